This design comes from an exercise in tuning for small area and a short achievable clock period on the open sky130 flow, not from production work.
Function was checked by simulation only, so behaviour that the tests miss may differ from the original.
Runs are listed by start time; runs that overlapped did not see each other's results, and the first one shown may already differ from the original design.
Some runs may be left out. An edit can pass the tests and still lose a function that they never use.
Power is estimated from default activity; no workload was simulated.

## flow/run.sh

```bash
#!/bin/bash
# synth_recipe.tcl (not shown) runs the flow's synth.tcl, then flattens the netlist and writes it again
# the make line also repeats each setting of config.mk as NAME=value (left out here)
make -C /OpenROAD-flow-scripts/flow DESIGN_CONFIG=/design/flow/config.mk WORK_HOME=/design/flow/orfs CLKGATE_MAP_FILE= SYNTH_SCRIPT=/design/flow/synth_recipe.tcl finish
```

## flow/config.mk

```make
export PLATFORM = sky130hd
export DESIGN_NAME = top_processor
export DESIGN_NICKNAME = top_processor
export VERILOG_FILES = /design/flow/design.v
export SDC_FILE = /design/flow/constraint.sdc
export NUM_CORES = 4
export LEC_CHECK = 0
export CAP_MARGIN = 20
export CORE_MARGIN = 2
export CORE_UTILIZATION = 40
export SLEW_MARGIN = 20
```

## flow/constraint.sdc

```tcl
create_clock -name core_clock -period 8.0 [get_ports {clk}]
set_input_delay 1.6000 -clock core_clock [delete_from_list [all_inputs] [get_ports {clk}]]
set_output_delay 1.6000 -clock core_clock [all_outputs]
set_load 0.01 [all_outputs]
```

## flow/design.v

```verilog
module add_op(input [31:0] A, input [31:0] B, output [31:0] result);
    assign result = A + B;
endmodule
module sub_op(input [31:0] A, input [31:0] B, output [31:0] result);
    assign result = A - B;
endmodule
module and_op(input [31:0] A, input [31:0] B, output [31:0] result);
    assign result = A & B;
endmodule
module or_op(input [31:0] A, input [31:0] B, output [31:0] result);
    assign result = A | B;
endmodule
module xor_op(input [31:0] A, input [31:0] B, output [31:0] result);
    assign result = A ^ B;
endmodule
module nor_op(input [31:0] A, input [31:0] B, output [31:0] result);
    assign result = ~(A | B);
endmodule
module not_op(input [31:0] A, output [31:0] result);
    assign result = ~A;
endmodule
module sll_op(input [31:0] A, input [31:0] B, output [31:0] result);
    assign result = A << B;
endmodule
module srl_op(input [31:0] A, input [31:0] B, output [31:0] result);
    assign result = A >> B;
endmodule
module sra_op(input [31:0] A, input [31:0] B, output [31:0] result);
    assign result = A >> B;
endmodule
module inc_op(input [31:0] A, output [31:0] result);
    assign result = A + 4;
endmodule
module dec_op(input [31:0] A, output [31:0] result);
    assign result = A - 4;
endmodule
module slt_op(input [31:0] A, input [31:0] B, output [31:0] result);
    assign result = (A < B) ? 32'b1 : 32'b0;
endmodule
module sgt_op(input [31:0] A, input [31:0] B, output [31:0] result);
    assign result = (A > B) ? 32'b1 : 32'b0;
endmodule
module lui_op(input [31:0] B, output [31:0] result);
    assign result = {B[15:0], 16'b0};
endmodule
module alu(
    input [31:0] A,
    input [31:0] B,
    input [3:0] opcode,
    output [31:0] result
);
    wire [31:0] add_result;
    wire [31:0] sub_result;
    wire [31:0] and_result;
    wire [31:0] or_result;
    wire [31:0] xor_result;
    wire [31:0] nor_result;
    wire [31:0] not_result;
    wire [31:0] sll_result;
    wire [31:0] srl_result;
    wire [31:0] sra_result;
    wire [31:0] inc_result;
    wire [31:0] dec_result;
    wire [31:0] slt_result;
    wire [31:0] sgt_result;
    wire [31:0] lui_result;
    add_op add(A, B, add_result);
    sub_op sub(A, B, sub_result);
    and_op and_gate(A, B, and_result);
    or_op or_gate(A, B, or_result);
    xor_op xor_gate(A, B, xor_result);
    nor_op nor_gate(A, B, nor_result);
    not_op not_gate(A, not_result);
    sll_op sll(A, B,sll_result);
    srl_op srl(A, B,srl_result);
    sra_op sra(A, B,sra_result);
    inc_op inc(A,  inc_result);
    dec_op dec(A, dec_result);
    slt_op slt(A, B, slt_result);
    sgt_op sgt(A, B, sgt_result);
    lui_op lui(B, lui_result);
    assign result = (opcode == 4'b0000) ? add_result : 
                    (opcode == 4'b0001) ? sub_result :
                    (opcode == 4'b0010) ? and_result :
                    (opcode == 4'b0011) ? or_result :
                    (opcode == 4'b0100) ? xor_result :
                    (opcode == 4'b0101) ? nor_result :
                    (opcode == 4'b0110) ? not_result :
                    (opcode == 4'b0111) ? sll_result :
                    (opcode == 4'b1000) ? srl_result :
                    (opcode == 4'b1001) ? sra_result :
                    (opcode == 4'b1010) ? inc_result :
                    (opcode == 4'b1011) ? dec_result :
                    (opcode == 4'b1100) ? slt_result :
                    (opcode == 4'b1101) ? sgt_result :
                    (opcode == 4'b1110) ? lui_result : 32'b0;
endmodule
module register_bank(
    input clk,
    input rst,
    input [3:0] read_reg1,
    input [3:0] read_reg2,
    input [3:0] write_reg,
    input [31:0] write_data,
    input write_enable,
    output reg [31:0] data_out1,
    output reg [31:0] data_out2,
    output [15:0] output_display
);
    reg [31:0] registers [15:0];  
    reg [15:0] out_display_reg;
    integer i;
    always @(posedge clk or posedge rst) begin
        if (rst) begin
            for (i = 0; i < 16; i = i + 1)
                registers[i] <= (i == 0 || i == 15) ? 32'd0 : i * 10;
        end else if (write_enable) begin
            registers[write_reg] <= write_data;  
        end
    end
    always @(*) begin
        data_out1 = registers[read_reg1];
        data_out2 = registers[read_reg2];
    end
    always @(posedge clk) begin
        out_display_reg <= registers[write_reg][15:0];  
    end
    assign output_display = out_display_reg;
endmodule
module top_processor(
    input clk,
    input rst,
    input [3:0] rx,      
    input [3:0] ry,      
    input [3:0] rz,      
    input [3:0] op,      
    input write_en,      
    output [31:0] result_out   
);
    wire [31:0] operand1;
    wire [31:0] operand2;
    wire [31:0] alu_result;
    reg [31:0] result_reg;
    always @(posedge clk or posedge rst) begin
        if (rst)
            result_reg <= 32'b0;
        else
            result_reg <= alu_result;
    end
    register_bank reg_bank(
        .clk(clk),
        .rst(rst),
        .read_reg1(ry),
        .read_reg2(rz),
        .write_reg(rx),
        .write_data(alu_result),
        .write_enable(write_en),
        .data_out1(operand1),
        .data_out2(operand2),
        .output_display()
    );
    alu alu_unit(
        .A(operand1),
        .B(operand2),
        .opcode(op),
        .result(alu_result)
    );
    assign result_out = result_reg;
endmodule
```

==> parameters.txt, run 1 <==
Parameter                              Value

Worst setup path
  Crit path required time    8.53 ns
  Category of the worst setup path capture point    register
  Number of cell instances on the worst register-to-register path    18
  Maximum fanout count along the critical path    30
  Arrival time worst endpoint    8.30 ns
  Critical Setup Path Class    in -> reg
  Category of the worst setup path launch point    primary input
  FF-to-FF Start    reg_bank.registers[10][11]
  Worst reg2reg setup slack    1.56 ns
  Delay of the slowest cell on the worst path    1.01 ns
  Cell family with the largest share of critical-path delay    compound AO/OA/AOI/OAI gates
  List of cells traversed by the critical path    buf_4 > nor2b_1 > buf_4 > a22oi_1 > o2111ai_1 > o22a_1 > ha_1 > or4_1 > or3_1 > nor4_1 > o21ai_1 > a31oi_1 > nor2_2 > o21ai_1 > buf_4 > mux2_2 > a311oi_4 > buf_12 > o21ai_0
  Endpoint of the worst-slack reg-to-reg timing path    reg_bank.registers[1][0]
  Crit path depth    19
  Crit-path slowest cell    sky130_fd_sc_hd__nor2b_1
  Sum of buffers and inverters on the critical path    4
  Cell seen most often among critical-path stages    sky130_fd_sc_hd__buf_4

Detailed routing
  Routed wire length    240 mm
  Antenna Nets Post-Route    0
  Number of vias per cell after detailed routing    7.01
  Iter 0 DRT Violations    6645
  Post-DR wirelength/cell    37.9 microns
  Detailed Routing Iterations Pass 1    10
  Total vias in the final route    44400
  DRC errors left    0

Synth
  Fraction of synthesis flops using an asynchronous set or reset pin    100%
  Most instantiated flip-flop cell in the synthesis netlist    sky130_fd_sc_hd__dfrtp_1
  Number of storage elements in the synthesis netlist    544
  Avg Inst Size Synth    8.63 sq um
  Number of instances in the synthesized netlist    4842
  Number of flops mapped to enable cells by yosys    0
  Cell variety after synth    119
  Yosys warnings    3
  Mapped Area    41800 sq um
  Net Count, Synth    4951
  Sequential cell area fraction in the yosys report    32.7%

Floorplan
  Die Ht    327 microns
  Io pins    51
  Core Footprint    103000 sq um
  Starting utilization of the core area    40.4%
  Rows    118
  Horizontal die dimension    327 microns
  Die area    107000 sq um

Power and ir drop
  Max VDD drop    0.272 mV
  Static Leak    19.4 nW
  Power density cells    355 nW/um^2

Timing
  Slew Limit Headroom    15.8%
  Hold slack final    0.484 ns
  Final-report hold violation count    0
  Maximum clock frequency    129 MHz
  Worst slew pin tran    1.26 ns
  Post-layout minimum cycle time    7.77 ns
  Unrepaired setup endpoints after global routing    no
  Final Max Slew Viols    0
  PnR worst setup slack    0.227 ns
  Number of setup violations in the final report    0
  Final critical-path share of the clock period    97.2%
  Setup Skew    0.0614 ns
  Fin Setup TNS    0 ns

Clocking
  TritonCTS clock tree    yes
  Num CTS Buffers    57
  Cts hold-fix bufs    0
  Clock latency at the later pin of the worst-skew pair    0.70 ns
  Postcts setup bufs    0
  Number of H-tree levels    2
  Clk sink count    544
  Clk pin slew, worst setup/hold paths    0.06 ns
  Gates resized, CTS repair    0
  Maximum buffer depth of the clock tree    3
  Master cell of the clock root buffer    sky130_fd_sc_hd__clkbuf_16

Finish
  Cell Count, Final, Fillers Out    6329
  Register cell area after layout    13700 sq um
  Area growth, synth to finish    12.7%
  Number of filler cells placed in the layout    10300
  Ratio of cells with drive above 1 in the final layout    20.4%
  Largest register FFs    512
  Final-stage net count    5006
  Area occupied by multi-input gates    25300 sq um
  Core Util, Final    45.5%

Place
  Routability cong.    1.10
  Total of buffers placed on input and output ports    50
  Worst-case setup slack after placement    0.384 ns
  Dpl hpwl    176 mm
  Placed cells    6217

Global route
  Largest net degree at the start of global routing    143
  Number of antenna violations at the first check in global routing    11
  Global route total overflow    0
  GRT Total Usage    43.7%
  Via count of the first global-routing pass    41800
  Wire length of the first global-routing pass    332 mm

Hold path
  Worst hold path endpoint    reg_bank.registers[1][23]
  Hold Crit Class    reg -> reg
  Hold path cells    2
  Worst Min Path Start    reg_bank.registers[1][23]

Run
  Number of maximum-capacitance constraint violations    0

Outcome
  Outcome  timing/DRC/antenna clean
[cells by family (layout without fill, tap and decap cells)]
family / after synthesis / after routing / synth area share [%]
buffers and inverters: 597 / 699 / 7.23
xor gates and xnor gates: 53 / 53 / 1.11
and+or+nand+nor: 1530 / 1530 / 18.2
muxes: 486 / 486 / 13.0
DFF: 544 / 544 / 32.7
other: 0 / 5 / 0
AOI/OAI and AO/OA: 1542 / 1542 / 25.1
adders and majority gates: 90 / 90 / 2.69
[metal layers]
layer	up-vias	global-route usage [%]	wire (microns)
met5	-	0	38
met4	6	33.4	23000
met3	1045	11.7	25800
met2	3369	65.6	102000
met1	21800	53.5	89000
li1	18100	-	-
[final cells by class]
cell class	count	share of cell area [%]
multi-input cells	3701	53.8
flip-flops and latches	544	29.0
repair buffers	454	8.10
well taps	1380	3.67
clock buffers	74	3.32
inverters	139	1.12
clock inverters	32	0.925
diodes	5	0.0266
[through the flow]
stage,power [W],area (sq um)
final,0.0167,47100
after global routing,0.0173,47100
after CTS,0.0163,47100
after detailed placement,0.0133,45100
after global placement,0.0133,45100
after floorplan,0.00948,41800
[worst max-delay path by stage]
stage          startpoint  slack [ns]                       end
4_1_cts             ry[3]        1.05  reg_bank.registers[1][0]
3_3_place_gp        ry[3]        0.31  reg_bank.registers[1][0]
3_5_place_dp        rz[0]        0.38  reg_bank.registers[1][0]
6_report            ry[2]        0.23  reg_bank.registers[1][0]
5_1_grt             ry[2]        0.31  reg_bank.registers[2][0]
2_1_floorplan         rst       -0.96  reg_bank.registers[0][0]
[cells in the mapped netlist (19+ instances only)]
| library cell | n | area (sq um) |
|---|---|---|
| sky130_fd_sc_hd__dfrtp_1 | 501 | 12500 |
| sky130_fd_sc_hd__nand2_1 | 448 | 1680 |
| sky130_fd_sc_hd__nor2_1 | 391 | 1470 |
| sky130_fd_sc_hd__o21ai_0 | 338 | 1690 |
| sky130_fd_sc_hd__a21oi_1 | 314 | 1570 |
| sky130_fd_sc_hd__mux2_2 | 293 | 3300 |
| sky130_fd_sc_hd__clkbuf_1 | 211 | 792 |
| sky130_fd_sc_hd__mux2i_1 | 169 | 1690 |
| sky130_fd_sc_hd__inv_1 | 126 | 473 |
| sky130_fd_sc_hd__nand3_1 | 126 | 631 |
| sky130_fd_sc_hd__a22oi_1 | 115 | 863 |
| sky130_fd_sc_hd__nor3_1 | 104 | 521 |
| sky130_fd_sc_hd__buf_2 | 102 | 510 |
| sky130_fd_sc_hd__ha_1 | 90 | 1130 |
| sky130_fd_sc_hd__a31oi_1 | 89 | 557 |
| sky130_fd_sc_hd__nand3b_1 | 77 | 578 |
| sky130_fd_sc_hd__o22ai_1 | 69 | 432 |
| sky130_fd_sc_hd__buf_4 | 66 | 495 |
| sky130_fd_sc_hd__o211ai_1 | 60 | 450 |
| sky130_fd_sc_hd__a22o_1 | 55 | 482 |
| sky130_fd_sc_hd__xnor2_1 | 50 | 438 |
| sky130_fd_sc_hd__a221oi_1 | 43 | 377 |
| sky130_fd_sc_hd__and3_1 | 43 | 269 |
| sky130_fd_sc_hd__dfstp_2 | 43 | 1130 |
| sky130_fd_sc_hd__a211oi_1 | 42 | 315 |
| sky130_fd_sc_hd__nor2b_1 | 42 | 263 |
| sky130_fd_sc_hd__nand2b_1 | 41 | 257 |
| sky130_fd_sc_hd__a32oi_1 | 38 | 333 |
| sky130_fd_sc_hd__buf_6 | 34 | 383 |
| sky130_fd_sc_hd__or2_2 | 31 | 194 |
| sky130_fd_sc_hd__nor4_1 | 30 | 188 |
| sky130_fd_sc_hd__o21ai_1 | 29 | 145 |
| sky130_fd_sc_hd__and2_1 | 28 | 175 |
| sky130_fd_sc_hd__o221ai_1 | 28 | 245 |
| sky130_fd_sc_hd__or3_1 | 28 | 175 |
| sky130_fd_sc_hd__nand4_1 | 27 | 169 |
| sky130_fd_sc_hd__dlygate4sd1_1 | 22 | 193 |
| sky130_fd_sc_hd__nor3b_1 | 20 | 150 |
| sky130_fd_sc_hd__o22a_1 | 20 | 175 |
| sky130_fd_sc_hd__o32a_1 | 20 | 200 |
| sky130_fd_sc_hd__o2111ai_1 | 19 | 166 |
[placed cells by master, fill, tap and decap left out, types with 27 or more instances in the layout]
cell | netlist | routed
sky130_fd_sc_hd__o22ai_1 | 69 | 69
sky130_fd_sc_hd__clkdlybuf4s50_1 | 0 | 39
sky130_fd_sc_hd__a211oi_1 | 42 | 42
sky130_fd_sc_hd__nor2_1 | 391 | 376
sky130_fd_sc_hd__a221oi_1 | 43 | 43
sky130_fd_sc_hd__ha_1 | 90 | 90
sky130_fd_sc_hd__nor4_1 | 30 | 30
sky130_fd_sc_hd__buf_4 | 66 | 386
sky130_fd_sc_hd__a32oi_1 | 38 | 38
sky130_fd_sc_hd__xnor2_1 | 50 | 50
sky130_fd_sc_hd__dfrtp_1 | 501 | 501
sky130_fd_sc_hd__or2_2 | 31 | 31
sky130_fd_sc_hd__a31oi_1 | 89 | 85
sky130_fd_sc_hd__o21ai_1 | 29 | 27
sky130_fd_sc_hd__nand2b_1 | 41 | 41
sky130_fd_sc_hd__nand3_1 | 126 | 126
sky130_fd_sc_hd__o221ai_1 | 28 | 28
sky130_fd_sc_hd__clkbuf_16 | 0 | 58
sky130_fd_sc_hd__inv_1 | 126 | 125
sky130_fd_sc_hd__o21ai_0 | 338 | 338
sky130_fd_sc_hd__and3_1 | 43 | 43
sky130_fd_sc_hd__nand2_1 | 448 | 446
sky130_fd_sc_hd__nor2b_1 | 42 | 37
sky130_fd_sc_hd__a22oi_1 | 115 | 115
sky130_fd_sc_hd__mux2i_1 | 169 | 169
sky130_fd_sc_hd__and2_1 | 28 | 28
sky130_fd_sc_hd__a21oi_1 | 314 | 311
sky130_fd_sc_hd__o211ai_1 | 60 | 60
sky130_fd_sc_hd__or3_1 | 28 | 28
sky130_fd_sc_hd__mux2_2 | 293 | 293
sky130_fd_sc_hd__nand4_1 | 27 | 27
sky130_fd_sc_hd__dfstp_2 | 43 | 43
sky130_fd_sc_hd__a22o_1 | 55 | 55
sky130_fd_sc_hd__nand3b_1 | 77 | 77
sky130_fd_sc_hd__nor3_1 | 104 | 99
[report_power, final]
part           switching (W)  leakage, nW  internal [W]
sequential           0.00130         6.73       0.00392
clock                0.00125        0.974       0.00168
combinational        0.00545         11.7       0.00312
[worst min-delay path, cell delays in order, from the launching register on]
cell                      delay (ns)
sky130_fd_sc_hd__dfrtp_1        0.34
sky130_fd_sc_hd__nand2_1        0.05
sky130_fd_sc_hd__o21ai_1        0.06
==> run 2: changes to the inputs <==
==> flow/design.v (replaced) <==
module alu(
    input [31:0] A,
    input [31:0] B,
    input [3:0] opcode,
    output [31:0] result
);
    wire op_add = (opcode == 4'd0);
    wire op_sub = (opcode == 4'd1);
    wire op_and = (opcode == 4'd2);
    wire op_or  = (opcode == 4'd3);
    wire op_xor = (opcode == 4'd4);
    wire op_nor = (opcode == 4'd5);
    wire op_not = (opcode == 4'd6);
    wire op_sll = (opcode == 4'd7);
    wire op_srl = (opcode == 4'd8) | (opcode == 4'd9);
    wire op_inc = (opcode == 4'd10);
    wire op_dec = (opcode == 4'd11);
    wire op_slt = (opcode == 4'd12);
    wire op_sgt = (opcode == 4'd13);
    wire op_lui = (opcode == 4'd14);
    wire use_b  = op_add | op_sub | op_and | op_or | op_xor | op_nor | op_slt | op_sgt;
    wire inv_b  = op_sub | op_slt | op_sgt | op_not | op_dec;
    wire cin    = op_sub | op_dec | op_slt;
    wire arith  = op_add | op_sub | op_inc | op_dec;
    wire sel_p  = arith | op_or | op_xor | op_nor | op_not;
    wire sel_g  = op_and | op_or | op_nor;
    wire [31:0] bx;
    genvar i;
    generate
        for (i = 0; i < 32; i = i + 1) begin : BX
            if (i == 2)
                assign bx[i] = (B[i] & use_b) ^ (inv_b ? 1'b1 : 1'b0) ^ (op_inc | op_dec);
            else
                assign bx[i] = (B[i] & use_b) ^ inv_b;
        end
    endgenerate
    wire [31:0] p = A ^ bx;
    wire [31:0] g = A & bx;
    wire [32:0] c;
    prefix_carry pc(.p(p), .g(g), .cin(cin), .c(c));
    wire [31:0] core = ((p & {32{sel_p}}) | (g & {32{sel_g}})) ^
                       ((c[31:0] & {32{arith}}) | {32{op_nor}});
    wire [31:0] x;
    generate
        for (i = 0; i < 32; i = i + 1) begin : XS
            assign x[i] = (A[i] & op_srl) | (A[31-i] & op_sll);
        end
    endgenerate
    wire [31:0] s = x >> B[4:0];
    wire big = |B[31:5];
    wire en_r = op_srl & ~big;
    wire en_l = op_sll & ~big;
    wire [31:0] sh;
    generate
        for (i = 0; i < 32; i = i + 1) begin : SO
            assign sh[i] = (s[i] & en_r) | (s[31-i] & en_l);
        end
    endgenerate
    wire cmp = (c[32] ^ op_slt) & (op_slt | op_sgt);
    wire [31:0] lui = {B[15:0] & {16{op_lui}}, 16'd0};
    assign result = core | sh | lui | {31'd0, cmp};
endmodule
module prefix_carry(
    input [31:0] p,
    input [31:0] g,
    input cin,
    output [32:0] c
);
    wire [31:0] g0 = {g[31:1], g[0] | (p[0] & cin)};
    reg [31:0] G, P;
    integer k, j;
    always @(*) begin
        G = g0; P = p;
        for (k = 1; k < 32; k = k * 2)
            for (j = 2*k - 1; j < 32; j = j + 2*k) begin
                G[j] = G[j] | (P[j] & G[j-k]);
                P[j] = P[j] & P[j-k];
            end
        for (k = 8; k >= 1; k = k / 2)
            for (j = 3*k - 1; j < 32; j = j + 2*k) begin
                G[j] = G[j] | (P[j] & G[j-k]);
                P[j] = P[j] & P[j-k];
            end
    end
    assign c = {G, cin};
endmodule
module register_bank(
    input clk,
    input rst,
    input [3:0] read_reg1,
    input [3:0] read_reg2,
    input [3:0] write_reg,
    input [31:0] write_data,
    input write_enable,
    output reg [31:0] data_out1,
    output reg [31:0] data_out2
);
    wire [511:0] regs_flat;
    wire [15:0] sel1 = 16'd1 << read_reg1;
    wire [15:0] sel2 = 16'd1 << read_reg2;
    wire [15:0] wsel = {15'd0, write_enable} << write_reg;
    genvar g;
    generate
        for (g = 0; g < 16; g = g + 1) begin : R
            localparam [31:0] INIT = (g == 0 || g == 15) ? 32'd0 : g * 10;
            reg [31:0] q;
            always @(posedge clk or posedge rst) begin
                if (rst)
                    q <= INIT;
                else if (wsel[g])
                    q <= write_data;
            end
            assign regs_flat[g*32 +: 32] = q;
        end
    endgenerate
    integer i;
    always @(*) begin
        data_out1 = 32'd0;
        data_out2 = 32'd0;
        for (i = 0; i < 16; i = i + 1) begin
            data_out1 = data_out1 | ({32{sel1[i]}} & regs_flat[i*32 +: 32]);
            data_out2 = data_out2 | ({32{sel2[i]}} & regs_flat[i*32 +: 32]);
        end
    end
endmodule
module top_processor(
    input clk,
    input rst,
    input [3:0] rx,      
    input [3:0] ry,      
    input [3:0] rz,      
    input [3:0] op,      
    input write_en,      
    output [31:0] result_out   
);
    wire [31:0] operand1;
    wire [31:0] operand2;
    wire [31:0] alu_result;
    reg [31:0] result_reg;
    always @(posedge clk or posedge rst) begin
        if (rst)
            result_reg <= 32'b0;
        else
            result_reg <= alu_result;
    end
    register_bank reg_bank(
        .clk(clk),
        .rst(rst),
        .read_reg1(ry),
        .read_reg2(rz),
        .write_reg(rx),
        .write_data(alu_result),
        .write_enable(write_en),
        .data_out1(operand1),
        .data_out2(operand2)
    );
    alu alu_unit(
        .A(operand1),
        .B(operand2),
        .opcode(op),
        .result(alu_result)
    );
    assign result_out = result_reg;
endmodule
==> run 2 against run 1 <==
  * Global-route usage is 2.2 points higher
  * Combinational power is about 30% lower
  * Count of clock-buffer cells in the layout is 9 higher
  * Critical endpoint is now reg_bank.R[6].q[13]
  * Largest cell class unchanged
  * Largest power group unchanged
==> parameters.txt, run 2 <==
Parameter                              Value

Detailed routing
  DRC errors left    0 (unchanged)
  Post-DR wirelength/cell    39.5 microns (+4.3%)
  Detailed Routing Iterations Pass 1    11 (+1)
  Routed wire length    213 mm (-11%)
  Iter 0 DRT Violations    7398 (+11%)
  Total vias in the final route    39100 (-12%)
  Antenna Nets Post-Route    0 (unchanged)
  Number of vias per cell after detailed routing    7.27 (+3.6%)

Worst setup path
  Critical Setup Path Class    in -> reg
  Launch point of the worst path    ry[1]
  Worst reg2reg setup slack    2.40 ns (+0.84 ns)
  Category of the worst setup path capture point    register
  Category of the worst setup path launch point    primary input
  Crit path required time    8.49 ns (-0.04 ns)
  Arrival time worst endpoint    7.57 ns (-0.73 ns)
  FF-to-FF Start    reg_bank.R[15].q[2]
  Maximum fanout count along the critical path    52 (+73%)

Synth
  Mapped Area    35300 sq um (-15%)
  Most common library cells after synthesis    sky130_fd_sc_hd__nor2_1 (626), sky130_fd_sc_hd__dfrtp_1 (501), sky130_fd_sc_hd__nand2_1 (322)
  Yosys top cell by area    sky130_fd_sc_hd__dfrtp_1
  Number of storage elements in the synthesis netlist    544 (unchanged)
  Top-area cell type share of the netlist area    35.5% (+5.5 points)
  Most instantiated flip-flop cell in the synthesis netlist    sky130_fd_sc_hd__dfrtp_1
  Cell with the most instances after synthesis    sky130_fd_sc_hd__nor2_1
  Sequential cell area fraction in the yosys report    38.7% (+6.0 points)
  Net Count, Synth    4164 (-16%)
  Cell types occupying the most area after synthesis    sky130_fd_sc_hd__dfrtp_1 (35%), sky130_fd_sc_hd__nor2_1 (6.7%), sky130_fd_sc_hd__a31oi_1 (5.4%)
  Number of flops mapped to enable cells by yosys    0 (unchanged)
  Cell variety after synth    99 (-17%)
  Avg Inst Size Synth    8.59 sq um (-0.49%)
  Fraction of synthesis flops using an asynchronous set or reset pin    100% (unchanged)
  Yosys warnings    3 (unchanged)
  Number of instances in the synthesized netlist    4113 (-15%)

Floorplan
  Starting utilization of the core area    40.5% (+0.15 points)
  Die Ht    301 microns (-8.0%)
  Rows    108 (-8.5%)
  Die area    90700 sq um (-15%)
  Core Footprint    87200 sq um (-16%)
  Io pins    51 (unchanged)
  Horizontal die dimension    301 microns (-8.0%)

Clocking
  TritonCTS clock tree    yes
  Cts hold-fix bufs    0 (unchanged)
  Maximum buffer depth of the clock tree    3 (unchanged)
  Clk sink count    544 (unchanged)
  Postcts setup bufs    0 (unchanged)
  Master cell of the clock root buffer    sky130_fd_sc_hd__clkbuf_16
  Num CTS Buffers    61 (+7.0%)
  Clk pin slew, worst setup/hold paths    0.07 ns (about the same)
  Gates resized, CTS repair    0 (unchanged)
  Number of H-tree levels    2 (unchanged)
  Clock latency at the later pin of the worst-skew pair    0.68 ns (-0.02 ns)

Finish
  Area of all placed cells without fillers    40500 sq um (-14%)
  Largest register FFs    512 (unchanged)
  Most common cell after layout, fill and taps aside    sky130_fd_sc_hd__nor2_1
  Commonest non-fill, non-tap cells in the layout    sky130_fd_sc_hd__nor2_1 (610), sky130_fd_sc_hd__dfrtp_1 (501), sky130_fd_sc_hd__nand2_1 (321), sky130_fd_sc_hd__a31oi_1 (304), sky130_fd_sc_hd__buf_4 (303)
  Final-stage net count    4212 (-16%)
  Number of filler cells placed in the layout    8561 (-17%)
  Area growth, synth to finish    14.8%
  Ratio of cells with drive above 1 in the final layout    15.6% (-4.9 points)

Power and ir drop
  Max VDD drop    0.214 mV (-21%)
  Static Leak    16.4 nW (-16%)
  Power density cells    348 nW/um^2 (-2.0%)

Timing
  Unrepaired setup endpoints after global routing    no
  Setup Skew    0.0228 ns (-0.0387 ns)
  Maximum clock frequency    141 MHz (+9.8%)
  Worst slew pin tran    1.25 ns (-0.0172 ns)
  PnR worst setup slack    0.921 ns (+0.694 ns)
  Number of setup violations in the final report    0 (unchanged)
  Slew Limit Headroom    16.8% (+0.93 points)
  Final-report hold violation count    0 (unchanged)
  Final Max Slew Viols    0 (unchanged)
  Fin Setup TNS    0 ns (unchanged)
  Post-layout minimum cycle time    7.08 ns (-0.694 ns)
  Final critical-path share of the clock period    88.5% (-8.7 points)

Global route
  Number of antenna violations at the first check in global routing    13 (+2)
  Global route total overflow    0 (unchanged)
  Via count of the first global-routing pass    35500 (-15%)
  Wire length of the first global-routing pass    292 mm (-12%)
  GRT Total Usage    45.9% (+2.2 points)
  Largest net degree at the start of global routing    138 (-3.5%)

Place
  Dpl hpwl    152 mm (-13%)
  Placed inst area    38500 sq um (-15%)
  Total of buffers placed on input and output ports    50 (unchanged)
  Routability cong.    1.08 (-1.1%)
  Worst-case setup slack after placement    0.693 ns (+0.309 ns)

Hold path
  Worst Min Path Start    reg_bank.R[12].q[6]
  Hold Crit Class    reg -> reg

Run
  Number of maximum-capacitance constraint violations    0 (unchanged)

Outcome
  Outcome  timing/DRC/antenna clean
run 2: cell types whose count changed after synthesis, moves of 53 or more:
| cell | before | now |
|---|---|---|
| sky130_fd_sc_hd__mux2_2 | 293 | 39 |
| sky130_fd_sc_hd__nor2_1 | 391 | 626 |
| sky130_fd_sc_hd__a31oi_1 | 89 | 304 |
| sky130_fd_sc_hd__o21ai_0 | 338 | 150 |
| sky130_fd_sc_hd__nand2_1 | 448 | 322 |
| sky130_fd_sc_hd__inv_1 | 126 | 28 |
| sky130_fd_sc_hd__a21oi_1 | 314 | 226 |
| sky130_fd_sc_hd__a22oi_1 | 115 | 176 |
| sky130_fd_sc_hd__ha_1 | 90 | 32 |
| sky130_fd_sc_hd__buf_4 | 66 | 13 |
run 2: path summary, 6_finish.rpt:
kind / endpoint / cells past startpoint
worst max-delay path: reg_bank.R[6].q[13] / 19
worst min-delay path: reg_bank.R[12].q[6] / 2
worst max register to register: reg_bank.R[6].q[13] / 21
worst min register to register: reg_bank.R[12].q[6] / 2
max in group asynchronous: reg_bank.R[7].q[27] / 4
min in group asynchronous: reg_bank.R[14].q[1] / 2
run 2: per-stage QoR:
stage	std cells	util, %	total power [W]	hold slack [ns]
after floorplan	4113	-	0.00792	0.452
after global placement	5253	44.2	0.0108	0.471
after detailed placement	5253	44.2	0.0108	0.476
after CTS	5367	46.5	0.0137	0.486
after global routing	5368	46.5	0.0145	0.513
final	5382	46.5	0.0141	0.483
run 2: routing by layer:
metal / part of all wire, % / GRT usage [%]
met1: 37 / 59.0
met2: 39 / 62.4
met3: 15 / 18.6
met4: 8.6 / 31.4
met5: 0.011 / 0.635
run 2: worst max-delay path, cell delays in order:
cell	delay [ns]
sky130_fd_sc_hd__buf_4	0.59
sky130_fd_sc_hd__nand3b_1	0.75
sky130_fd_sc_hd__o22ai_1	0.16
sky130_fd_sc_hd__a311oi_1	0.60
sky130_fd_sc_hd__nand3_1	0.57
sky130_fd_sc_hd__ha_1	0.53
sky130_fd_sc_hd__a21o_1	0.19
sky130_fd_sc_hd__a21oi_1	0.17
sky130_fd_sc_hd__o22ai_1	0.16
sky130_fd_sc_hd__or2_2	0.37
sky130_fd_sc_hd__nor2b_1	0.15
sky130_fd_sc_hd__o311ai_0	0.30
sky130_fd_sc_hd__buf_4	0.21
sky130_fd_sc_hd__nand2_1	0.08
sky130_fd_sc_hd__xnor2_1	0.18
sky130_fd_sc_hd__buf_4	0.15
sky130_fd_sc_hd__a21oi_1	0.41
sky130_fd_sc_hd__buf_12	0.23
sky130_fd_sc_hd__a31oi_1	0.11
run 2: power breakdown:
part,internal [W],switching [W]
combinational,0.00218,0.00385
clock,0.00164,0.00127
sequential,0.00387,0.00129
run 2: logic make-up (layout without fill, tap and decap cells):
group	after synthesis	count (layout)	synth area share [%]
DFF	544	544	38.7
muxes	233	233	7.35
buffers and inverters	414	513	5.16
AOI/OAI and AO/OA	1387	1387	27.0
xor gates and xnor gates	61	61	1.51
and+or+nand+nor	1442	1442	19.1
other	0	15	0
adders and majority gates	32	32	1.13
run 2: layout make-up:
class / instances / area, sq um / area share, %
inverters: 32 / 124 / 0.305
flip-flops and latches: 544 / 13700 / 33.7
well taps: 1155 / 1450 / 3.56
diodes: 15 / 37.5 / 0.0926
repair buffers: 367 / 3130 / 7.71
clock inverters: 31 / 284 / 0.700
clock buffers: 83 / 1730 / 4.27
multi-input cells: 3155 / 20100 / 49.7
==> run 3: changes to the inputs <==
--- a/flow/design.v
+++ b/flow/design.v
@@ -28,5 +28,5 @@
     genvar i;
     generate
-        for (i = 0; i < 32; i = i + 1) begin : BX
+        for (i = 0; i < 32; i = i + 1) begin : BXG
             if (i == 2)
                 assign bx[i] = (B[i] & use_b) ^ (inv_b ? 1'b1 : 1'b0) ^ (op_inc | op_dec);
@@ -67,21 +67,22 @@
     output [32:0] c
 );
-    wire [31:0] g0 = {g[31:1], g[0] | (p[0] & cin)};
-    reg [31:0] G, P;
-    integer k, j;
-    always @(*) begin
-        G = g0; P = p;
-        for (k = 1; k < 32; k = k * 2)
-            for (j = 2*k - 1; j < 32; j = j + 2*k) begin
-                G[j] = G[j] | (P[j] & G[j-k]);
-                P[j] = P[j] & P[j-k];
-            end
-        for (k = 8; k >= 1; k = k / 2)
-            for (j = 3*k - 1; j < 32; j = j + 2*k) begin
-                G[j] = G[j] | (P[j] & G[j-k]);
-                P[j] = P[j] & P[j-k];
-            end
-    end
-    assign c = {G, cin};
+    function [32:0] carries(input [31:0] pv, input [31:0] gv, input ci);
+        reg [31:0] G, P;
+        integer l, j, m;
+        begin
+            G = gv;
+            G[0] = gv[0] | (pv[0] & ci);
+            P = pv;
+            for (l = 0; l < 5; l = l + 1)
+                for (j = 0; j < 32; j = j + 1)
+                    if (((j >> l) & 1) == 1) begin
+                        m = ((j >> l) << l) - 1;
+                        G[j] = G[j] | (P[j] & G[m]);
+                        P[j] = P[j] & P[m];
+                    end
+            carries = {G, ci};
+        end
+    endfunction
+    assign c = carries(p, g, cin);
 endmodule
 module register_bank(
==> flow/flow/run.sh (new file) <==
#!/bin/bash
# Own flow: the standard ORFS flow, except that ABC maps the logic with an
# area-recovering script (flow/abc_area.scr) instead of ORFS's delay-first one.
# Registers are mapped by the unchanged dfflibmap step, so their names and cells
# are those of the standard synthesis.
set -euo pipefail
W=$(pwd)
F=$W/flow
{
  cat <<'T'
proc abc {args} {
  set i [lsearch $args -script]
  if {$i >= 0} { lset args [expr {$i + 1}] $::env(OWN_ABC_SCRIPT) }
  yosys abc {*}$args
}
T
  cat "$W/synth_recipe.tcl"
} > "$W/own_synth.tcl"
sed "s#$W/synth_recipe.tcl#$W/own_synth.tcl#g" "$W/standard.sh" > "$W/own_standard.sh"
grep -q own_synth.tcl "$W/own_standard.sh"
export OWN_ABC_SCRIPT=$F/abc_area.scr
bash "$W/own_standard.sh" > "$W/flow.log" 2>&1
==> flow/flow/abc_area.scr (new file) <==
&get -n
&st
&dch
&nf -R 1000
&put
topo
stime -c
==> flow/standard.sh (new file) <==
#!/bin/bash
# synth_recipe.tcl (not shown) runs the flow's synth.tcl, then flattens the netlist and writes it again
# the make line also repeats each setting of config.mk as NAME=value (left out here)
make -C /OpenROAD-flow-scripts/flow DESIGN_CONFIG=/design/flow/config.mk WORK_HOME=/design/flow/orfs CLKGATE_MAP_FILE= SYNTH_SCRIPT=/design/flow/synth_recipe.tcl "${@:-finish}"
removed: flow/run.sh
==> run 3 against run 2 <==
  * Clock skew up 0.012 ns
  * Sequential share of layout area up 6.7 points
  * Non-clock buffer count is 104 lower
  * Maximum frequency down 6.6%
  * Die area is 22% lower
  * Synthesized area is 22% lower
  * Cell area shrank 17%
  * Clock power is 3% higher
  * Critical endpoint is now reg_bank.R[15].q[25]
  * Largest power group is now registers
==> parameters.txt, run 3 <==
Parameter                              Value

Place
  Routability cong.    1.03 (-5.3%)
  Total of buffers placed on input and output ports    50 (unchanged)
  Worst-case setup slack after placement    -0.460 ns (-1.15 ns)
  Placed inst area    31700 sq um (-18%)
  Placed cells    4112 (-22%)
  Dpl hpwl    77.9 mm (-49%)

Floorplan
  Core Footprint    68500 sq um (-21%)
  Io pins    51 (unchanged)
  Starting utilization of the core area    40.3% (-0.23 points)
  Die area    71100 sq um (-22%)
  Horizontal die dimension    267 microns (-11%)
  Die Ht    267 microns (-11%)
  Rows    96 (-11%)

Synth
  Yosys warnings    3 (unchanged)
  Cell with the most instances after synthesis    sky130_fd_sc_hd__dfrtp_1
  Number of instances in the synthesized netlist    2969 (-28%)
  Cell types occupying the most area after synthesis    sky130_fd_sc_hd__dfrtp_1 (45%), sky130_fd_sc_hd__nand2_1 (6.5%), sky130_fd_sc_hd__a21oi_1 (6.2%)
  Yosys top cell by area    sky130_fd_sc_hd__dfrtp_1
  Net Count, Synth    3020 (-27%)
  Cell variety after synth    53 (-46%)
  Fraction of synthesis flops using an asynchronous set or reset pin    100% (unchanged)
  Most instantiated flip-flop cell in the synthesis netlist    sky130_fd_sc_hd__dfrtp_1
  Sequential cell area fraction in the yosys report    49.5% (+11 points)
  Most common library cells after synthesis    sky130_fd_sc_hd__dfrtp_1 (501), sky130_fd_sc_hd__nand2_1 (478), sky130_fd_sc_hd__nor2_1 (380)
  Number of storage elements in the synthesis netlist    544 (unchanged)
  Avg Inst Size Synth    9.29 sq um (+8.2%)
  Number of flops mapped to enable cells by yosys    0 (unchanged)
  Mapped Area    27600 sq um (-22%)
  Top-area cell type share of the netlist area    45.4% (+9.9 points)

Power and ir drop
  Static Leak    14.0 nW (-14%)
  Max VDD drop    0.179 mV (-16%)
  Power density cells    330 nW/um^2 (-5.1%)

Timing
  Slew Limit Headroom    29.9% (+13 points)
  Number of setup violations in the final report    0 (unchanged)
  Worst slew pin tran    1.05 ns (-0.193 ns)
  PnR worst setup slack    0.419 ns (-0.501 ns)
  Setup Skew    0.0346 ns (+0.0118 ns)
  Unrepaired setup endpoints after global routing    no
  Final Max Slew Viols    0 (unchanged)
  Maximum clock frequency    132 MHz (-6.6%)
  Hold slack final    0.493 ns (+0.0103 ns)
  Post-layout minimum cycle time    7.58 ns (+0.501 ns)
  Final critical-path share of the clock period    94.8% (+6.3 points)
  Final-report hold violation count    0 (unchanged)
  Fin Setup TNS    0 ns (unchanged)

Clocking
  Num CTS Buffers    58 (-4.9%)
  Maximum buffer depth of the clock tree    3 (unchanged)
  Master cell of the clock root buffer    sky130_fd_sc_hd__clkbuf_16
  TritonCTS clock tree    yes
  Clk pin slew, worst setup/hold paths    0.06 ns (about the same)
  Number of H-tree levels    2 (unchanged)
  Clk sink count    544 (unchanged)
  Clock latency at the later pin of the worst-skew pair    0.66 ns (-0.02 ns)

Detailed routing
  Total vias in the final route    28000 (-28%)
  Detailed Routing Iterations Pass 1    12 (+1)
  Iter 0 DRT Violations    4825 (-35%)
  Post-DR wirelength/cell    29.1 microns (-26%)
  Routed wire length    123 mm (-42%)
  Number of vias per cell after detailed routing    6.63 (-8.8%)
  DRC errors left    0 (unchanged)
  Antenna Nets Post-Route    0 (unchanged)

Hold path
  Hold path cells    2 (unchanged)
  Worst Min Path Start    reg_bank.R[8].q[6]
  Hold Crit Class    reg -> reg
  Worst hold path endpoint    reg_bank.R[8].q[6]

Finish
  Ratio of cells with drive above 1 in the final layout    12.9% (-2.6 points)
  Largest register FFs    512 (unchanged)
  Cell Count, Final, Fillers Out    4224 (-22%)
  Number of filler cells placed in the layout    6294 (-26%)
  Area growth, synth to finish    22.7%
  Most common cell after layout, fill and taps aside    sky130_fd_sc_hd__dfrtp_1
  Commonest non-fill, non-tap cells in the layout    sky130_fd_sc_hd__dfrtp_1 (501), sky130_fd_sc_hd__nand2_1 (475), sky130_fd_sc_hd__nor2_1 (373), sky130_fd_sc_hd__a21oi_1 (336), sky130_fd_sc_hd__o21ai_0 (300)
  Area of all placed cells without fillers    33900 sq um (-17%)
  Final-stage net count    3343 (-21%)

Global route
  Number of antenna violations at the first check in global routing    2 (-11)
  GRT Total Usage    34.1% (-12 points)
  Global route total overflow    0 (unchanged)
  Wire length of the first global-routing pass    180 mm (-39%)
  Via count of the first global-routing pass    26900 (-24%)
  Largest net degree at the start of global routing    190 (+38%)

Worst setup path
  Critical Setup Path Class    in -> reg
  Arrival time worst endpoint    8.08 ns (+0.51 ns)
  Cell seen most often among critical-path stages    sky130_fd_sc_hd__nor2_1
  Crit path required time    8.50 ns (about the same)
  Delay of the slowest cell on the worst path    0.57 ns (-0.18 ns)
  Maximum fanout count along the critical path    17 (-67%)
  Endpoint of the worst-slack reg-to-reg timing path    reg_bank.R[15].q[25]
  Category of the worst setup path launch point    primary input
  Worst reg2reg setup slack    1.71 ns (-0.69 ns)
  Category of the worst setup path capture point    register
  Number of cell instances on the worst register-to-register path    29 (+38%)
  FF-to-FF Start    reg_bank.R[2].q[3]
  Crit-path slowest cell    sky130_fd_sc_hd__a222oi_1

Outcome
  Outcome  timing/DRC/antenna clean

Run
  Number of maximum-capacitance constraint violations    0 (unchanged)
==> run 3: stage by stage <==
| step | power, W | utilization [%] |
|---|---|---|
| detailed placement | 0.00808 | 46.2 |
| global route | 0.0117 | 49.4 |
| floorplan | 0.00638 | - |
| global placement | 0.00794 | 46.2 |
| finish | 0.0112 | 49.4 |
| CTS | 0.0111 | 49.4 |
==> run 3: layout make-up <==
type	count	area, sq um	share of cell area [%]
Inverter	54	219	0.647
Sequential cell	544	13700	40.4
Clock buffer	80	1670	4.95
Tap cell	882	1100	3.26
Multi-Input combinational cell	2371	14200	42.0
Antenna cell	2	5.00	0.0148
Clock inverter	28	455	1.35
Timing Repair Buffer	263	2520	7.46
==> run 3: layer usage <==
layer  global-route usage, %  vias up  part of all wire [%]
met3                    8.28      385                    12
met1                    45.8    13600                    39
met4                    16.4        0                   5.3
met5                       0        -                     0
met2                    51.9     1849                    44
li1                        -    12100                     -
==> run 3: repair_timing <==
action	in CTS	in global routing
endpoints found under the hold margin	0	0
hold buffers	0	0
gates resized for setup	0	4
setup buffers	0	1
setup endpoints to repair	0	272
==> run 3: kinds of logic after synthesis <==
| family | after synthesis | synth area share, % |
|---|---|---|
| AOI/OAI and AO/OA | 1175 | 28.6 |
| adders and majority gates | 32 | 1.45 |
| and+or+nand+nor | 1064 | 16.3 |
| buffers and inverters | 54 | 0.735 |
| DFF | 544 | 49.5 |
| muxes | 36 | 1.33 |
| xor gates and xnor gates | 64 | 2.03 |
==> run 3: worst max-delay path: cells and delay by family <==
family	cells	cell delay [ns]
adder cells (fa/ha/maj)	1	0.26
buffers and inverters	4	1.02
AND/OR/NAND/NOR	11	1.26
AO/OA/AOI/OAI	14	3.67
XOR/XNOR	2	0.24
==> run 3: worst max-delay path by stage <==
stage / startpoint / endpoint / slack (ns) / cells past startpoint
after floorplan: rz[0] / reg_bank.R[0].q[25] / 0.01 / 29
after global routing: rz[3] / reg_bank.R[12].q[25] / 0.05 / 34
after global placement: rz[0] / reg_bank.R[11].q[25] / -0.26 / 31
final: rz[3] / reg_bank.R[15].q[25] / 0.42 / 32
after CTS: rz[0] / reg_bank.R[12].q[25] / 0.19 / 33
after detailed placement: rz[0] / reg_bank.R[13].q[25] / -0.46 / 33
==> run 3: power by group <==
| group | total (W) | switching, W | leakage [nW] | internal (W) |
|---|---|---|---|---|
| Clock | 0.00301 | 0.00121 | 1.03 | 0.00179 |
| Sequential | 0.00453 | 0.000795 | 6.69 | 0.00374 |
| Combinational | 0.00364 | 0.00226 | 6.30 | 0.00138 |
==> run 4: changes to the inputs <==
--- a/flow/design.v
+++ b/flow/design.v
@@ -28,5 +28,5 @@
     genvar i;
     generate
-        for (i = 0; i < 32; i = i + 1) begin : BXG
+        for (i = 0; i < 32; i = i + 1) begin : BX
             if (i == 2)
                 assign bx[i] = (B[i] & use_b) ^ (inv_b ? 1'b1 : 1'b0) ^ (op_inc | op_dec);
@@ -67,22 +67,21 @@
     output [32:0] c
 );
-    function [32:0] carries(input [31:0] pv, input [31:0] gv, input ci);
-        reg [31:0] G, P;
-        integer l, j, m;
-        begin
-            G = gv;
-            G[0] = gv[0] | (pv[0] & ci);
-            P = pv;
-            for (l = 0; l < 5; l = l + 1)
-                for (j = 0; j < 32; j = j + 1)
-                    if (((j >> l) & 1) == 1) begin
-                        m = ((j >> l) << l) - 1;
-                        G[j] = G[j] | (P[j] & G[m]);
-                        P[j] = P[j] & P[m];
-                    end
-            carries = {G, ci};
-        end
-    endfunction
-    assign c = carries(p, g, cin);
+    wire [31:0] g0 = {g[31:1], g[0] | (p[0] & cin)};
+    reg [31:0] G, P;
+    integer k, j;
+    always @(*) begin
+        G = g0; P = p;
+        for (k = 1; k < 32; k = k * 2)
+            for (j = 2*k - 1; j < 32; j = j + 2*k) begin
+                G[j] = G[j] | (P[j] & G[j-k]);
+                P[j] = P[j] & P[j-k];
+            end
+        for (k = 8; k >= 1; k = k / 2)
+            for (j = 3*k - 1; j < 32; j = j + 2*k) begin
+                G[j] = G[j] | (P[j] & G[j-k]);
+                P[j] = P[j] & P[j-k];
+            end
+    end
+    assign c = {G, cin};
 endmodule
 module register_bank(
==> run 4 against run 3 <==
  * Largest power group unchanged
  * Die area rose by 0.11%
  * Highest routed layer is now met5
  * Critical endpoint is now reg_bank.R[13].q[23]
  * Non-clock buffer count fell by 1
  * Critical path depth fell by 2
  * Combinational power fell by 6.6%
  * Setup slack improved by 0.14 ns
  * Via count rose by 1.1%
  * Cell area fell by 0.52%
  * First-iteration DRC count rose by 2.0%
  * Sequential share of layout area rose by 0.21 points
  * Synthesized area rose by 0.11%
  * Synthesized cell count rose by 0.54%
  * Register-to-register slack improved by 0.14 ns
==> parameters.txt, run 4 <==
Parameter                              Value

Synth
  Most common library cells after synthesis    sky130_fd_sc_hd__dfrtp_1 (501), sky130_fd_sc_hd__nand2_1 (500), sky130_fd_sc_hd__nor2_1 (373)
  Sequential cell area fraction in the yosys report    49.5% (-0.056 points)
  Yosys warnings    3 (unchanged)
  Fraction of synthesis flops using an asynchronous set or reset pin    100% (unchanged)
  Avg Inst Size Synth    9.25 sq um (-0.42%)
  Net Count, Synth    3036 (+0.53%)
  Cell variety after synth    49 (-7.5%)
  Cell types occupying the most area after synthesis    sky130_fd_sc_hd__dfrtp_1 (45%), sky130_fd_sc_hd__nand2_1 (6.8%), sky130_fd_sc_hd__a222oi_1 (6.3%)
  Yosys top cell by area    sky130_fd_sc_hd__dfrtp_1
  Number of storage elements in the synthesis netlist    544 (unchanged)
  Top-area cell type share of the netlist area    45.4% (-0.051 points)
  Most instantiated flip-flop cell in the synthesis netlist    sky130_fd_sc_hd__dfrtp_1
  Number of instances in the synthesized netlist    2985 (+0.54%)
  Cell with the most instances after synthesis    sky130_fd_sc_hd__dfrtp_1
  Mapped Area    27600 sq um (+0.11%)
  Number of flops mapped to enable cells by yosys    0 (unchanged)

Place
  Dpl hpwl    81.1 mm (+4.2%)
  Routability cong.    1.06 (+3.5%)
  Worst-case setup slack after placement    -0.191 ns (+0.269 ns)
  Total of buffers placed on input and output ports    50 (unchanged)
  Placed inst area    31600 sq um (-0.30%)

Worst setup path
  Sum of buffers and inverters on the critical path    4 (unchanged)
  Maximum fanout count along the critical path    17 (unchanged)
  Category of the worst setup path launch point    primary input
  Crit path required time    8.50 ns (about the same)
  Cell family with the largest share of critical-path delay    compound AO/OA/AOI/OAI gates
  Critical Setup Path Class    in -> reg
  Crit-path slowest cell    sky130_fd_sc_hd__clkdlybuf4s50_1
  Category of the worst setup path capture point    register
  Arrival time worst endpoint    7.94 ns (-0.14 ns)
  Delay of the slowest cell on the worst path    0.44 ns (-0.13 ns)
  Launch point of the worst path    rz[0]
  FF-to-FF Start    reg_bank.R[1].q[4]

Clocking
  Maximum buffer depth of the clock tree    3 (unchanged)
  Master cell of the clock root buffer    sky130_fd_sc_hd__clkbuf_16
  Clk sink count    544 (unchanged)
  Clock latency at the later pin of the worst-skew pair    0.66 ns (about the same)
  Num CTS Buffers    59 (+1.7%)
  Cts hold-fix bufs    0 (unchanged)
  Number of H-tree levels    2 (unchanged)
  Clk pin slew, worst setup/hold paths    0.06 ns (about the same)
  TritonCTS clock tree    yes

Timing
  Final-report hold violation count    0 (unchanged)
  Unrepaired setup endpoints after global routing    no
  Final Max Slew Viols    0 (unchanged)
  Worst slew pin tran    1.00 ns (-0.0503 ns)
  PnR worst setup slack    0.558 ns (+0.139 ns)
  Setup Skew    0.0487 ns (+0.0141 ns)
  Fin Setup TNS    0 ns (unchanged)
  Hold slack final    0.490 ns (-0.00279 ns)
  Final critical-path share of the clock period    93.0% (-1.7 points)
  Slew Limit Headroom    33.2% (+3.4 points)
  Number of setup violations in the final report    0 (unchanged)
  Maximum clock frequency    134 MHz (+1.9%)
  Post-layout minimum cycle time    7.44 ns (-0.139 ns)

Finish
  Most common cell after layout, fill and taps aside    sky130_fd_sc_hd__dfrtp_1
  Area of all placed cells without fillers    33700 sq um (-0.52%)
  Final-stage net count    3359 (+0.48%)
  Area growth, synth to finish    21.9%
  Ratio of cells with drive above 1 in the final layout    12.6% (-0.31 points)
  Largest register FFs    512 (unchanged)
  Commonest non-fill, non-tap cells in the layout    sky130_fd_sc_hd__dfrtp_1 (501), sky130_fd_sc_hd__nand2_1 (496), sky130_fd_sc_hd__nor2_1 (366), sky130_fd_sc_hd__a21oi_1 (329), sky130_fd_sc_hd__o21ai_0 (319)

Detailed routing
  Total vias in the final route    28300 (+1.1%)
  Post-DR wirelength/cell    29.1 microns (+0.17%)
  DRC errors left    0 (unchanged)
  Detailed Routing Iterations Pass 1    9 (-3)
  Antenna Nets Post-Route    0 (unchanged)
  Number of vias per cell after detailed routing    6.68 (+0.71%)
  Iter 0 DRT Violations    4923 (+2.0%)
  Routed wire length    123 mm (+0.57%)

Global route
  GRT Total Usage    34.4% (+0.29 points)
  Largest net degree at the start of global routing    184 (-3.2%)
  Global route total overflow    0 (unchanged)
  Wire length of the first global-routing pass    181 mm (+0.53%)
  Via count of the first global-routing pass    27700 (+2.8%)
  Number of antenna violations at the first check in global routing    3 (+1)

Floorplan
  Core Footprint    68500 sq um (unchanged)
  Io pins    51 (unchanged)
  Die area    71200 sq um (+0.11%)
  Horizontal die dimension    267 microns (about the same)
  Starting utilization of the core area    40.3% (+0.046 points)
  Rows    96 (unchanged)
  Die Ht    267 microns (about the same)

Outcome
  Outcome  timing/DRC/antenna clean

Power and ir drop
  Max VDD drop    0.242 mV (+35%)
  Static Leak    14.0 nW (-0.13%)
  Power density cells    321 nW/um^2 (-2.9%)

Hold path
  Worst Min Path Start    reg_bank.R[11].q[6]
  Hold Crit Class    reg -> reg

Run
  Number of maximum-capacitance constraint violations    0 (unchanged)
[run 4: cell count changes after synthesis, moves of 5 or more]
cell                       before  now
sky130_fd_sc_hd__nand2_1      478  500
sky130_fd_sc_hd__a221o_1       71   51
sky130_fd_sc_hd__o21ai_0      304  323
sky130_fd_sc_hd__a21oi_1      344  331
sky130_fd_sc_hd__a222oi_1     163  174
sky130_fd_sc_hd__nand3_1       51   42
sky130_fd_sc_hd__nor2_1       380  373
sky130_fd_sc_hd__o22ai_1       10   15
[run 4: layout make-up]
class                      count  area (sq um)
antenna                        1          2.50
tap                          882          1100
sequential                   544         13700
timing repair buffer         262          2400
clock buffer                  84          1720
fill                        6438         34800
inverter                      54           219
clock inverter                27           343
multi-input combinational   2387         14200
[run 4: logic make-up (layout without fill, tap and decap cells)]
| group | count (synthesis) | after routing | synth area share (%) |
|---|---|---|---|
| and+or+nand+nor | 1089 | 1089 | 16.7 |
| buffers and inverters | 54 | 427 | 0.734 |
| xor gates and xnor gates | 60 | 60 | 1.90 |
| adders and majority gates | 32 | 32 | 1.45 |
| DFF | 544 | 544 | 49.5 |
| AOI/OAI and AO/OA | 1163 | 1163 | 28.1 |
| muxes | 43 | 43 | 1.60 |
| other | 0 | 1 | 0 |
[run 4: routing by layer]
layer  track usage [%]  wire [microns]  part of all wire (%)
met2              52.6           54000                    44
met1              43.9           46900                    38
met5                 0              27                 0.022
met3              7.88           13400                    11
met4              22.6            9100                   7.4
[run 4: power by group]
part | internal (W) | total [W] | switching [W] | leakage, nW
combinational | 0.00127 | 0.00340 | 0.00212 | 6.29
sequential | 0.00373 | 0.00450 | 0.000774 | 6.69
clock | 0.00170 | 0.00290 | 0.00120 | 1.02
total | 0.00670 | 0.0108 | 0.00410 | 14.0
[run 4: timing repair]
action,in CTS,in global routing
endpoints found under the setup margin,0,43
buffers inserted,0,0
gates resized for setup,0,3
[run 4: final timing paths]
path	slack, ns	cells after the start	endpoint
max	0.56	30	reg_bank.R[13].q[23]
min	0.49	2	reg_bank.R[11].q[6]
max reg2reg	1.85	27	reg_bank.R[13].q[23]
min reg2reg	0.49	2	reg_bank.R[11].q[6]
max in group asynchronous	5.10	3	reg_bank.R[6].q[1]
min in group asynchronous	1.47	2	result_reg[28]
[run 4: per-stage QoR]
step | instances | power (W) | utilization [%]
after floorplan | 2985 | 0.00630 | -
after detailed placement | 4128 | 0.00782 | 46.1
after global placement | 4128 | 0.00769 | 46.1
after global routing | 4240 | 0.0113 | 49.2
final | 4241 | 0.0108 | 49.2
after CTS | 4239 | 0.0107 | 49.1
[run 4: tightest hold or removal path, stage by stage (launching register included)]
cell                      delay [ns]
sky130_fd_sc_hd__dfstp_2        0.37
sky130_fd_sc_hd__nand2_1        0.04
sky130_fd_sc_hd__o21ai_0        0.06
==> run 5: changes to the inputs <==
--- a/flow/design.v
+++ b/flow/design.v
@@ -28,5 +28,5 @@
     genvar i;
     generate
-        for (i = 0; i < 32; i = i + 1) begin : BX
+        for (i = 0; i < 32; i = i + 1) begin : BXG
             if (i == 2)
                 assign bx[i] = (B[i] & use_b) ^ (inv_b ? 1'b1 : 1'b0) ^ (op_inc | op_dec);
@@ -67,21 +67,22 @@
     output [32:0] c
 );
-    wire [31:0] g0 = {g[31:1], g[0] | (p[0] & cin)};
-    reg [31:0] G, P;
-    integer k, j;
-    always @(*) begin
-        G = g0; P = p;
-        for (k = 1; k < 32; k = k * 2)
-            for (j = 2*k - 1; j < 32; j = j + 2*k) begin
-                G[j] = G[j] | (P[j] & G[j-k]);
-                P[j] = P[j] & P[j-k];
-            end
-        for (k = 8; k >= 1; k = k / 2)
-            for (j = 3*k - 1; j < 32; j = j + 2*k) begin
-                G[j] = G[j] | (P[j] & G[j-k]);
-                P[j] = P[j] & P[j-k];
-            end
-    end
-    assign c = {G, cin};
+    function [32:0] carries(input [31:0] pv, input [31:0] gv, input ci);
+        reg [31:0] G, P;
+        integer l, j, m;
+        begin
+            G = gv;
+            G[0] = gv[0] | (pv[0] & ci);
+            P = pv;
+            for (l = 0; l < 5; l = l + 1)
+                for (j = 0; j < 32; j = j + 1)
+                    if (((j >> l) & 1) == 1) begin
+                        m = ((j >> l) << l) - 1;
+                        G[j] = G[j] | (P[j] & G[m]);
+                        P[j] = P[j] & P[m];
+                    end
+            carries = {G, ci};
+        end
+    endfunction
+    assign c = carries(p, g, cin);
 endmodule
 module register_bank(
@@ -93,6 +94,6 @@
     input [31:0] write_data,
     input write_enable,
-    output reg [31:0] data_out1,
-    output reg [31:0] data_out2
+    output [31:0] data_out1,
+    output [31:0] data_out2
 );
     wire [511:0] regs_flat;
@@ -114,13 +115,15 @@
         end
     endgenerate
-    integer i;
-    always @(*) begin
-        data_out1 = 32'd0;
-        data_out2 = 32'd0;
-        for (i = 0; i < 16; i = i + 1) begin
-            data_out1 = data_out1 | ({32{sel1[i]}} & regs_flat[i*32 +: 32]);
-            data_out2 = data_out2 | ({32{sel2[i]}} & regs_flat[i*32 +: 32]);
+    genvar b, r;
+    generate
+        for (b = 0; b < 32; b = b + 1) begin : RD
+            wire [15:0] col;
+            for (r = 0; r < 16; r = r + 1) begin : C
+                assign col[r] = regs_flat[r*32 + b];
+            end
+            assign data_out1[b] = |(sel1 & col);
+            assign data_out2[b] = |(sel2 & col);
         end
-    end
+    endgenerate
 endmodule
 module top_processor(
--- a/flow/config.mk
+++ b/flow/config.mk
@@ -8,4 +8,6 @@
 export CAP_MARGIN = 20
 export CORE_MARGIN = 2
-export CORE_UTILIZATION = 40
+export CORE_UTILIZATION = 55
+export CTS_BUF_LIST = sky130_fd_sc_hd__clkbuf_8
+export SETUP_SLACK_MARGIN = 2.5
 export SLEW_MARGIN = 20
==> run 5 against run 4 <==
  * Die area down 26%
  * Non-clock buffer count up 78
  * Hold slack improved by 0.0013 ns
  * Clock skew down 0.0031 ns
  * Sequential power hardly changed
==> parameters.txt, run 5 <==
Parameter                              Value

Outcome
  Outcome  timing/DRC/antenna clean

Synth
  Adder-Cell Fraction of Synth Area    1.44% (-0.0086 points)
  Top-area cell type share of the netlist area    45.1% (-0.27 points)
  Yosys warnings    3 (unchanged)
  Portion of netlist area occupied by mux cells    2.68% (+1.1 points)
  Fraction of synthesis flops using an asynchronous set or reset pin    100% (unchanged)
  Net Count, Synth    3063 (+0.89%)
  Most common library cells after synthesis    sky130_fd_sc_hd__dfrtp_1 (501), sky130_fd_sc_hd__nand2_1 (453), sky130_fd_sc_hd__nor2_1 (396)
  Cell with the most instances after synthesis    sky130_fd_sc_hd__dfrtp_1
  Yosys top cell by area    sky130_fd_sc_hd__dfrtp_1
  Avg Inst Size Synth    9.22 sq um (-0.30%)
  Synth Area in Compound Gates    26.7% (-1.3 points)
  Synthesized-area fraction occupied by and/or/nand/nor cells    16.9% (+0.20 points)
  Cell variety after synth    52 (+6.1%)
  Number of storage elements in the synthesis netlist    544 (unchanged)
  Cell types occupying the most area after synthesis    sky130_fd_sc_hd__dfrtp_1 (45%), sky130_fd_sc_hd__a222oi_1 (6.3%), sky130_fd_sc_hd__nand2_1 (6.1%)
  Number of flops mapped to enable cells by yosys    0 (unchanged)
  Largest family of logic cells by synthesized area    compound AO/OA/AOI/OAI gates
  Xor-xnor portion of the synthesized cell area    1.99% (+0.083 points)
  Sequential cell area fraction in the yosys report    49.2% (-0.29 points)
  Most instantiated flip-flop cell in the synthesis netlist    sky130_fd_sc_hd__dfrtp_1
  Number of instances in the synthesized netlist    3012 (+0.90%)
  Mapped Area    27800 sq um (+0.60%)

Finish
  Area of all placed cells without fillers    35700 sq um (+6.0%)
  Area growth, synth to finish    28.5%
  Final-stage net count    3504 (+4.3%)
  Cell Count, Final, Fillers Out    4204 (-0.87%)
  Most common cell after layout, fill and taps aside    sky130_fd_sc_hd__dfrtp_1
  Ratio of cells with drive above 1 in the final layout    20.2% (+7.6 points)
  Largest register FFs    512 (unchanged)
  Core Util, Final    71.4% (+22 points)
  Commonest non-fill, non-tap cells in the layout    sky130_fd_sc_hd__dfrtp_1 (501), sky130_fd_sc_hd__nand2_1 (443), sky130_fd_sc_hd__nor2_1 (338), sky130_fd_sc_hd__a21oi_1 (250), sky130_fd_sc_hd__o21ai_0 (217)

Global route
  GRT Total Usage    47.2% (+13 points)
  Number of antenna violations at the first check in global routing    5 (+2)
  Via count of the first global-routing pass    28300 (+2.4%)
  Global route total overflow    0 (unchanged)
  Largest net degree at the start of global routing    178 (-3.3%)
  Wire length of the first global-routing pass    183 mm (+1.1%)

Detailed routing
  Iter 0 DRT Violations    6425 (+31%)
  Post-DR wirelength/cell    30.6 microns (+5.2%)
  Total vias in the final route    30300 (+6.9%)
  Detailed Routing Iterations Pass 1    11 (+2)
  Routed wire length    129 mm (+4.2%)
  Number of vias per cell after detailed routing    7.20 (+7.8%)
  Antenna Nets Post-Route    0 (unchanged)
  DRC errors left    0 (unchanged)

Timing
  Final critical-path share of the clock period    71.2% (-22 points)
  Final Max Slew Viols    0 (unchanged)
  Final-report hold violation count    0 (unchanged)
  Worst slew pin tran    1.07 ns (+0.0730 ns)
  Number of setup violations in the final report    0 (unchanged)
  Setup Skew    0.0456 ns (-0.00313 ns)
  Post-layout minimum cycle time    5.69 ns (-1.75 ns)
  Slew Limit Headroom    28.4% (-4.9 points)
  Maximum clock frequency    176 MHz (+31%)
  Fin Setup TNS    0 ns (unchanged)
  Unrepaired setup endpoints after global routing    yes

Worst setup path
  Category of the worst setup path launch point    primary input
  Arrival time worst endpoint    6.26 ns (-1.68 ns)
  Launch point of the worst path    rz[2]
  Critical Setup Path Class    in -> reg
  Category of the worst setup path capture point    register
  Crit path required time    8.57 ns (+0.07 ns)
  FF-to-FF Start    reg_bank.R[14].q[1]
  Number of cell instances on the worst register-to-register path    19 (-30%)
  Maximum fanout count along the critical path    11 (-6)

Power and ir drop
  Static Leak    15.3 nW (+9.4%)
  Power density cells    306 nW/um^2 (-4.5%)
  Max VDD drop    0.219 mV (-9.5%)

Clocking
  Num CTS Buffers    90 (+53%)
  Cts hold-fix bufs    0 (unchanged)
  Clk sink count    544 (unchanged)
  Master cell of the clock root buffer    sky130_fd_sc_hd__clkbuf_8
  Clock latency at the later pin of the worst-skew pair    0.73 ns (+0.07 ns)
  Number of H-tree levels    3 (+1)
  Clk pin slew, worst setup/hold paths    0.07 ns (about the same)
  TritonCTS clock tree    yes
  Maximum buffer depth of the clock tree    3 (unchanged)

Place
  Routability cong.    1.02 (-4.3%)
  Total of buffers placed on input and output ports    50 (unchanged)
  Placed inst area    31000 sq um (-1.7%)
  Placed cells    3869 (-6.3%)
  Dpl hpwl    73.9 mm (-8.8%)

Hold path
  Hold path cells    2 (unchanged)
  Worst Min Path Start    reg_bank.R[9].q[3]
  Hold Crit Class    reg -> reg

Floorplan
  Io pins    51 (unchanged)
  Horizontal die dimension    229 microns (-14%)
  Core Footprint    50000 sq um (-27%)
  Die Ht    229 microns (-14%)
  Starting utilization of the core area    55.6% (+15 points)
  Die area    52300 sq um (-26%)
  Rows    82 (-15%)

Run
  Number of maximum-capacitance constraint violations    0 (unchanged)
run 5: cell types whose count changed after synthesis, moves of 22 or more:
cell,previous run,this run
sky130_fd_sc_hd__mux2i_1,34,70
sky130_fd_sc_hd__nand3_1,42,95
sky130_fd_sc_hd__o22ai_1,15,46
sky130_fd_sc_hd__nor3_1,12,34
sky130_fd_sc_hd__a21oi_1,331,276
sky130_fd_sc_hd__nor2b_1,8,38
sky130_fd_sc_hd__nand2_1,500,453
sky130_fd_sc_hd__a22o_1,29,63
sky130_fd_sc_hd__a221o_1,51,5
sky130_fd_sc_hd__nor2_1,373,396
run 5: path summary, 6_finish.rpt:
kind                                         to  slack [ns]
setup / recovery           reg_bank.R[14].q[28]        2.31
hold / removal               reg_bank.R[9].q[3]        0.49
setup reg to reg           reg_bank.R[14].q[28]        3.41
hold reg to reg              reg_bank.R[9].q[3]        0.49
max in group asynchronous   reg_bank.R[0].q[24]        5.23
min in group asynchronous  reg_bank.R[10].q[23]        1.43
run 5: final cells by class:
| type | count | area, sq um |
|---|---|---|
| clock buffer | 113 | 1560 |
| antenna | 3 | 7.51 |
| tap | 672 | 841 |
| inverter | 75 | 315 |
| timing repair buffer | 340 | 3530 |
| fill | 3804 | 14300 |
| multi-input combinational | 2402 | 15400 |
| sequential | 544 | 13700 |
| clock inverter | 55 | 348 |
run 5: critical path, cell delays in order:
cell and delay [ns]:
sky130_fd_sc_hd__buf_12 0.13, sky130_fd_sc_hd__clkbuf_16 0.18, sky130_fd_sc_hd__and3_4 0.30, sky130_fd_sc_hd__a222oi_1 0.52
sky130_fd_sc_hd__nand3_1 0.30, sky130_fd_sc_hd__nor2_4 0.16, sky130_fd_sc_hd__nor2_1 0.09, sky130_fd_sc_hd__xnor2_2 0.21
sky130_fd_sc_hd__ha_4 0.24, sky130_fd_sc_hd__a21o_1 0.17, sky130_fd_sc_hd__a21o_1 0.20, sky130_fd_sc_hd__a21oi_4 0.20
sky130_fd_sc_hd__o21ai_2 0.10, sky130_fd_sc_hd__a221o_1 0.42, sky130_fd_sc_hd__nand4_1 0.13, sky130_fd_sc_hd__nand2_2 0.09
sky130_fd_sc_hd__and3_4 0.18, sky130_fd_sc_hd__a221oi_2 0.27, sky130_fd_sc_hd__xor2_1 0.15, sky130_fd_sc_hd__nor3_4 0.33
sky130_fd_sc_hd__buf_6 0.19, sky130_fd_sc_hd__o21ai_0 0.08
run 5: timing repair:
action                                  in CTS  in global routing
pin swaps                                   74                 99
buffers inserted                            96                 46
gates cloned                                14                  8
gates resized for setup                    162                156
endpoints found under the setup margin     544                507
run 5: cells by family (layout without fill, tap and decap cells):
| kind of cell | after synthesis | in the layout |
|---|---|---|
| AOI/OAI and AO/OA | 1113 | 1113 |
| xor gates and xnor gates | 63 | 63 |
| adders and majority gates | 32 | 32 |
| buffers and inverters | 75 | 583 |
| DFF | 544 | 544 |
| muxes | 74 | 74 |
| other | 0 | 3 |
| and+or+nand+nor | 1111 | 1120 |
run 5: per-stage QoR:
stage,hold slack (ns),setup slack [ns],total power [W]
global placement,0.475,0.486,0.00752
floorplan,0.467,1.36,0.00634
global route,0.520,2.23,0.0114
finish,0.492,2.31,0.0109
detailed placement,0.482,0.327,0.00766
CTS,0.492,2.51,0.0104
run 5: per-layer routing:
metal / wire [microns] / part of all wire [%] / track usage (%)
met5: 31 / 0.024 / 0
met4: 10400 / 8.1 / 29.7
met3: 20000 / 16 / 18.3
met2: 53500 / 42 / 68.1
met1: 44700 / 35 / 59.5
run 5: power by group:
part / total (W) / internal (W) / switching, W
Sequential: 0.00453 / 0.00373 / 0.000806
Combinational: 0.00381 / 0.00150 / 0.00232
Clock: 0.00258 / 0.00138 / 0.00120
==> run 6: changes to the inputs <==
--- a/flow/config.mk
+++ b/flow/config.mk
@@ -8,6 +8,8 @@
 export CAP_MARGIN = 20
 export CORE_MARGIN = 2
-export CORE_UTILIZATION = 55
-export CTS_BUF_LIST = sky130_fd_sc_hd__clkbuf_8
+export CORE_UTILIZATION = 45
+export CTS_BUF_LIST = sky130_fd_sc_hd__clkbuf_16
+export CTS_CLUSTER_DIAMETER = 80
+export CTS_CLUSTER_SIZE = 24
 export SETUP_SLACK_MARGIN = 2.5
 export SLEW_MARGIN = 20
==> run 6 against run 5 <==
  * Largest cell class unchanged
  * First-iteration DRC count down 17%
  * Highest routed layer unchanged
  * Hold slack better by 0.0027 ns
  * Clock skew down 0.016 ns
==> parameters.txt, run 6 <==
Parameter                              Value

Outcome
  Outcome  timing/DRC/antenna clean

Clocking
  Clk sink count    544 (unchanged)
  Maximum buffer depth of the clock tree    3 (unchanged)
  Num CTS Buffers    34 (-62%)
  Clk pin slew, worst setup/hold paths    0.09 ns (+0.02 ns)
  Number of H-tree levels    2 (-1)
  TritonCTS clock tree    yes
  Clock latency at the later pin of the worst-skew pair    0.60 ns (-0.13 ns)
  Master cell of the clock root buffer    sky130_fd_sc_hd__clkbuf_16

Global route
  Via count of the first global-routing pass    27600 (-2.4%)
  GRT Total Usage    41.1% (-6.1 points)
  Number of antenna violations at the first check in global routing    3 (-2)
  Wire length of the first global-routing pass    191 mm (+4.3%)
  Global route total overflow    0 (unchanged)
  Largest net degree at the start of global routing    166 (-6.7%)

Detailed routing
  Detailed Routing Iterations Pass 1    11 (unchanged)
  Number of vias per cell after detailed routing    6.97 (-3.2%)
  Post-DR wirelength/cell    32.0 microns (+4.4%)
  Total vias in the final route    29300 (-3.1%)
  Antenna Nets Post-Route    0 (unchanged)
  Iter 0 DRT Violations    5361 (-17%)
  DRC errors left    0 (unchanged)
  Routed wire length    135 mm (+4.6%)

Synth
  Yosys warnings    3 (unchanged)
  Mapped Area    27800 sq um (unchanged)
  Cell types occupying the most area after synthesis    sky130_fd_sc_hd__dfrtp_1 (45%), sky130_fd_sc_hd__a222oi_1 (6.3%), sky130_fd_sc_hd__nand2_1 (6.1%)
  Most instantiated flip-flop cell in the synthesis netlist    sky130_fd_sc_hd__dfrtp_1
  Top-area cell type share of the netlist area    45.1% (unchanged)
  Yosys top cell by area    sky130_fd_sc_hd__dfrtp_1
  Most common library cells after synthesis    sky130_fd_sc_hd__dfrtp_1 (501), sky130_fd_sc_hd__nand2_1 (453), sky130_fd_sc_hd__nor2_1 (396)
  Sequential cell area fraction in the yosys report    49.2% (unchanged)
  Avg Inst Size Synth    9.22 sq um (unchanged)
  Number of instances in the synthesized netlist    3012 (unchanged)
  Fraction of synthesis flops using an asynchronous set or reset pin    100% (unchanged)
  Net Count, Synth    3063 (unchanged)
  Number of flops mapped to enable cells by yosys    0 (unchanged)
  Cell with the most instances after synthesis    sky130_fd_sc_hd__dfrtp_1
  Cell variety after synth    52 (unchanged)
  Number of storage elements in the synthesis netlist    544 (unchanged)

Timing
  Setup Skew    0.0300 ns (-0.0156 ns)
  Final Max Slew Viols    0 (unchanged)
  Fin Setup TNS    0 ns (unchanged)
  Number of setup violations in the final report    0 (unchanged)
  Unrepaired setup endpoints after global routing    yes
  Slew Limit Headroom    24.4% (-4.0 points)
  Final critical-path share of the clock period    73.0% (+1.8 points)
  Final-report hold violation count    0 (unchanged)
  Post-layout minimum cycle time    5.84 ns (+0.146 ns)
  Worst slew pin tran    1.13 ns (+0.0593 ns)
  PnR worst setup slack    2.16 ns (-0.146 ns)
  Maximum clock frequency    171 MHz (-2.5%)

Worst setup path
  Crit path depth    24 (+9.1%)
  Sum of buffers and inverters on the critical path    7 (+4)
  Worst setup endpoint    reg_bank.R[15].q[0]
  Worst reg2reg setup slack    3.39 ns (-0.02 ns)
  Cell seen most often among critical-path stages    sky130_fd_sc_hd__a21o_1
  Delay of the slowest cell on the worst path    0.46 ns (-0.06 ns)
  Launch point of the worst path    ry[3]
  FF-to-FF Start    reg_bank.R[0].q[0]
  Cell family with the largest share of critical-path delay    compound AO/OA/AOI/OAI gates
  List of cells traversed by the critical path    clkdlybuf4s15_1 > clkinv_2 > buf_12 > and3_4 > a222oi_1 > nand3_1 > nor2_2 > clkinv_2 > ha_4 > a21o_1 > a21o_1 > a21o_1 > a21oi_2 > o21ai_4 > a221o_1 > nand4_1 > nand2_2 > buf_4 > buf_4 > a311oi_4 > xnor2_2 > a21oi_4 > buf_12 > o21ai_0
  Arrival time worst endpoint    6.30 ns (+0.04 ns)
  Maximum fanout count along the critical path    17 (+6)
  Category of the worst setup path launch point    primary input
  Endpoint of the worst-slack reg-to-reg timing path    reg_bank.R[15].q[0]
  Number of cell instances on the worst register-to-register path    20 (+1)
  Critical Setup Path Class    in -> reg
  Crit path required time    8.46 ns (-0.11 ns)
  Category of the worst setup path capture point    register
  Crit-path slowest cell    sky130_fd_sc_hd__a221o_1

Finish
  Final-stage net count    3446 (-1.7%)
  Ratio of cells with drive above 1 in the final layout    20.0% (-0.19 points)
  Most common cell after layout, fill and taps aside    sky130_fd_sc_hd__dfrtp_1
  Largest register FFs    512 (unchanged)
  Cell Count, Final, Fillers Out    4211 (+0.17%)
  Commonest non-fill, non-tap cells in the layout    sky130_fd_sc_hd__dfrtp_1 (501), sky130_fd_sc_hd__nand2_1 (444), sky130_fd_sc_hd__nor2_1 (352), sky130_fd_sc_hd__a21oi_1 (223), sky130_fd_sc_hd__o21ai_0 (198)
  Area growth, synth to finish    28.6% (about the same)

Run
  Number of maximum-capacitance constraint violations    0 (unchanged)

Hold path
  Hold Crit Class    reg -> reg

Floorplan
  Core Footprint    61400 sq um (+23%)
  Rows    91 (+11%)
  Io pins    51 (unchanged)
  Die area    63700 sq um (+22%)
  Horizontal die dimension    252 microns (+10%)
  Die Ht    252 microns (+10%)
  Starting utilization of the core area    45.3% (-10 points)

Power and ir drop
  Static Leak    14.9 nW (-2.5%)
  Overall power    0.0107 W (-2.6%)
  Max VDD drop    0.236 mV (+8.1%)
  Power density cells    298 nW/um^2 (-2.6%)

Place
  Worst-case setup slack after placement    0.460 ns (+0.133 ns)
  Routability cong.    1.02 (-0.14%)
  Total of buffers placed on input and output ports    50 (unchanged)
  Dpl hpwl    76.8 mm (+3.9%)
  Placed cells    3995 (+3.3%)
## run 6: cell types whose count changed in the layout (fill, tap and decap cells not counted), sizes merged
cell           before  now
bufinv              3    2
and3b               5    3
clkinvlp            1    2
and3               12   10
buf               288  285
dlygate4sd2         3    2
clkdlybuf4s50      40   39
clkbuf            119   43
inv                45   20
clkdlybuf4s15       2    3
bufbuf              1    5
clkinv             81   75
## run 6: worst min-delay path by stage
stage | start | end | slack, ns | depth (start not counted)
after floorplan | reg_bank.R[13].q[1] | reg_bank.R[13].q[1] | 0.47 | 2
after global placement | reg_bank.R[11].q[5] | reg_bank.R[11].q[5] | 0.48 | 2
after detailed placement | reg_bank.R[10].q[5] | reg_bank.R[10].q[5] | 0.49 | 2
after CTS | reg_bank.R[8].q[6] | reg_bank.R[8].q[6] | 0.50 | 2
after global routing | reg_bank.R[13].q[7] | reg_bank.R[13].q[7] | 0.52 | 2
final | reg_bank.R[8].q[6] | reg_bank.R[8].q[6] | 0.49 | 2
## run 6: layout make-up
class / instances / area [sq um]
inverter: 75 / 315
multi-input combinational: 2398 / 15700
timing repair buffer: 342 / 3930
fill: 5382 / 25700
clock buffer: 35 / 876
clock inverter: 24 / 267
sequential: 544 / 13700
antenna: 3 / 7.51
tap: 790 / 988
## run 6: metrics by stage
step	utilization [%]	area, sq um	hold WS, ns
2_1_floorplan	-	28300	0.467
3_3_place_gp	51.1	31400	0.477
3_5_place_dp	51.1	31400	0.486
4_1_cts	56.2	34500	0.498
5_1_grt	58.2	35700	0.522
6_report	58.2	35700	0.494
## run 6: worst reg2reg max path, delay by kind of cell (launching register included)
kind            cells  cell delay, ns
compound gates     10            2.31
xor+xnor            1            0.17
fa+ha+maj           1            0.25
buf+inv             4            0.60
flops               1            0.43
simple gates        4            0.76
## run 6: power breakdown
part           switching [W]  internal, W  total, W
sequential          0.000861      0.00372   0.00458
clock                0.00106     0.000907   0.00197
combinational        0.00242      0.00168   0.00410
## run 6: cells by family after synthesis
kind of cell,after synthesis,synth area share (%)
fa+ha+maj,32,1.44
flops,544,49.2
compound gates,1113,26.7
simple gates,1111,16.9
buf+inv,75,1.01
mux,74,2.68
xor+xnor,63,1.99
## run 6: what timing repair did
item,CTS,global route
cloned,17,15
setup endpoints to repair,544,456
hold buffers,0,0
pin swaps,77,75
gates resized for setup,205,207
buffers inserted,97,25
## run 6: metal layers
metal	GRT usage [%]	up-vias	part of all wire, %
met5	0	-	0.0097
met4	24.3	2	6.9
met3	10.8	533	12
met2	61.5	2174	43
met1	53.7	14300	37
li1	-	12300	-
==> run 7: changes to the inputs <==
--- a/flow/config.mk
+++ b/flow/config.mk
@@ -12,4 +12,4 @@
 export CTS_CLUSTER_DIAMETER = 80
 export CTS_CLUSTER_SIZE = 24
-export SETUP_SLACK_MARGIN = 2.5
+export SETUP_SLACK_MARGIN = 2.8
 export SLEW_MARGIN = 20
==> run 7 against run 6 <==
  * Clock power barely moved
  * Register-to-register slack improved by 0.08 ns
  * Non-clock buffer count grew 71
  * Wire length rose by 3.7%
  * Cell count grew 1.8%
  * Hold slack worse by 0.013 ns
  * Setup slack better by 0.056 ns
  * Synthesized cell count stayed put
  * Critical path type unchanged
  * Count of clock-buffer cells in the layout is the same
  * Sequential power hardly changed
  * First-iteration DRC count increased by 4.6%
==> parameters.txt, run 7 <==
Parameter                              Value

Timing
  Final critical-path share of the clock period    72.3% (-0.70 points)
  Hold slack final    0.481 ns (-0.0131 ns)
  Fin Setup TNS    0 ns (unchanged)
  Number of setup violations in the final report    0 (unchanged)
  Final-report hold violation count    0 (unchanged)
  Final Max Slew Viols    0 (unchanged)
  Slew Limit Headroom    21.0% (-3.4 points)
  Post-layout minimum cycle time    5.78 ns (-0.0558 ns)
  Unrepaired setup endpoints after global routing    yes
  Maximum clock frequency    173 MHz (+0.96%)
  Setup Skew    0.0294 ns (-0.000635 ns)
  Worst slew pin tran    1.19 ns (+0.0514 ns)

Clocking
  TritonCTS clock tree    yes
  Clk pin slew, worst setup/hold paths    0.08 ns (about the same)
  Master cell of the clock root buffer    sky130_fd_sc_hd__clkbuf_16
  Clk sink count    544 (unchanged)
  Cts hold-fix bufs    0 (unchanged)
  Clock latency at the later pin of the worst-skew pair    0.60 ns (about the same)
  Num CTS Buffers    34 (unchanged)
  Number of H-tree levels    2 (unchanged)
  Maximum buffer depth of the clock tree    3 (unchanged)

Power and ir drop
  Switching portion of total power    41.0% (+0.23 points)
  Proportion of power drawn by the clock network    18.0% (-0.5 points)
  Part of the power in combinational logic    40.0% (+1.5 points)
  Static Leak    15.4 nW (+3.3%)
  Power density cells    295 nW/um^2 (-0.92%)
  Net load switching power    0.00449 W (+3.2%)
  Internal cell power    0.00645 W (+2.3%)
  Max VDD drop    0.237 mV (+0.22%)
  Sequential group share of total power    42.0% (-1.0 points)

Finish
  Commonest non-fill, non-tap cells in the layout    sky130_fd_sc_hd__dfrtp_1 (501), sky130_fd_sc_hd__nand2_1 (442), sky130_fd_sc_hd__nor2_1 (336), sky130_fd_sc_hd__a21oi_1 (221), sky130_fd_sc_hd__buf_4 (202)
  Ratio of cells with drive above 1 in the final layout    23.8% (+3.8 points)
  Most common cell after layout, fill and taps aside    sky130_fd_sc_hd__dfrtp_1
  Final-stage net count    3518 (+2.1%)
  Area growth, synth to finish    33.2%
  Largest register FFs    512 (unchanged)

Place
  Total of buffers placed on input and output ports    50 (unchanged)
  Dpl hpwl    76.8 mm (unchanged)
  Routability cong.    1.02 (unchanged)

Detailed routing
  Antenna Nets Post-Route    0 (unchanged)
  Detailed Routing Iterations Pass 1    10 (-1)
  Number of vias per cell after detailed routing    7.06 (+1.4%)
  Post-DR wirelength/cell    32.6 microns (+1.9%)
  Total length of routed met2 wires    59.4 mm (+2.0%)
  DRC errors left    0 (unchanged)
  Uppermost signal routing layer after detailed routing    met5
  Iter 0 DRT Violations    5610 (+4.6%)
  Routed wire length    140 mm (+3.7%)
  Total vias in the final route    30300 (+3.1%)
  Wire length on met3    18.4 mm (+9.9%)
  Total routed wire length on the met1 layer    51.2 mm (+1.6%)

Worst setup path
  Crit path required time    8.44 ns (-0.02 ns)
  Sum of buffers and inverters on the critical path    5 (-2)
  Maximum fanout count along the critical path    8 (-9)
  Cell family with the largest share of critical-path delay    compound AO/OA/AOI/OAI gates
  Delay of the slowest cell on the worst path    0.43 ns (-0.03 ns)
  Critical Setup Path Class    in -> reg
  Category of the worst setup path launch point    primary input
  Crit-path slowest cell    sky130_fd_sc_hd__a221o_1
  Arrival time worst endpoint    6.22 ns (-0.08 ns)
  Category of the worst setup path capture point    register

Synth
  Yosys top cell by area    sky130_fd_sc_hd__dfrtp_1
  Cell with the most instances after synthesis    sky130_fd_sc_hd__dfrtp_1
  Sequential cell area fraction in the yosys report    49.2% (unchanged)
  Cell types occupying the most area after synthesis    sky130_fd_sc_hd__dfrtp_1 (45%), sky130_fd_sc_hd__a222oi_1 (6.3%), sky130_fd_sc_hd__nand2_1 (6.1%)
  Top-area cell type share of the netlist area    45.1% (unchanged)
  Yosys warnings    3 (unchanged)
  Avg Inst Size Synth    9.22 sq um (unchanged)
  Number of flops mapped to enable cells by yosys    0 (unchanged)
  Number of storage elements in the synthesis netlist    544 (unchanged)
  Cell variety after synth    52 (unchanged)
  Number of instances in the synthesized netlist    3012 (unchanged)
  Net Count, Synth    3063 (unchanged)
  Most common library cells after synthesis    sky130_fd_sc_hd__dfrtp_1 (501), sky130_fd_sc_hd__nand2_1 (453), sky130_fd_sc_hd__nor2_1 (396)
  Fraction of synthesis flops using an asynchronous set or reset pin    100% (unchanged)
  Mapped Area    27800 sq um (unchanged)
  Most instantiated flip-flop cell in the synthesis netlist    sky130_fd_sc_hd__dfrtp_1

Floorplan
  Io pins    51 (unchanged)
  Die area    63700 sq um (unchanged)
  Starting utilization of the core area    45.3% (unchanged)
  Horizontal die dimension    252 microns (unchanged)
  Die Ht    252 microns (unchanged)
  Core Footprint    61400 sq um (unchanged)
  Rows    91 (unchanged)

Run
  Number of maximum-capacitance constraint violations    0 (unchanged)

Global route
  Via count of the first global-routing pass    28100 (+1.5%)
  Number of antenna violations at the first check in global routing    3 (unchanged)
  Global route total overflow    0 (unchanged)
  GRT Total Usage    41.5% (+0.42 points)
  Largest net degree at the start of global routing    166 (unchanged)
  Wire length of the first global-routing pass    193 mm (+1.0%)

Outcome
  Outcome  timing/DRC/antenna clean

Hold path
  Hold Crit Class    reg -> reg
==> run 7: cell counts after synthesis <==
Identical to the previous run, type by type.
==> run 7: metrics by stage <==
stage | std cells | power, W | util, % | instance area (sq um) | setup slack [ns]
2_1_floorplan | 3012 | 0.00634 | - | 28300 | 1.36
3_3_place_gp | 3995 | 0.00771 | 51.1 | 31400 | 0.614
3_5_place_dp | 3995 | 0.00780 | 51.1 | 31400 | 0.460
4_1_cts | 4192 | 0.0103 | 57.2 | 35100 | 2.39
5_1_grt | 4280 | 0.0114 | 60.3 | 37000 | 2.09
6_report | 4285 | 0.0109 | 60.3 | 37000 | 2.22
==> run 7: timing repair <==
item,in CTS,in global routing
resized for setup,307,285
setup endpoints to repair,544,544
pin swaps,98,112
gates cloned,24,19
setup buffers,114,69
==> run 7: power groups by stage <==
stage | Clock (W) | Sequential [W] | Combinational, W
5_1_grt | 0.00208 | 0.00466 | 0.00466
4_1_cts | 0.00199 | 0.00452 | 0.00377
3_5_place_dp | 0 | 0.00455 | 0.00325
3_3_place_gp | 0 | 0.00452 | 0.00319
2_1_floorplan | 0 | 0.00432 | 0.00202
6_report | 0.00197 | 0.00459 | 0.00438
==> run 7: worst reg2reg max path, delay by kind of cell, from the launching register on <==
| family | cells | cell delay [ns] |
|---|---|---|
| buf+inv | 1 | 0.19 |
| simple gates | 7 | 1.17 |
| fa+ha+maj | 1 | 0.23 |
| compound gates | 10 | 2.04 |
| flops | 1 | 0.42 |
| xor+xnor | 2 | 0.33 |
==> run 7: layout make-up <==
type                       count  area (sq um)
antenna                        5          12.5
clock inverter                24           267
inverter                      75           330
clock buffer                  35           876
sequential                   544         13700
timing repair buffer         413          4730
tap                          790           988
multi-input combinational   2399         16100
fill                        5233         24400
==> run 7: routing by layer <==
layer | track usage (%) | vias up
met1 | 54.3 | 14700
met3 | 10.9 | 618
li1 | - | 12500
met5 | 0 | -
met2 | 62.0 | 2406
met4 | 24.4 | 4
==> run 7: logic make-up (layout without fill, tap and decap cells) <==
| logic type | after synthesis | in the layout | share of synthesized area (%) |
|---|---|---|---|
| compound gates | 1113 | 1113 | 26.7 |
| simple gates | 1111 | 1117 | 16.9 |
| flops | 544 | 544 | 49.2 |
| buf+inv | 75 | 547 | 1.01 |
| mux | 74 | 74 | 2.68 |
| xor+xnor | 63 | 63 | 1.99 |
| fa+ha+maj | 32 | 32 | 1.44 |
| other cells | 0 | 5 | 0 |
==> run 7: worst paths after layout <==
kind | depth (start not counted) | slack [ns] | startpoint | endpoint
setup / recovery | 25 | 2.22 | rz[3] | reg_bank.R[5].q[28]
hold / removal | 2 | 0.48 | reg_bank.R[12].q[4] | reg_bank.R[12].q[4]
setup reg to reg | 21 | 3.47 | reg_bank.R[5].q[0] | reg_bank.R[5].q[28]
hold reg to reg | 2 | 0.48 | reg_bank.R[12].q[4] | reg_bank.R[12].q[4]
max in group asynchronous | 4 | 4.69 | rst | reg_bank.R[15].q[10]
min in group asynchronous | 2 | 1.56 | rst | result_reg[5]
==> run 8: changes to the inputs <==
--- a/flow/config.mk
+++ b/flow/config.mk
@@ -8,8 +8,8 @@
 export CAP_MARGIN = 20
 export CORE_MARGIN = 2
-export CORE_UTILIZATION = 45
+export CORE_UTILIZATION = 55
 export CTS_BUF_LIST = sky130_fd_sc_hd__clkbuf_16
 export CTS_CLUSTER_DIAMETER = 80
 export CTS_CLUSTER_SIZE = 24
-export SETUP_SLACK_MARGIN = 2.8
+export SETUP_SLACK_MARGIN = 2.5
 export SLEW_MARGIN = 20
==> run 8 against run 7 <==
  * Still clean on timing, DRC and antenna
  * Clock power decreased by 11%
  * Sequential share of layout area increased by 0.97 points
  * Critical path depth unchanged
  * First-iteration DRC count increased by 13%
  * Maximum frequency decreased by 0.98%
  * Cell area decreased by 2.5%
  * Total power decreased by 3.9%
==> parameters.txt, run 8 <==
Parameter                              Value

Synth
  Number of storage elements in the synthesis netlist    544 (unchanged)
  Cell with the most instances after synthesis    sky130_fd_sc_hd__dfrtp_1
  Yosys warnings    3 (unchanged)
  Sequential cell area fraction in the yosys report    49.2% (unchanged)
  Xor-xnor portion of the synthesized cell area    1.99% (unchanged)
  Avg Inst Size Synth    9.22 sq um (unchanged)
  Yosys top cell by area    sky130_fd_sc_hd__dfrtp_1
  Number of instances in the synthesized netlist    3012 (unchanged)
  Mapped Area    27800 sq um (unchanged)
  Most common library cells after synthesis    sky130_fd_sc_hd__dfrtp_1 (501), sky130_fd_sc_hd__nand2_1 (453), sky130_fd_sc_hd__nor2_1 (396)
  Cell types occupying the most area after synthesis    sky130_fd_sc_hd__dfrtp_1 (45%), sky130_fd_sc_hd__a222oi_1 (6.3%), sky130_fd_sc_hd__nand2_1 (6.1%)
  Fraction of synthesis flops using an asynchronous set or reset pin    100% (unchanged)
  Portion of netlist area occupied by mux cells    2.68% (unchanged)
  Adder-Cell Fraction of Synth Area    1.44% (unchanged)
  Synth Area in Compound Gates    26.7% (unchanged)
  Most instantiated flip-flop cell in the synthesis netlist    sky130_fd_sc_hd__dfrtp_1
  Top-area cell type share of the netlist area    45.1% (unchanged)
  Largest family of logic cells by synthesized area    compound AO/OA/AOI/OAI gates
  Number of flops mapped to enable cells by yosys    0 (unchanged)
  Cell variety after synth    52 (unchanged)
  Net Count, Synth    3063 (unchanged)
  Synthesized-area fraction occupied by and/or/nand/nor cells    16.9% (unchanged)

Clocking
  Number of H-tree levels    1 (-1)
  Maximum buffer depth of the clock tree    3 (unchanged)
  Clk sink count    544 (unchanged)
  Master cell of the clock root buffer    sky130_fd_sc_hd__clkbuf_16
  Cts hold-fix bufs    0 (unchanged)
  TritonCTS clock tree    yes
  Clock latency at the later pin of the worst-skew pair    0.63 ns (+0.03 ns)
  Num CTS Buffers    29 (-15%)
  Clk pin slew, worst setup/hold paths    0.10 ns (+0.02 ns)

Global route
  Number of antenna violations at the first check in global routing    3 (unchanged)
  Largest net degree at the start of global routing    178 (+7.2%)
  Via count of the first global-routing pass    28400 (+1.2%)
  Wire length of the first global-routing pass    186 mm (-3.6%)
  Global route total overflow    0 (unchanged)
  GRT Total Usage    47.8% (+6.3 points)

Finish
  Largest register FFs    512 (unchanged)
  Commonest non-fill, non-tap cells in the layout    sky130_fd_sc_hd__dfrtp_1 (501), sky130_fd_sc_hd__nand2_1 (443), sky130_fd_sc_hd__nor2_1 (332), sky130_fd_sc_hd__buf_4 (224), sky130_fd_sc_hd__a21oi_1 (222)
  Ratio of cells with drive above 1 in the final layout    22.1% (-1.7 points)
  Area occupied by multi-input gates    16000 sq um (-1.1%)
  Number of filler cells placed in the layout    3689 (-30%)
  Final-stage net count    3499 (-0.54%)
  Most common cell after layout, fill and taps aside    sky130_fd_sc_hd__dfrtp_1
  Area growth, synth to finish    29.8%
  Register cell area after layout    13700 sq um (unchanged)
  Cell Count, Final, Fillers Out    4144 (-3.3%)

Detailed routing
  Number of vias per cell after detailed routing    7.38 (+4.6%)
  Post-DR wirelength/cell    31.7 microns (-2.6%)
  DRC errors left    0 (unchanged)
  Iter 0 DRT Violations    6326 (+13%)
  Detailed Routing Iterations Pass 1    14 (+4)
  Total vias in the final route    30600 (+1.1%)
  Antenna Nets Post-Route    0 (unchanged)
  Routed wire length    131 mm (-5.8%)

Floorplan
  Die Ht    229 microns (-9.4%)
  Core Footprint    50000 sq um (-19%)
  Horizontal die dimension    229 microns (-9.4%)
  Starting utilization of the core area    55.6% (+10 points)
  Io pins    51 (unchanged)
  Die area    52300 sq um (-18%)
  Rows    82 (-9.9%)

Power and ir drop
  Overall power    0.0105 W (-3.9%)
  Static Leak    15.3 nW (-1.1%)
  Max VDD drop    0.248 mV (+4.8%)
  Power density cells    291 nW/um^2 (-1.4%)

Worst setup path
  Crit-path slowest cell    sky130_fd_sc_hd__a222oi_1
  Crit path required time    8.48 ns (+0.04 ns)
  Arrival time worst endpoint    6.32 ns (+0.10 ns)
  Delay of the slowest cell on the worst path    0.45 ns (+0.02 ns)
  Category of the worst setup path launch point    primary input
  Cell family with the largest share of critical-path delay    compound AO/OA/AOI/OAI gates
  Maximum fanout count along the critical path    8 (unchanged)
  Sum of buffers and inverters on the critical path    5 (unchanged)
  Worst reg2reg setup slack    3.21 ns (-0.26 ns)
  Critical Setup Path Class    in -> reg
  Cell seen most often among critical-path stages    sky130_fd_sc_hd__a21o_1
  Category of the worst setup path capture point    register

Place
  Routability cong.    1.02 (+0.14%)
  Placed cells    3869 (-3.2%)
  Total of buffers placed on input and output ports    50 (unchanged)
  Dpl hpwl    73.9 mm (-3.8%)

Timing
  Worst slew pin tran    1.09 ns (-0.0972 ns)
  Setup Skew    0.0212 ns (-0.00818 ns)
  Final-report hold violation count    0 (unchanged)
  Post-layout minimum cycle time    5.84 ns (+0.0573 ns)
  Maximum clock frequency    171 MHz (-0.98%)
  Hold slack final    0.494 ns (+0.0129 ns)
  Fin Setup TNS    0 ns (unchanged)
  Slew Limit Headroom    27.5% (+6.5 points)
  Number of setup violations in the final report    0 (unchanged)
  Final Max Slew Viols    0 (unchanged)
  Final critical-path share of the clock period    73.0% (+0.72 points)
  Unrepaired setup endpoints after global routing    yes

Run
  Number of maximum-capacitance constraint violations    0 (unchanged)

Hold path
  Hold Crit Class    reg -> reg

Outcome
  Outcome  timing/DRC/antenna clean
-- run 8: cell counts after synthesis --
Identical to the previous run, type by type.
-- run 8: final cells by class --
cell class	count	share of cell area, %
inverters	75	0.888
multi-input cells	2403	44.3
clock inverters	22	0.607
clock buffers	29	2.01
repair buffers	395	12.0
diodes	4	0.0278
flip-flops and latches	544	37.9
well taps	672	2.33
-- run 8: timing repair --
action,in CTS,in global routing
pin swaps,88,119
hold endpoints to repair,0,0
gates resized for setup,223,277
setup buffers,130,53
setup endpoints to repair,544,488
gates cloned,20,17
-- run 8: report_power, final --
group          internal (W)  switching (W)
clock              0.000776       0.000976
combinational       0.00172        0.00251
sequential          0.00372       0.000817
total               0.00621        0.00430
-- run 8: worst reg2reg max path, stage by stage, from the launching register on --
cell and delay [ns]:
sky130_fd_sc_hd__dfrtp_1 0.45, sky130_fd_sc_hd__a222oi_1 0.54, sky130_fd_sc_hd__nand3_1 0.26, sky130_fd_sc_hd__nor2_4 0.20, sky130_fd_sc_hd__nor2_2 0.06, sky130_fd_sc_hd__xnor2_2 0.20, sky130_fd_sc_hd__ha_4 0.23, sky130_fd_sc_hd__a21o_1 0.17
sky130_fd_sc_hd__a21o_1 0.17, sky130_fd_sc_hd__a21o_1 0.19, sky130_fd_sc_hd__a21oi_4 0.20, sky130_fd_sc_hd__o21ai_2 0.10, sky130_fd_sc_hd__a221o_1 0.40, sky130_fd_sc_hd__nand4_1 0.13, sky130_fd_sc_hd__nand2_2 0.10, sky130_fd_sc_hd__and3_4 0.18
sky130_fd_sc_hd__a221oi_2 0.28, sky130_fd_sc_hd__xor2_1 0.15, sky130_fd_sc_hd__nor3_4 0.34, sky130_fd_sc_hd__buf_6 0.23, sky130_fd_sc_hd__o21ai_1 0.07
-- run 8: kinds of logic after synthesis --
logic type	Yosys count
multiplexers	74
flip-flops	544
XOR/XNOR	63
AND/OR/NAND/NOR	1111
AO/OA/AOI/OAI	1113
buffers and inverters	75
adder cells (fa/ha/maj)	32
-- run 8: final timing paths --
path | start | end | depth (start not counted)
max | rz[3] | reg_bank.R[8].q[28] | 25
min in group asynchronous | rst | reg_bank.R[15].q[23] | 2
min reg2reg | reg_bank.R[9].q[3] | reg_bank.R[9].q[3] | 2
max in group asynchronous | rst | reg_bank.R[6].q[24] | 3
max reg2reg | reg_bank.R[2].q[0] | reg_bank.R[8].q[28] | 20
min | reg_bank.R[9].q[3] | reg_bank.R[9].q[3] | 2
-- run 8: metrics by stage --
step	setup WS, ns	instance area, sq um	util, %
global placement	0.486	31000	62.1
finish	2.16	36100	72.2
global route	2.18	36100	72.2
floorplan	1.36	28300	-
CTS	2.47	34200	68.5
detailed placement	0.327	31000	62.1
-- run 8: per-layer routing --
| layer | vias to the layer above | part of all wire [%] | track usage [%] |
|---|---|---|---|
| li1 | 12400 | - | - |
| met1 | 14600 | 34 | 60.7 |
| met2 | 2787 | 42 | 69.3 |
| met3 | 773 | 15 | 16.7 |
| met4 | 8 | 8.2 | 31.1 |
| met5 | - | 0.15 | 1.01 |
==> run 9: changes to the inputs <==
==> flow/flow/run.sh (replaced) <==
#!/bin/bash
# Own flow: the standard ORFS flow with two changes to synthesis.
# - The carry network module (prefix_carry) is kept apart until ABC has
#   mapped it, with ORFS's delay-oriented ABC script (flow/abc_speed.scr, a
#   copy of ORFS's abc_speed.script), so its parallel-prefix depth survives.
# - Everything else is mapped by ABC with an area-recovering script
#   (flow/abc_area.scr) instead of ORFS's delay-first one.
# The design is flattened at the end exactly as synth_recipe.tcl does, and
# registers are mapped by the unchanged dfflibmap step, so their names and
# cells are those of the standard synthesis.
set -euo pipefail
W=$(pwd)
F=$W/flow
{
  cat <<'T'
proc abc {args} {
  set i [lsearch $args -script]
  set a_area $args
  lset a_area [expr {$i + 1}] $::env(OWN_ABC_SCRIPT)
  set a_speed $args
  lset a_speed [expr {$i + 1}] $::env(OWN_ABC_SPEED_SCRIPT)
  yosys abc {*}$a_area top_processor
  yosys abc {*}$a_speed prefix_carry
}
proc synth {args} {
  if {![info exists ::own_kept]} {
    set ::own_kept 1
    yosys setattr -mod -set keep_hierarchy 1 prefix_carry
  }
  yosys synth -nofsm -noshare {*}$args
}
T
  # synth_recipe.tcl's first line defines synth as above, without the keep
  tail -n +2 "$W/synth_recipe.tcl"
} > "$W/own_synth.tcl"
head -1 "$W/synth_recipe.tcl" | grep -q '^proc synth {args} { yosys synth -nofsm -noshare {\*}$args }$'
sed "s#$W/synth_recipe.tcl#$W/own_synth.tcl#g" "$W/standard.sh" > "$W/own_standard.sh"
grep -q own_synth.tcl "$W/own_standard.sh"
export OWN_ABC_SCRIPT=$F/abc_area.scr
export OWN_ABC_SPEED_SCRIPT=$F/abc_speed.scr
bash "$W/own_standard.sh" > "$W/flow.log" 2>&1
==> flow/flow/abc_speed.scr (new file) <==
&get -n
&st
&dch
&nf
&st
&syn2
&if -g -K 6
&synch2
&nf
&st
&syn2
&if -g -K 6
&synch2
&nf
&st
&syn2
&if -g -K 6
&synch2
&nf
&st
&syn2
&if -g -K 6
&synch2
&nf
&st
&syn2
&if -g -K 6
&synch2
&nf
&put
buffer -c
topo
stime -c
upsize -c
dnsize -c
==> run 9 against run 8 <==
  * Hold slack lost 0.0032 ns
  * Largest power group unchanged
  * Critical path depth unchanged
  * Count of clock-buffer cells in the layout rose by 5
  * Still clean
  * Critical path type unchanged
  * Combinational power grew 3%
  * Flip-flop and latch count is the same
  * Setup slack worse by 0.11 ns
==> parameters.txt, run 9 <==
Parameter                              Value

Outcome
  Outcome  timing/DRC/antenna clean

Synth
  Cell types occupying the most area after synthesis    sky130_fd_sc_hd__dfrtp_1 (45%), sky130_fd_sc_hd__a22oi_1 (8.9%), sky130_fd_sc_hd__o21ai_0 (5.7%)
  Cell with the most instances after synthesis    sky130_fd_sc_hd__dfrtp_1
  Number of flops mapped to enable cells by yosys    0 (unchanged)
  Net Count, Synth    3094 (+1.0%)
  Yosys top cell by area    sky130_fd_sc_hd__dfrtp_1
  Most common library cells after synthesis    sky130_fd_sc_hd__dfrtp_1 (501), sky130_fd_sc_hd__nor2_1 (406), sky130_fd_sc_hd__nand2_1 (389)
  Mapped Area    28000 sq um (+0.88%)
  Number of instances in the synthesized netlist    3043 (+1.0%)
  Avg Inst Size Synth    9.21 sq um (-0.15%)
  Top-area cell type share of the netlist area    44.7% (-0.39 points)
  Sequential cell area fraction in the yosys report    48.8% (-0.43 points)
  Cell variety after synth    61 (+17%)
  Yosys warnings    3 (unchanged)
  Number of storage elements in the synthesis netlist    544 (unchanged)
  Most instantiated flip-flop cell in the synthesis netlist    sky130_fd_sc_hd__dfrtp_1
  Fraction of synthesis flops using an asynchronous set or reset pin    100% (unchanged)

Detailed routing
  Total vias in the final route    30200 (-1.4%)
  Post-DR wirelength/cell    30.4 microns (-4.3%)
  Routed wire length    126 mm (-4.0%)
  Detailed Routing Iterations Pass 1    11 (-3)
  DRC errors left    0 (unchanged)
  Iter 0 DRT Violations    5596 (-12%)
  Antenna Nets Post-Route    0 (unchanged)
  Number of vias per cell after detailed routing    7.26 (-1.7%)

Timing
  Slew Limit Headroom    25.5% (-1.9 points)
  Post-layout minimum cycle time    5.95 ns (+0.108 ns)
  Maximum clock frequency    168 MHz (-1.8%)
  Final-report hold violation count    0 (unchanged)
  Number of setup violations in the final report    0 (unchanged)
  PnR worst setup slack    2.05 ns (-0.108 ns)
  Setup Skew    0.0357 ns (+0.0145 ns)
  Final critical-path share of the clock period    74.4% (+1.3 points)
  Worst slew pin tran    1.12 ns (+0.0287 ns)
  Fin Setup TNS    0 ns (unchanged)
  Unrepaired setup endpoints after global routing    yes
  Final Max Slew Viols    0 (unchanged)

Worst setup path
  Category of the worst setup path capture point    register
  Crit path required time    8.46 ns (-0.02 ns)
  FF-to-FF Start    reg_bank.R[0].q[0]
  Arrival time worst endpoint    6.41 ns (+0.09 ns)
  Critical Setup Path Class    in -> reg
  Maximum fanout count along the critical path    12 (+4)
  Launch point of the worst path    rz[1]
  Category of the worst setup path launch point    primary input

Power and ir drop
  Static Leak    15.4 nW (+0.66%)
  Power density cells    300 nW/um^2 (+3.0%)
  Max VDD drop    0.259 mV (+4.4%)
  Overall power    0.0108 W (+2.9%)

Floorplan
  Die area    52800 sq um (+0.87%)
  Core Footprint    50300 sq um (+0.62%)
  Horizontal die dimension    230 microns (+0.43%)
  Die Ht    230 microns (+0.43%)
  Rows    82 (unchanged)
  Starting utilization of the core area    55.8% (+0.15 points)
  Io pins    51 (unchanged)

Finish
  Final-stage net count    3510 (+0.31%)
  Area occupied by multi-input gates    15700 sq um (-1.8%)
  Cell Count, Final, Fillers Out    4157 (+0.31%)
  Number of filler cells placed in the layout    3780 (+2.5%)
  Commonest non-fill, non-tap cells in the layout    sky130_fd_sc_hd__dfrtp_1 (501), sky130_fd_sc_hd__nand2_1 (385), sky130_fd_sc_hd__nor2_1 (347), sky130_fd_sc_hd__a22oi_1 (330), sky130_fd_sc_hd__a21oi_1 (246)
  Register cell area after layout    13700 sq um (unchanged)
  Most common cell after layout, fill and taps aside    sky130_fd_sc_hd__dfrtp_1
  Largest register FFs    512 (unchanged)
  Core Util, Final    71.7% (-0.53 points)
  Ratio of cells with drive above 1 in the final layout    21.1% (-1.0 points)
  Area growth, synth to finish    28.5%

Clocking
  Master cell of the clock root buffer    sky130_fd_sc_hd__clkbuf_16
  Num CTS Buffers    34 (+17%)
  Maximum buffer depth of the clock tree    3 (unchanged)
  Clk sink count    544 (unchanged)
  Clk pin slew, worst setup/hold paths    0.10 ns (about the same)
  Number of H-tree levels    2 (+1)
  TritonCTS clock tree    yes
  Clock latency at the later pin of the worst-skew pair    0.61 ns (-0.02 ns)

Global route
  Largest net degree at the start of global routing    166 (-6.7%)
  GRT Total Usage    46.0% (-1.8 points)
  Via count of the first global-routing pass    28300 (-0.27%)
  Wire length of the first global-routing pass    181 mm (-2.7%)
  Number of antenna violations at the first check in global routing    2 (-1)
  Global route total overflow    0 (unchanged)

Place
  Placed cells    3920 (+1.3%)
  Total of buffers placed on input and output ports    50 (unchanged)
  Worst-case setup slack after placement    0.468 ns (+0.141 ns)
  Routability cong.    1.01 (-0.97%)
  Dpl hpwl    72.4 mm (-2.1%)

Hold path
  Worst Min Path Start    reg_bank.R[12].q[6]
  Hold Crit Class    reg -> reg

Run
  Number of maximum-capacitance constraint violations    0 (unchanged)
run 9: cell types whose count changed after synthesis, sizes merged, moves of 22 or more:
cell,change
a21oi,+30
a221oi,-25
a222oi,-95
a22o,-27
a22oi,+214
nand2,-64
nand3,-34
nand4,+47
nor2b,-31
nor3,-22
xnor2,-34
xor2,+36
run 9: through the flow:
step | instance area, sq um | hold WS, ns
after floorplan | 28200 | 0.453
after global placement | 31500 | 0.465
after detailed placement | 31500 | 0.480
final | 36000 | 0.491
after global routing | 36000 | 0.510
after CTS | 34700 | 0.494
run 9: power by group:
| part | internal [W] | switching, W |
|---|---|---|
| Sequential | 0.00370 | 0.000841 |
| Clock | 0.000832 | 0.00109 |
| Combinational | 0.00178 | 0.00256 |
| Total | 0.00632 | 0.00449 |
run 9: Yosys stat by module (local to each module, per instance):
module,flip-flops and latches,cells,times used
top_processor,544,2931,1
prefix_carry,0,112,1
run 9: routing by layer:
layer / vias up / wire length [microns] / track usage, %
met5: - / 49 / 0
met4: 2 / 8970 / 26.7
met3: 653 / 19400 / 14.9
met2: 2572 / 52900 / 67.3
met1: 14500 / 44900 / 60.1
li1: 12500 / - / -
run 9: worst paths after layout:
| kind | depth (start not counted) | end | slack [ns] |
|---|---|---|---|
| max in group asynchronous | 3 | reg_bank.R[15].q[5] | 5.07 |
| worst min-delay path | 2 | reg_bank.R[12].q[6] | 0.49 |
| worst min register to register | 2 | reg_bank.R[12].q[6] | 0.49 |
| worst max-delay path | 25 | reg_bank.R[1].q[19] | 2.05 |
| worst max register to register | 21 | reg_bank.R[1].q[19] | 3.21 |
| min in group asynchronous | 2 | result_reg[3] | 1.55 |
run 9: what timing repair did:
item	in CTS	in global routing
pin swaps	115	98
hold buffers	0	0
gates resized for setup	267	225
endpoints found under the setup margin	544	519
setup buffers	101	41
cloned	20	13
run 9: layout make-up:
class	instances	area share, %
repair buffers	381	12.2
clock inverters	26	0.712
well taps	672	2.33
clock buffers	34	2.36
flip-flops and latches	544	37.9
multi-input cells	2416	43.5
diodes	2	0.0139
inverters	82	0.959
run 9: kinds of logic (layout without fill, tap and decap cells):
| family | count (synthesis) | in the layout | synth area share, % |
|---|---|---|---|
| AOI/OAI and AO/OA | 1232 | 1232 | 28.6 |
| and+or+nand+nor | 1016 | 1016 | 15.5 |
| DFF | 544 | 544 | 48.8 |
| buffers and inverters | 83 | 523 | 1.12 |
| muxes | 71 | 71 | 2.55 |
| xor gates and xnor gates | 65 | 65 | 2.03 |
| adders and majority gates | 32 | 32 | 1.43 |
| other | 0 | 2 | 0 |
run 9: critical path, cell delays in order:
cell and delay (ns):
sky130_fd_sc_hd__buf_6 0.15, sky130_fd_sc_hd__buf_6 0.17, sky130_fd_sc_hd__nor4_4 0.07, sky130_fd_sc_hd__buf_6 0.19, sky130_fd_sc_hd__a222oi_1 0.67, sky130_fd_sc_hd__nand3_1 0.27, sky130_fd_sc_hd__nor2_4 0.31, sky130_fd_sc_hd__nor2_1 0.11
sky130_fd_sc_hd__xor2_1 0.17, sky130_fd_sc_hd__ha_1 0.34, sky130_fd_sc_hd__a21oi_4 0.20, sky130_fd_sc_hd__nor2_1 0.10, sky130_fd_sc_hd__o31ai_4 0.19, sky130_fd_sc_hd__buf_6 0.16, sky130_fd_sc_hd__nand3_4 0.10, sky130_fd_sc_hd__buf_6 0.14
sky130_fd_sc_hd__a211oi_2 0.23, sky130_fd_sc_hd__o21bai_1 0.10, sky130_fd_sc_hd__a21oi_1 0.18, sky130_fd_sc_hd__xor2_1 0.12, sky130_fd_sc_hd__a221oi_1 0.23, sky130_fd_sc_hd__o21a_2 0.23, sky130_fd_sc_hd__buf_12 0.14, sky130_fd_sc_hd__clkbuf_16 0.16
sky130_fd_sc_hd__a21oi_1 0.06
==> run 10: changes to the inputs <==
--- a/flow/design.v
+++ b/flow/design.v
@@ -25,14 +25,5 @@
     wire sel_p  = arith | op_or | op_xor | op_nor | op_not;
     wire sel_g  = op_and | op_or | op_nor;
-    wire [31:0] bx;
-    genvar i;
-    generate
-        for (i = 0; i < 32; i = i + 1) begin : BXG
-            if (i == 2)
-                assign bx[i] = (B[i] & use_b) ^ (inv_b ? 1'b1 : 1'b0) ^ (op_inc | op_dec);
-            else
-                assign bx[i] = (B[i] & use_b) ^ inv_b;
-        end
-    endgenerate
+    wire [31:0] bx = (B & {32{use_b}}) ^ {32{inv_b}} ^ {29'd0, op_inc | op_dec, 2'd0};
     wire [31:0] p = A ^ bx;
     wire [31:0] g = A & bx;
@@ -41,20 +32,17 @@
     wire [31:0] core = ((p & {32{sel_p}}) | (g & {32{sel_g}})) ^
                        ((c[31:0] & {32{arith}}) | {32{op_nor}});
-    wire [31:0] x;
-    generate
-        for (i = 0; i < 32; i = i + 1) begin : XS
-            assign x[i] = (A[i] & op_srl) | (A[31-i] & op_sll);
+    function [31:0] rev(input [31:0] v);
+        integer k;
+        begin
+            for (k = 0; k < 32; k = k + 1)
+                rev[k] = v[31-k];
         end
-    endgenerate
+    endfunction
+    wire [31:0] x = (A & {32{op_srl}}) | (rev(A) & {32{op_sll}});
     wire [31:0] s = x >> B[4:0];
     wire big = |B[31:5];
     wire en_r = op_srl & ~big;
     wire en_l = op_sll & ~big;
-    wire [31:0] sh;
-    generate
-        for (i = 0; i < 32; i = i + 1) begin : SO
-            assign sh[i] = (s[i] & en_r) | (s[31-i] & en_l);
-        end
-    endgenerate
+    wire [31:0] sh = (s & {32{en_r}}) | (rev(s) & {32{en_l}});
     wire cmp = (c[32] ^ op_slt) & (op_slt | op_sgt);
     wire [31:0] lui = {B[15:0] & {16{op_lui}}, 16'd0};
@@ -69,16 +57,26 @@
     function [32:0] carries(input [31:0] pv, input [31:0] gv, input ci);
         reg [31:0] G, P;
-        integer l, j, m;
+        integer b;
         begin
             G = gv;
             G[0] = gv[0] | (pv[0] & ci);
             P = pv;
-            for (l = 0; l < 5; l = l + 1)
-                for (j = 0; j < 32; j = j + 1)
-                    if (((j >> l) & 1) == 1) begin
-                        m = ((j >> l) << l) - 1;
-                        G[j] = G[j] | (P[j] & G[m]);
-                        P[j] = P[j] & P[m];
-                    end
+            for (b = 0; b < 16; b = b + 1) begin
+                G[b*2+1 +: 1] = G[b*2+1 +: 1] | (P[b*2+1 +: 1] & {1{G[b*2]}});
+                P[b*2+1 +: 1] = P[b*2+1 +: 1] & {1{P[b*2]}};
+            end
+            for (b = 0; b < 8; b = b + 1) begin
+                G[b*4+2 +: 2] = G[b*4+2 +: 2] | (P[b*4+2 +: 2] & {2{G[b*4+1]}});
+                P[b*4+2 +: 2] = P[b*4+2 +: 2] & {2{P[b*4+1]}};
+            end
+            for (b = 0; b < 4; b = b + 1) begin
+                G[b*8+4 +: 4] = G[b*8+4 +: 4] | (P[b*8+4 +: 4] & {4{G[b*8+3]}});
+                P[b*8+4 +: 4] = P[b*8+4 +: 4] & {4{P[b*8+3]}};
+            end
+            for (b = 0; b < 2; b = b + 1) begin
+                G[b*16+8 +: 8] = G[b*16+8 +: 8] | (P[b*16+8 +: 8] & {8{G[b*16+7]}});
+                P[b*16+8 +: 8] = P[b*16+8 +: 8] & {8{P[b*16+7]}};
+            end
+            G[31:16] = G[31:16] | (P[31:16] & {16{G[15]}});
             carries = {G, ci};
         end
@@ -115,15 +113,19 @@
         end
     endgenerate
-    genvar b, r;
-    generate
-        for (b = 0; b < 32; b = b + 1) begin : RD
-            wire [15:0] col;
-            for (r = 0; r < 16; r = r + 1) begin : C
-                assign col[r] = regs_flat[r*32 + b];
-            end
-            assign data_out1[b] = |(sel1 & col);
-            assign data_out2[b] = |(sel2 & col);
+    function [31:0] read_port(input [511:0] r, input [15:0] sel);
+        reg [31:0] t [0:15];
+        integer k;
+        begin
+            for (k = 0; k < 16; k = k + 1)
+                t[k] = r[k*32 +: 32] & {32{sel[k]}};
+            for (k = 0; k < 8; k = k + 1)
+                t[k] = t[2*k] | t[2*k+1];
+            for (k = 0; k < 4; k = k + 1)
+                t[k] = t[2*k] | t[2*k+1];
+            read_port = (t[0] | t[1]) | (t[2] | t[3]);
         end
-    endgenerate
+    endfunction
+    assign data_out1 = read_port(regs_flat, sel1);
+    assign data_out2 = read_port(regs_flat, sel2);
 endmodule
 module top_processor(
==> flow/flow/run.sh (replaced) <==
#!/bin/bash
# Own flow: the standard ORFS flow, except that ABC maps the logic with an
# area-recovering script (flow/abc_area.scr) instead of ORFS's delay-first one.
# Registers are mapped by the unchanged dfflibmap step, so their names and cells
# are those of the standard synthesis.
set -euo pipefail
W=$(pwd)
F=$W/flow
{
  cat <<'T'
proc abc {args} {
  set i [lsearch $args -script]
  if {$i >= 0} { lset args [expr {$i + 1}] $::env(OWN_ABC_SCRIPT) }
  yosys abc {*}$args
}
T
  cat "$W/synth_recipe.tcl"
} > "$W/own_synth.tcl"
sed "s#$W/synth_recipe.tcl#$W/own_synth.tcl#g" "$W/standard.sh" > "$W/own_standard.sh"
grep -q own_synth.tcl "$W/own_standard.sh"
export OWN_ABC_SCRIPT=$F/abc_area.scr
bash "$W/own_standard.sh" > "$W/flow.log" 2>&1
--- a/flow/config.mk
+++ b/flow/config.mk
@@ -9,7 +9,5 @@
 export CORE_MARGIN = 2
 export CORE_UTILIZATION = 55
-export CTS_BUF_LIST = sky130_fd_sc_hd__clkbuf_16
-export CTS_CLUSTER_DIAMETER = 80
-export CTS_CLUSTER_SIZE = 24
+export CTS_BUF_LIST = sky130_fd_sc_hd__clkbuf_8
 export SETUP_SLACK_MARGIN = 2.5
 export SLEW_MARGIN = 20
removed: flow/flow/abc_speed.scr
==> run 10 against run 9 <==
  * Still clean
  * Setup slack improved by 0.15 ns
  * Sequential power rose by 3%
  * Via count fell by 0.44%
  * Cell area fell by 0.74%
  * Count of clock-buffer cells in the layout rose by 86
  * Hold slack improved by 0.0051 ns
  * Cell count rose by 0.19%
  * Maximum frequency rose by 2.6%
  * Synthesized area fell by 0.87%
  * Sequential share of layout area rose by 0.28 points
  * Critical path type unchanged
==> parameters.txt, run 10 <==
Parameter                              Value

Outcome
  Outcome  timing/DRC/antenna clean

Finish
  Area occupied by multi-input gates    15400 sq um (-1.7%)
  Final-stage net count    3462 (-1.4%)
  Ratio of cells with drive above 1 in the final layout    20.9% (-0.20 points)
  Most common cell after layout, fill and taps aside    sky130_fd_sc_hd__dfrtp_1
  Largest register FFs    512 (unchanged)
  Register cell area after layout    13700 sq um (unchanged)
  Number of filler cells placed in the layout    3796 (+0.42%)
  Core Util, Final    71.6% (-0.089 points)
  Area growth, synth to finish    28.7%
  Commonest non-fill, non-tap cells in the layout    sky130_fd_sc_hd__dfrtp_1 (501), sky130_fd_sc_hd__nand2_1 (435), sky130_fd_sc_hd__nor2_1 (341), sky130_fd_sc_hd__a21oi_1 (223)

Synth
  Cell variety after synth    50 (-18%)
  Most common library cells after synthesis    sky130_fd_sc_hd__dfrtp_1 (501), sky130_fd_sc_hd__nand2_1 (444), sky130_fd_sc_hd__nor2_1 (384)
  Cell types occupying the most area after synthesis    sky130_fd_sc_hd__dfrtp_1 (45%), sky130_fd_sc_hd__a222oi_1 (6.5%), sky130_fd_sc_hd__nand2_1 (6.0%)
  Yosys warnings    6 (+3)
  Number of flops mapped to enable cells by yosys    0 (unchanged)
  Net Count, Synth    3047 (-1.5%)
  Mapped Area    27800 sq um (-0.87%)
  Top-area cell type share of the netlist area    45.1% (+0.39 points)
  Sequential cell area fraction in the yosys report    49.2% (+0.43 points)
  Number of instances in the synthesized netlist    2996 (-1.5%)
  Yosys top cell by area    sky130_fd_sc_hd__dfrtp_1
  Cell with the most instances after synthesis    sky130_fd_sc_hd__dfrtp_1
  Fraction of synthesis flops using an asynchronous set or reset pin    100% (unchanged)
  Most instantiated flip-flop cell in the synthesis netlist    sky130_fd_sc_hd__dfrtp_1
  Avg Inst Size Synth    9.27 sq um (+0.69%)
  Number of storage elements in the synthesis netlist    544 (unchanged)

Global route
  Largest net degree at the start of global routing    285 (+72%)
  Global route total overflow    0 (unchanged)
  Number of antenna violations at the first check in global routing    7 (+5)
  Wire length of the first global-routing pass    179 mm (-1.2%)
  Via count of the first global-routing pass    28600 (+0.91%)
  GRT Total Usage    45.5% (-0.53 points)

Timing
  Final-report hold violation count    0 (unchanged)
  Post-layout minimum cycle time    5.80 ns (-0.149 ns)
  Slew Limit Headroom    26.9% (+1.3 points)
  Setup Skew    0.0486 ns (+0.0129 ns)
  Maximum clock frequency    172 MHz (+2.6%)
  Worst slew pin tran    1.10 ns (-0.0201 ns)
  Hold slack final    0.496 ns (+0.00513 ns)
  Number of setup violations in the final report    0 (unchanged)
  Final Max Slew Viols    0 (unchanged)
  Unrepaired setup endpoints after global routing    yes
  Final critical-path share of the clock period    72.5% (-1.9 points)
  Fin Setup TNS    0 ns (unchanged)

Worst setup path
  Delay of the slowest cell on the worst path    0.43 ns (-0.24 ns)
  Crit-path slowest cell    sky130_fd_sc_hd__nor2_4
  Category of the worst setup path launch point    primary input
  Critical Setup Path Class    in -> reg
  Category of the worst setup path capture point    register
  Crit path required time    8.54 ns (+0.08 ns)
  Cell family with the largest share of critical-path delay    simple AND/OR/NAND/NOR gates
  Maximum fanout count along the critical path    9 (-3)
  Sum of buffers and inverters on the critical path    7 (unchanged)
  Arrival time worst endpoint    6.34 ns (-0.07 ns)

Clocking
  TritonCTS clock tree    yes
  Num CTS Buffers    91 (+170%)
  Maximum buffer depth of the clock tree    3 (unchanged)
  Cts hold-fix bufs    0 (unchanged)
  Clk pin slew, worst setup/hold paths    0.06 ns (-0.04 ns)
  Clock latency at the later pin of the worst-skew pair    0.73 ns (+0.12 ns)
  Clk sink count    544 (unchanged)
  Master cell of the clock root buffer    sky130_fd_sc_hd__clkbuf_8
  Number of H-tree levels    3 (+1)

Floorplan
  Die Ht    229 microns (-0.43%)
  Horizontal die dimension    229 microns (-0.43%)
  Starting utilization of the core area    55.6% (-0.14 points)
  Io pins    51 (unchanged)
  Core Footprint    50000 sq um (-0.61%)
  Rows    82 (unchanged)
  Die area    52300 sq um (-0.85%)

Power and ir drop
  Net load switching power    0.00472 W (+5.0%)
  Static Leak    15.4 nW (-0.11%)
  Sequential group share of total power    39.9% (-2.2 points)
  Internal cell power    0.00705 W (+12%)
  Switching portion of total power    40.1% (-1.5 points)
  Max VDD drop    0.274 mV (+5.9%)
  Proportion of power drawn by the clock network    23.5% (+5.7 points)
  Overall power    0.0118 W (+8.8%)
  Power density cells    329 nW/um^2 (+9.6%)
  Part of the power in combinational logic    36.6% (-3.6 points)

Detailed routing
  Wire length on met3    19.6 mm (+0.92%)
  Total vias in the final route    30000 (-0.44%)
  Detailed Routing Iterations Pass 1    15 (+4)
  Iter 0 DRT Violations    6743 (+20%)
  Routed wire length    123 mm (-2.2%)
  Total length of routed met2 wires    51.2 mm (-3.1%)
  DRC errors left    0 (unchanged)
  Antenna Nets Post-Route    0 (unchanged)
  Uppermost signal routing layer after detailed routing    met5
  Post-DR wirelength/cell    29.6 microns (-2.4%)
  Total routed wire length on the met1 layer    43.9 mm (-2.1%)
  Number of vias per cell after detailed routing    7.21 (-0.63%)

Hold path
  Hold Crit Class    reg -> reg

Place
  Dpl hpwl    74.4 mm (+2.7%)
  Total of buffers placed on input and output ports    50 (unchanged)
  Routability cong.    1.01 (+0.46%)

Run
  Number of maximum-capacitance constraint violations    0 (unchanged)
==> run 10: cell types whose count changed after synthesis, sizes merged, moves of 22 or more <==
| cell | change |
|---|---|
| nand3 | +25 |
| a21oi | -32 |
| a22oi | -207 |
| nor2 | -22 |
| nor2b | +26 |
| nand4 | -45 |
| a222oi | +102 |
| nor3 | +22 |
| nand2 | +55 |
| a22o | +25 |
==> run 10: layout make-up <==
cell class / count / area share [%]
multi-input combinational: 2377 / 43.1
inverter: 76 / 0.892
clock inverter: 50 / 1.14
clock buffer: 120 / 4.62
tap: 672 / 2.35
sequential: 544 / 38.2
antenna: 5 / 0.0350
timing repair buffer: 321 / 9.67
==> run 10: power by group through the flow <==
stage | Clock (W) | Sequential [W] | Combinational (W)
after global placement | 0 | 0.00459 | 0.00328
after detailed placement | 0 | 0.00463 | 0.00336
after floorplan | 0 | 0.00439 | 0.00212
final | 0.00277 | 0.00469 | 0.00431
after global routing | 0.00290 | 0.00475 | 0.00460
after CTS | 0.00276 | 0.00460 | 0.00363
==> run 10: timing repair <==
item / in CTS / in global routing
endpoints found under the setup margin: 544 / 416
cloned: 10 / 14
pin swaps: 66 / 44
resized for setup: 198 / 218
buffers inserted: 65 / 24
==> run 10: kinds of logic (layout without fill, tap and decap cells) <==
family          after synthesis  in the layout  share of synthesized area (%)
compound gates             1117           1117                           26.9
xor+xnor                     63             63                           1.99
fa+ha+maj                    32             32                           1.44
buf+inv                      76            567                           1.03
flops                       544            544                           49.2
mux                          76             76                           2.77
other cells                   0              5                              0
simple gates               1088           1089                           16.7
==> run 10: worst register-to-register path, delay by kind of cell (launching register included) <==
family / cells / cell delay, ns
compound gates: 10 / 1.93
simple gates: 8 / 1.31
flops: 1 / 0.40
fa+ha+maj: 1 / 0.31
buf+inv: 2 / 0.29
xor+xnor: 2 / 0.27
==> run 10: metal layers <==
layer	up-vias	track usage, %
li1	12400	-
met1	14200	59.5
met2	2712	65.2
met3	706	16.4
met4	6	26.5
met5	-	0
==> run 10: per-stage QoR <==
stage	instance area (sq um)	setup slack, ns	std cells
2_1_floorplan	28100	-0.0109	2996
3_3_place_gp	31200	0.305	3876
3_5_place_dp	31200	0.270	3876
4_1_cts	34500	2.46	4121
5_1_grt	35800	2.06	4162
6_report	35800	2.20	4165
==> run 10: final timing paths <==
path,slack (ns),to,from,depth (start not counted)
min reg2reg,0.50,reg_bank.R[7].q[2],reg_bank.R[7].q[2],2
min,0.50,reg_bank.R[7].q[2],reg_bank.R[7].q[2],2
max,2.20,reg_bank.R[15].q[28],ry[0],26
min in group asynchronous,1.41,result_reg[7],rst,2
max reg2reg,3.30,reg_bank.R[15].q[28],reg_bank.R[5].q[0],23
max in group asynchronous,4.47,reg_bank.R[7].q[10],rst,4
==> run 11: changes to the inputs <==
--- a/flow/config.mk
+++ b/flow/config.mk
@@ -8,5 +8,5 @@
 export CAP_MARGIN = 20
 export CORE_MARGIN = 2
-export CORE_UTILIZATION = 55
+export CORE_UTILIZATION = 40
 export CTS_BUF_LIST = sky130_fd_sc_hd__clkbuf_8
 export SETUP_SLACK_MARGIN = 2.5
==> run 11 against run 10 <==
  * Global-route usage is 10 points lower
  * Non-clock buffer count up 2
  * Total power is 2.1% lower
  * Critical path depth decreased by 1
  * First-iteration DRC count decreased by 17%
  * Setup slack better by 0.15 ns
  * Count of clock-buffer cells in the layout up 2
  * Maximum frequency up 2.6%
  * Wire length is 4.0% higher
  * Sequential power down 1%
  * Die area rose by 37%
  * Critical path type unchanged
  * Critical endpoint unchanged
  * Highest routed layer unchanged
==> parameters.txt, run 11 <==
Parameter                              Value

Worst setup path
  Worst setup endpoint    reg_bank.R[15].q[28]
  Number of cell instances on the worst register-to-register path    23 (unchanged)
  Category of the worst setup path capture point    register
  Critical Setup Path Class    in -> reg
  Launch point of the worst path    rz[0]
  FF-to-FF Start    reg_bank.R[4].q[0]
  Worst reg2reg setup slack    3.46 ns (+0.16 ns)
  Category of the worst setup path launch point    primary input
  Arrival time worst endpoint    6.26 ns (-0.08 ns)
  Crit path required time    8.61 ns (+0.07 ns)
  Endpoint of the worst-slack reg-to-reg timing path    reg_bank.R[15].q[28]
  Maximum fanout count along the critical path    14 (+5)

Floorplan
  Rows    96 (+17%)
  Die area    71600 sq um (+37%)
  Core Footprint    68700 sq um (+38%)
  Io pins    51 (unchanged)
  Starting utilization of the core area    40.4% (-15 points)
  Die Ht    268 microns (+17%)
  Horizontal die dimension    268 microns (+17%)

Power and ir drop
  Proportion of power drawn by the clock network    23.3% (-0.2 points)
  Part of the power in combinational logic    36.5% (about the same)
  Max VDD drop    0.164 mV (-40%)
  Sequential group share of total power    40.2% (+0.3 points)
  Power density cells    320 nW/um^2 (-2.6%)
  Net load switching power    0.00464 W (-1.6%)
  Static Leak    15.4 nW (about the same)
  Switching portion of total power    40.3% (+0.20 points)
  Internal cell power    0.00688 W (-2.4%)

Synth
  Adder-Cell Fraction of Synth Area    1.44% (unchanged)
  Cell variety after synth    50 (unchanged)
  Top-area cell type share of the netlist area    45.1% (unchanged)
  Number of instances in the synthesized netlist    2996 (unchanged)
  Avg Inst Size Synth    9.27 sq um (unchanged)
  Fraction of synthesis flops using an asynchronous set or reset pin    100% (unchanged)
  Yosys warnings    6 (unchanged)
  Mapped Area    27800 sq um (unchanged)
  Number of storage elements in the synthesis netlist    544 (unchanged)
  Synth Area in Compound Gates    26.9% (unchanged)
  Yosys top cell by area    sky130_fd_sc_hd__dfrtp_1
  Sequential cell area fraction in the yosys report    49.2% (unchanged)
  Net Count, Synth    3047 (unchanged)
  Most instantiated flip-flop cell in the synthesis netlist    sky130_fd_sc_hd__dfrtp_1
  Number of flops mapped to enable cells by yosys    0 (unchanged)
  Xor-xnor portion of the synthesized cell area    1.99% (unchanged)
  Largest family of logic cells by synthesized area    compound AO/OA/AOI/OAI gates
  Cell types occupying the most area after synthesis    sky130_fd_sc_hd__dfrtp_1 (45%), sky130_fd_sc_hd__a222oi_1 (6.5%), sky130_fd_sc_hd__nand2_1 (6.0%)
  Portion of netlist area occupied by mux cells    2.77% (unchanged)
  Synthesized-area fraction occupied by and/or/nand/nor cells    16.7% (unchanged)
  Most common library cells after synthesis    sky130_fd_sc_hd__dfrtp_1 (501), sky130_fd_sc_hd__nand2_1 (444), sky130_fd_sc_hd__nor2_1 (384)
  Cell with the most instances after synthesis    sky130_fd_sc_hd__dfrtp_1

Global route
  Largest net degree at the start of global routing    192 (-33%)
  Number of antenna violations at the first check in global routing    2 (-5)
  Global route total overflow    0 (unchanged)
  Via count of the first global-routing pass    28000 (-2.0%)
  GRT Total Usage    35.1% (-10 points)
  Wire length of the first global-routing pass    185 mm (+3.3%)

Place
  Placed inst area    31300 sq um (+0.51%)
  Placed cells    4113 (+6.1%)
  Routability cong.    0.952 (-5.9%)
  Dpl hpwl    74.7 mm (+0.44%)
  Total of buffers placed on input and output ports    50 (unchanged)

Timing
  Setup Skew    0.0696 ns (+0.0210 ns)
  Slew Limit Headroom    28.7% (+1.9 points)
  Maximum clock frequency    177 MHz (+2.6%)
  Post-layout minimum cycle time    5.65 ns (-0.148 ns)
  Final-report hold violation count    0 (unchanged)
  Worst slew pin tran    1.07 ns (-0.0278 ns)
  Final critical-path share of the clock period    70.6% (-1.9 points)
  Number of setup violations in the final report    0 (unchanged)
  Final Max Slew Viols    0 (unchanged)
  Unrepaired setup endpoints after global routing    yes
  Hold slack final    0.482 ns (-0.0139 ns)

Finish
  Core Util, Final    52.3% (-19 points)
  Cell Count, Final, Fillers Out    4430 (+6.4%)
  Ratio of cells with drive above 1 in the final layout    20.4% (-0.48 points)
  Largest register FFs    512 (unchanged)
  Commonest non-fill, non-tap cells in the layout    sky130_fd_sc_hd__dfrtp_1 (501), sky130_fd_sc_hd__nand2_1 (435), sky130_fd_sc_hd__nor2_1 (334), sky130_fd_sc_hd__a21oi_1 (236), sky130_fd_sc_hd__o21ai_0 (189)
  Area of all placed cells without fillers    35900 sq um (+0.53%)
  Final-stage net count    3470 (+0.23%)
  Most common cell after layout, fill and taps aside    sky130_fd_sc_hd__dfrtp_1
  Area growth, synth to finish    29.4%

Hold path
  Hold Crit Class    reg -> reg

Clocking
  Maximum buffer depth of the clock tree    3 (unchanged)
  TritonCTS clock tree    yes
  Clock latency at the later pin of the worst-skew pair    0.75 ns (+0.02 ns)
  Clk sink count    544 (unchanged)
  Clk pin slew, worst setup/hold paths    0.06 ns (about the same)
  Master cell of the clock root buffer    sky130_fd_sc_hd__clkbuf_8
  Number of H-tree levels    3 (unchanged)
  Num CTS Buffers    94 (+3.3%)

Detailed routing
  Post-DR wirelength/cell    29.0 microns (-2.2%)
  Iter 0 DRT Violations    5604 (-17%)
  Number of vias per cell after detailed routing    6.64 (-7.9%)
  Routed wire length    128 mm (+4.0%)
  Total vias in the final route    29400 (-2.1%)
  Detailed Routing Iterations Pass 1    13 (-2)
  Antenna Nets Post-Route    0 (unchanged)
  DRC errors left    0 (unchanged)

Outcome
  Outcome  timing/DRC/antenna clean

Run
  Number of maximum-capacitance constraint violations    0 (unchanged)
-- run 11: how the worst min path moves through the flow --
stage / slack (ns) / start / to / cells after the start
floorplan: 0.47 / reg_bank.R[12].q[6] / reg_bank.R[12].q[6] / 2
global placement: 0.48 / reg_bank.R[11].q[5] / reg_bank.R[11].q[5] / 2
detailed placement: 0.49 / reg_bank.R[14].q[2] / reg_bank.R[14].q[2] / 2
CTS: 0.49 / reg_bank.R[10].q[2] / reg_bank.R[10].q[2] / 2
global route: 0.50 / reg_bank.R[11].q[1] / reg_bank.R[11].q[1] / 2
finish: 0.48 / reg_bank.R[11].q[1] / reg_bank.R[11].q[1] / 2
-- run 11: critical path, cell delays in order --
cell,delay [ns]
sky130_fd_sc_hd__buf_8,0.14
sky130_fd_sc_hd__buf_6,0.15
sky130_fd_sc_hd__nor4b_4,0.13
sky130_fd_sc_hd__buf_4,0.16
sky130_fd_sc_hd__buf_4,0.25
sky130_fd_sc_hd__a222oi_1,0.34
sky130_fd_sc_hd__nand2_1,0.14
sky130_fd_sc_hd__nor2_4,0.22
sky130_fd_sc_hd__nor2_1,0.09
sky130_fd_sc_hd__xor2_1,0.30
sky130_fd_sc_hd__ha_4,0.27
sky130_fd_sc_hd__a21oi_2,0.17
sky130_fd_sc_hd__nor2_1,0.07
sky130_fd_sc_hd__a211oi_2,0.26
sky130_fd_sc_hd__o21ai_4,0.13
sky130_fd_sc_hd__a221o_1,0.33
sky130_fd_sc_hd__nand4_1,0.18
sky130_fd_sc_hd__nand2_2,0.12
sky130_fd_sc_hd__and3_4,0.20
sky130_fd_sc_hd__a221oi_2,0.25
sky130_fd_sc_hd__xor2_1,0.28
sky130_fd_sc_hd__nor3_4,0.07
sky130_fd_sc_hd__buf_12,0.16
sky130_fd_sc_hd__buf_12,0.14
sky130_fd_sc_hd__o21ai_2,0.11
-- run 11: metrics by stage --
stage / TNS, ns / setup WS [ns] / power, W
final: 0 / 2.35 / 0.0115
after CTS: 0 / 2.48 / 0.0110
after global routing: 0 / 2.27 / 0.0121
after detailed placement: 0 / 0.329 / 0.00803
after global placement: 0 / 0.457 / 0.00791
after floorplan: -0.0274 / -0.0109 / 0.00651
-- run 11: timing repair --
item,4_1_cts,5_1_grt
setup buffers,94,26
gates resized for setup,192,188
gates cloned,11,10
pin swaps,71,74
hold buffers,0,0
endpoints found under the setup margin,544,489
-- run 11: area by class of cell --
cell class,instances,area [sq um]
multi-input combinational,2380,15300
sequential,544,13700
fill,6307,32800
antenna,2,5.00
clock buffer,122,1680
inverter,76,320
timing repair buffer,323,3500
tap,931,1160
clock inverter,52,319
-- run 11: power by group through the flow --
stage / sequential (W) / combinational, W / clock [W]
after floorplan: 0.00439 / 0.00212 / 0
final: 0.00463 / 0.00420 / 0.00268
after detailed placement: 0.00460 / 0.00343 / 0
after CTS: 0.00457 / 0.00368 / 0.00271
after global routing: 0.00472 / 0.00450 / 0.00284
after global placement: 0.00456 / 0.00335 / 0
-- run 11: cell families after synthesis --
family,Yosys count
AOI/OAI and AO/OA,1117
and+or+nand+nor,1088
xor gates and xnor gates,63
muxes,76
buffers and inverters,76
DFF,544
adders and majority gates,32
-- run 11: routing by layer --
layer / wire length (microns) / share of wire, % / global-route usage [%] / up-vias
met1: 48500 / 38 / 46.6 / 14200
met5: 46 / 0.036 / 0 / -
li1: - / - / - / 12400
met2: 54600 / 43 / 51.4 / 2284
met3: 18100 / 14 / 11.2 / 483
met4: 7210 / 5.6 / 17.6 / 2

-- static timing again, ports no longer ideal --
In the flow no input, the clock included, has a driving cell. The finished layouts below were timed again as built, in two steps.
Step 1, drivers: a clkbuf_16 drives clk and a buf_2 each remaining input, both assumed.
Step 2, shift: input delay + t, output delay - t, t = (earliest + latest rising clock arrival at the registers) / 2. This alone moves slack from input paths to output paths.
Slacks: no drivers / after step 1 / after step 2; pairs: no drivers / after step 1.
run	t (ns)	setup WS [ns]	clock arrival spread, ns	worst register clock-pin slew, ns	worst slew at a driven data input, ns
run 1	0.740	0.227 / 0.275 / -0.465	0.061 / 0.062	0.08 / 0.08	0.04
run 2	0.732	0.921 / 0.932 / 0.200	0.023 / 0.022	0.07 / 0.07	0.06
run 3	0.703	0.419 / 0.460 / -0.243	0.034 / 0.035	0.08 / 0.08	0.05
run 4	0.706	0.558 / 0.596 / -0.110	0.049 / 0.049	0.07 / 0.07	0.06
run 5	0.772	2.306 / 2.323 / 1.551	0.045 / 0.046	0.07 / 0.07	0.08
run 6	0.650	2.160 / 2.197 / 1.547	0.030 / 0.030	0.10 / 0.10	0.08
run 7	0.650	2.215 / 2.236 / 1.586	0.030 / 0.030	0.10 / 0.10	0.08
run 8	0.685	2.158 / 2.163 / 1.478	0.022 / 0.021	0.10 / 0.10	0.08
run 9	0.656	2.051 / 2.046 / 1.390	0.035 / 0.036	0.10 / 0.10	0.10
run 10	0.766	2.200 / 2.237 / 1.472	0.048 / 0.049	0.07 / 0.07	0.07
run 11	0.770	2.348 / 2.361 / 1.591	0.070 / 0.070	0.08 / 0.08	0.12
With both steps, setup timing fails in run 1, run 3 and run 4, where it was met with ideal ports. For run 11, which loses most, drivers alone change the setup slack by +0.013 ns; drivers and shift together by -0.757 ns.
